From an optimization exercise on the open Yosys and OpenROAD flow, aimed at small area, a short achievable clock period and few clock cycles; shortcuts taken in it are not production practice. The RTL was checked by simulation tests, not by an equivalence proof against the original design. Runs are listed by start time; runs that overlapped did not see each other's results, and the first one shown may already differ from the original design. The series may have gaps, and a smaller design here may also do less where the tests do not look.

==> flow/run.sh <==
#!/bin/bash
# synth_recipe.tcl (not shown) runs the flow's synth.tcl, then flattens the netlist and writes it again
# the make line also repeats each setting of config.mk as NAME=value (left out here)
make -C /OpenROAD-flow-scripts/flow DESIGN_CONFIG=/design/flow/config.mk WORK_HOME=/design/flow/orfs CLKGATE_MAP_FILE= SYNTH_SCRIPT=/design/flow/synth_recipe.tcl finish
==> flow/config.mk <==
export PLATFORM = sky130hd
export DESIGN_NAME = sphere_decoder
export DESIGN_NICKNAME = sphere_decoder
export VERILOG_FILES = /design/flow/design.v
export SDC_FILE = /design/flow/constraint.sdc
export NUM_CORES = 4
export LEC_CHECK = 0
export CAP_MARGIN = 20
export CORE_MARGIN = 2
export CORE_UTILIZATION = 40
export SLEW_MARGIN = 20
==> flow/constraint.sdc <==
create_clock -name core_clock -period 10.0 [get_ports {Clk}]
set_input_delay 2.0000 -clock core_clock [delete_from_list [all_inputs] [get_ports {Clk}]]
set_output_delay 2.0000 -clock core_clock [all_outputs]
set_load 0.01 [all_outputs]
==> flow/design.v <==
`timescale 1ns / 1ps
module sphere_decoder #(
    parameter WI = 10
)(
    input Clk,
    input Reset,
    input in_valid,
    input flagChannelorData,
    input [ (4*2*WI)-1 : 0] InData,
    output [11 : 0] OutData,
    output out_valid
);
    localparam S_IDLE = 3'd0;
    localparam S_GET = 3'd1;
    localparam S_LAYER4 = 3'd2;
    localparam S_LAYER3 = 3'd3;
    localparam S_LAYER2 = 3'd4;
    localparam S_LAYER1 = 3'd5;
    localparam S_OUT = 3'd6;
    localparam S_PREP = 3'd7;
    reg [2:0] state_r, state_w;
    reg [2:0] count_PSK_r, count_PSK_w;
    reg [3:0] count_best_r, count_best_w;
    reg [ (WI+11) : 0] k_best_r[0:7], k_best_w[0:7];
    reg [ (WI+11) : 0] k_prev_r[0:7], k_prev_w[0:7];
    reg [ (2*WI-1) : 0] channel_r[0:9], channel_w[0:9];
    reg [ (2*WI-1) : 0] z_r[0:3], z_w[0:3];
    reg [ (2*WI-1) : 0] pipelined_1_data1_r;
    reg [ (2*WI-1) : 0] pipelined_1_data2_r;
    reg [ (2*WI-1) : 0] pipelined_1_data3_r;
    reg [ (2*WI-1) : 0] pipelined_1_data4_r;
    reg [2:0] pipelined_1_PSK_r;
    reg [ (WI+11) : 0] pipelined_1_prev_r;
    reg [ (2*WI-1) : 0] pipelined_2_data1_r;
    reg [2:0] pipelined_2_PSK_r;
    reg [ (WI+11) : 0] pipelined_2_prev_r;
    wire [WI-1 : 0] real_1, imag_1;
    wire [WI-1 : 0] real_2, imag_2;
    wire [WI-1 : 0] real_3, imag_3;
    wire [WI-1 : 0] real_4, imag_4;
    wire [WI-1 : 0] temp1, temp2, temp3, temp4, temp5, temp6;
    wire [WI-1 : 0] final_dat_real, final_dat_imag;
    reg  [WI-1 : 0] current_z_real, current_z_imag;
    reg [ (WI-1) : 0] pipelined_3_data1_r;
    reg [11:0] pipelined_3_index_r;
    reg [2:0] pipelined_3_PSK_r;
    wire [WI-1 : 0] real_abs, imag_abs;
    wire [WI-1 : 0] temp9;
    wire [WI-1 : 0] final_dat_pipeleine3;
    reg [ (WI+11) : 0] choose_for_kbest[0:7];
    reg [WI+11 :0] next_best_data;
    reg comp1, comp2, comp3, comp4, comp5, comp6, comp7, comp8;
    wire big1, big2, big3, big4, big5, big6, big7, big8;
    wire can_start_compare;
    wire [3:0] pos;
    reg [2*WI-1 : 0] Rij_1, Rij_2, Rij_3, Rij_4;
    reg [2:0] PSK_1, PSK_2, PSK_3, PSK_4;
    wire [2*WI-1 : 0] result_1, result_2, result_3, result_4;
    reg flagChannelorData_r;
    reg in_valid_r;
    reg [ (4*2*WI)-1 : 0] InData_r;
    always@ (posedge Clk or posedge Reset) begin
        if(Reset) begin
            in_valid_r <= 1'd0;
            flagChannelorData_r <= 1'd0;
            InData_r <= {(8*WI){1'd0}};
        end
        else begin
            flagChannelorData_r <= flagChannelorData;
            in_valid_r <= in_valid;
            InData_r <= InData;
        end
    end
    reg out_valid_r;
    wire out_valid_w;
    assign out_valid = out_valid_r;
    assign out_valid_w = state_w==S_OUT; 
    assign OutData = k_prev_r[0][WI +: 12];
    integer i;
    always@ (*) begin
        for(i=0 ; i<=9; i=i+1) begin
            channel_w[i] = channel_r[i];
        end
        if(in_valid_r && flagChannelorData_r) begin
            if(count_best_r != 3'd2) begin
                channel_w[0] = channel_r[4];
                channel_w[1] = channel_r[5];
                channel_w[2] = channel_r[6];
                channel_w[3] = channel_r[7];
                channel_w[4] = channel_r[8];
                channel_w[5] = channel_r[9];
                channel_w[6] = InData_r[0 +: (2*WI)];
                channel_w[7] = InData_r[(2*WI) +: (2*WI)];
                channel_w[8] = InData_r[(4*WI) +: (2*WI)];
                channel_w[9] = InData_r[(6*WI) +: (2*WI)];
            end
            else begin
                channel_w[0] = channel_r[2];
                channel_w[1] = channel_r[3];
                channel_w[2] = channel_r[4];
                channel_w[3] = channel_r[5];
                channel_w[4] = channel_r[6];
                channel_w[5] = channel_r[7];
                channel_w[6] = channel_r[8];
                channel_w[7] = channel_r[9];
                channel_w[8] = InData_r[0 +: (2*WI)];
                channel_w[9] = InData_r[(2*WI) +: (2*WI)];
            end
        end
    end
    always@ (posedge Clk or posedge Reset) begin
        if(Reset) begin
            for(i=0 ; i<=9; i=i+1) begin
                channel_r[i] <= {(2*WI){1'd0}};
            end
        end
        else begin
            for(i=0 ; i<=9; i=i+1) begin
                channel_r[i] <= channel_w[i];
            end
        end
    end
    always@ (*) begin
        for(i=0 ; i<=3; i=i+1) begin
            z_w[i] = z_r[i];
        end
        if(in_valid_r && (!flagChannelorData_r)) begin
            z_w[0] = InData_r[0 +: (WI*2)];
            z_w[1] = InData_r[(2*WI) +: (WI*2)];
            z_w[2] = InData_r[(4*WI) +: (WI*2)];
            z_w[3] = InData_r[(6*WI) +: (WI*2)];
        end
    end
    always@ (posedge Clk or posedge Reset) begin
        if(Reset) begin
            for(i=0 ; i<=3; i=i+1) begin
                z_r[i] <= {(2*WI){1'd0}};
            end
        end
        else begin
            for(i=0 ; i<=3; i=i+1) begin
                z_r[i] <= z_w[i];
            end
        end
    end
    always@ (*) begin
        case(state_r)
            S_IDLE: state_w = (in_valid_r) ? S_GET : S_IDLE;
            S_GET:  state_w = (!in_valid_r) ? S_LAYER4 : S_GET;
            S_LAYER4: state_w = (count_best_r==4'b0100) ? S_LAYER3 : S_LAYER4;
            S_LAYER3: state_w = (count_best_r==4'b1011) ? S_LAYER2 : S_LAYER3;
            S_LAYER2: state_w = (count_best_r==4'b1011) ? S_LAYER1 : S_LAYER2;
            S_LAYER1: state_w = (count_best_r==4'b1011) ? S_OUT : S_LAYER1;
            S_OUT: state_w = (in_valid && (!flagChannelorData)) ? S_PREP : S_OUT; 
            S_PREP: state_w = S_LAYER4;
            default: state_w = state_r;
        endcase
    end
    always@ (posedge Clk or posedge Reset) begin
        if(Reset) begin
            state_r <= S_IDLE;
            out_valid_r <= 1'd0;
        end
        else begin
            state_r <= state_w;
            out_valid_r <= out_valid_w;
        end
    end
    always@ (*) begin
        count_PSK_w = 3'd0;
        if(state_r == S_LAYER4) begin
            if(state_w == S_LAYER3)
                count_PSK_w = 3'd0;
            else if(&count_PSK_r)
                count_PSK_w = count_PSK_r;
            else if (&(~count_best_r))  
                count_PSK_w = count_PSK_r + 3'd1;  
        end
        else if(state_r >= 3'd3 && state_r <= 3'd5) begin  
            if (!count_best_r[3])
                count_PSK_w = count_PSK_r + 3'd1;
        end
    end
    wire [3:0] temp10;
    assign temp10 = count_best_r + 4'd1;
    always@ (*) begin
        if((in_valid_r && flagChannelorData_r)) begin
            count_best_w = temp10;
        end
        else if(state_r != state_w) begin
            count_best_w = 4'd0;
        end
        else if( (&count_PSK_r) || (count_best_r[3] && count_best_r!=4'b1011) ) begin
            count_best_w = temp10;
        end
        else begin
            count_best_w = count_best_r;
        end
    end
    always@ (posedge Clk or posedge Reset) begin
        if(Reset) begin
            count_PSK_r <= 3'd0;
            count_best_r <= 4'd0;
        end
        else begin
            count_PSK_r <= count_PSK_w;
            count_best_r <= count_best_w;
        end
    end
    complex_mult_approx_unit #(.WI(WI)) u1 (.Rij(Rij_1), .PSK(PSK_1), .result(result_1));
    complex_mult_approx_unit #(.WI(WI)) u2 (.Rij(Rij_2), .PSK(PSK_2), .result(result_2));
    complex_mult_approx_unit #(.WI(WI)) u3 (.Rij(Rij_3), .PSK(PSK_3), .result(result_3));
    complex_mult_approx_unit #(.WI(WI)) u4 (.Rij(Rij_4), .PSK(PSK_4), .result(result_4));
    always@ (*) begin
        if(state_r == S_LAYER4) begin
            Rij_1 = channel_r[9];  
            Rij_2 = {(2*WI){1'd0}}; 
            Rij_3 = {(2*WI){1'd0}}; 
            Rij_4 = {(2*WI){1'd0}}; 
        end
        else if(state_r == S_LAYER3) begin
            Rij_1 = channel_r[7];
            Rij_2 = channel_r[8];
            Rij_3 = {(2*WI){1'd0}}; 
            Rij_4 = {(2*WI){1'd0}}; 
        end
        else if(state_r == S_LAYER2) begin
            Rij_1 = channel_r[4];
            Rij_2 = channel_r[5];
            Rij_3 = channel_r[6];
            Rij_4 = {(2*WI){1'd0}}; 
        end
        else if(state_r == S_LAYER1) begin
            Rij_1 = channel_r[0];
            Rij_2 = channel_r[1];
            Rij_3 = channel_r[2];
            Rij_4 = channel_r[3];
        end
        else begin
            Rij_1 = {(2*WI){1'd0}}; 
            Rij_2 = {(2*WI){1'd0}}; 
            Rij_3 = {(2*WI){1'd0}}; 
            Rij_4 = {(2*WI){1'd0}}; 
        end
    end
    always@ (*) begin
        if(state_r == S_LAYER4) begin
            PSK_1 = count_PSK_r;
            PSK_2 = 3'd0;
            PSK_3 = 3'd0;
            PSK_4 = 3'd0;
        end
        else if(state_r == S_LAYER3) begin
            PSK_1 = count_PSK_r;
            PSK_2 = k_prev_r[count_best_r[2:0]][WI +: 3];
            PSK_3 = 3'd0;
            PSK_4 = 3'd0;
        end
        else if(state_r == S_LAYER2) begin
            PSK_1 = count_PSK_r;
            PSK_2 = k_prev_r[count_best_r[2:0]][(WI+3) +: 3];
            PSK_3 = k_prev_r[count_best_r[2:0]][WI +: 3];
            PSK_4 = 3'd0;
        end
        else if(state_r == S_LAYER1) begin
            PSK_1 = count_PSK_r;
            PSK_2 = k_prev_r[count_best_r[2:0]][(WI+6) +: 3];
            PSK_3 = k_prev_r[count_best_r[2:0]][(WI+3) +: 3];
            PSK_4 = k_prev_r[count_best_r[2:0]][WI +: 3];
        end
        else begin
            PSK_1 = 3'd0;
            PSK_2 = 3'd0;
            PSK_3 = 3'd0;
            PSK_4 = 3'd0;
        end
    end
    always@ (*) begin
        case(state_r)
            S_LAYER4: begin
                current_z_real = z_r[3][WI +: WI];
                current_z_imag = z_r[3][0 +: WI];
            end
            S_LAYER3: begin
                current_z_real = z_r[2][WI +: WI];
                current_z_imag = z_r[2][0  +: WI];
            end
            S_LAYER2: begin
                current_z_real = z_r[1][WI +: WI];
                current_z_imag = z_r[1][0  +: WI];
            end
            S_LAYER1: begin
                current_z_real = z_r[0][WI +: WI];
                current_z_imag = z_r[0][0  +: WI];
            end
            default: begin
                current_z_real = {WI{1'd0}};
                current_z_imag = {WI{1'd0}};
            end
        endcase
    end
    assign real_1 = pipelined_1_data1_r[WI +: (WI)];
    assign imag_1 = pipelined_1_data1_r[0  +: (WI)];
    assign real_2 = pipelined_1_data2_r[WI +: (WI)];
    assign imag_2 = pipelined_1_data2_r[0  +: (WI)];
    assign real_3 = pipelined_1_data3_r[WI +: (WI)];
    assign imag_3 = pipelined_1_data3_r[0  +: (WI)];
    assign real_4 = pipelined_1_data4_r[WI +: (WI)];
    assign imag_4 = pipelined_1_data4_r[0  +: (WI)];
    assign temp1 = real_1 + real_2;
    assign temp2 = imag_1 + imag_2;
    assign temp3 = real_3 + real_4;
    assign temp4 = imag_3 + imag_4;
    assign temp5 = temp1 + temp3;
    assign temp6 = temp2 + temp4;
    assign final_dat_real = current_z_real - temp5;
    assign final_dat_imag = current_z_imag - temp6;
    assign real_abs = (pipelined_2_data1_r[2*WI-1]) ? (~pipelined_2_data1_r[WI +: WI] + { {(WI-1){1'd0}}, 1'd1}) : pipelined_2_data1_r[WI +: WI];
    assign imag_abs = (pipelined_2_data1_r[WI-1])   ? (~pipelined_2_data1_r[0 +:  WI] + { {(WI-1){1'd0}}, 1'd1}) : pipelined_2_data1_r[0 +: WI];
    assign temp9 = real_abs + imag_abs;
    assign final_dat_pipeleine3 = temp9 + pipelined_2_prev_r[0 +: WI];
    always@ (posedge Clk or posedge Reset) begin
        if(Reset) begin
            pipelined_1_data1_r <= {(2*WI){1'd0}}; 
            pipelined_1_data2_r <= {(2*WI){1'd0}};
            pipelined_1_data3_r <= {(2*WI){1'd0}};
            pipelined_1_data4_r <= {(2*WI){1'd0}};
            pipelined_1_prev_r  <= {(WI+12){1'd0}};
            pipelined_1_PSK_r   <= 3'd0;
            pipelined_2_data1_r <= {(2*WI){1'd0}};
            pipelined_2_prev_r  <= {(WI+12){1'd0}};
            pipelined_2_PSK_r   <= 3'd0;
            pipelined_3_data1_r <= {(2*WI){1'd0}};
            pipelined_3_index_r <= 12'd0;
            pipelined_3_PSK_r   <= 3'd0;
        end
        else begin
            pipelined_1_data1_r <= result_1;
            pipelined_1_data2_r <= result_2;
            pipelined_1_data3_r <= result_3;
            pipelined_1_data4_r <= result_4;
            pipelined_1_prev_r  <= k_prev_r[count_best_r[2:0]];
            pipelined_1_PSK_r   <= count_PSK_r;
            pipelined_2_data1_r <= {final_dat_real, final_dat_imag};
            pipelined_2_prev_r  <= pipelined_1_prev_r;
            pipelined_2_PSK_r   <= pipelined_1_PSK_r;
            pipelined_3_data1_r <= final_dat_pipeleine3;
            pipelined_3_index_r <= pipelined_2_prev_r[WI +: 12];
            pipelined_3_PSK_r   <= pipelined_2_PSK_r;
        end
    end
    assign pos = comp1 + comp2 + comp3 + comp4 + comp5 + comp6 + comp7 + comp8;
    assign big1 = pipelined_3_data1_r >= k_best_r[0][0 +: WI];
    assign big2 = pipelined_3_data1_r >= k_best_r[1][0 +: WI];
    assign big3 = pipelined_3_data1_r >= k_best_r[2][0 +: WI];
    assign big4 = pipelined_3_data1_r >= k_best_r[3][0 +: WI];
    assign big5 = pipelined_3_data1_r >= k_best_r[4][0 +: WI];
    assign big6 = pipelined_3_data1_r >= k_best_r[5][0 +: WI];
    assign big7 = pipelined_3_data1_r >= k_best_r[6][0 +: WI];
    assign big8 = pipelined_3_data1_r >= k_best_r[7][0 +: WI];
    assign can_start_compare = ( {count_best_r, count_PSK_r} > 7'b0001010 ) && (state_r >= 3'd3 && state_r <= 3'd5);
    always@ (*) begin
        if(can_start_compare) begin
            comp1 = big1;
            comp2 = big2;
            comp3 = big3;
            comp4 = big4;
            comp5 = big5;
            comp6 = big6;
            comp7 = big7;
            comp8 = big8;
        end
        else begin
            case(pipelined_3_PSK_r)
                3'd0: begin
                    comp1 = 1'd0;
                    comp2 = 1'd0;
                    comp3 = 1'd0;
                    comp4 = 1'd0;
                    comp5 = 1'd0;
                    comp6 = 1'd0;
                    comp7 = 1'd0;
                    comp8 = 1'd0;
                end
                3'd1: begin
                    comp1 = big1;
                    comp2 = 1'd0;
                    comp3 = 1'd0;
                    comp4 = 1'd0;
                    comp5 = 1'd0;
                    comp6 = 1'd0;
                    comp7 = 1'd0;
                    comp8 = 1'd0;
                end
                3'd2: begin
                    comp1 = big1;
                    comp2 = big2;
                    comp3 = 1'd0;
                    comp4 = 1'd0;
                    comp5 = 1'd0;
                    comp6 = 1'd0;
                    comp7 = 1'd0;
                    comp8 = 1'd0;
                end
                3'd3: begin
                    comp1 = big1;
                    comp2 = big2;
                    comp3 = big3;
                    comp4 = 1'd0;
                    comp5 = 1'd0;
                    comp6 = 1'd0;
                    comp7 = 1'd0;
                    comp8 = 1'd0;
                end
                3'd4: begin
                    comp1 = big1;
                    comp2 = big2;
                    comp3 = big3;
                    comp4 = big4;
                    comp5 = 1'd0;
                    comp6 = 1'd0;
                    comp7 = 1'd0;
                    comp8 = 1'd0;
                end
                3'd5: begin
                    comp1 = big1;
                    comp2 = big2;
                    comp3 = big3;
                    comp4 = big4;
                    comp5 = big5;
                    comp6 = 1'd0;
                    comp7 = 1'd0;
                    comp8 = 1'd0;
                end
                3'd6: begin
                    comp1 = big1;
                    comp2 = big2;
                    comp3 = big3;
                    comp4 = big4;
                    comp5 = big5;
                    comp6 = big6;
                    comp7 = 1'd0;
                    comp8 = 1'd0;
                end
                3'd7: begin
                    comp1 = big1;
                    comp2 = big2;
                    comp3 = big3;
                    comp4 = big4;
                    comp5 = big5;
                    comp6 = big6;
                    comp7 = big7;
                    comp8 = 1'd0;
                end
                default: begin
                    comp1 = 1'd0;
                    comp2 = 1'd0;
                    comp3 = 1'd0;
                    comp4 = 1'd0;
                    comp5 = 1'd0;
                    comp6 = 1'd0;
                    comp7 = 1'd0;
                    comp8 = 1'd0;
                end
            endcase
        end
    end
    always@ (*) begin
        case(state_r)
            S_LAYER4: next_best_data = {9'd0, pipelined_3_PSK_r, pipelined_3_data1_r};
            S_LAYER3: next_best_data = {6'd0, pipelined_3_PSK_r, pipelined_3_index_r[0 +: 3], pipelined_3_data1_r};
            S_LAYER2: next_best_data = {3'd0, pipelined_3_PSK_r, pipelined_3_index_r[0 +: 6], pipelined_3_data1_r};
            S_LAYER1: next_best_data = {pipelined_3_PSK_r, pipelined_3_index_r[0 +: 9], pipelined_3_data1_r};
            default: next_best_data = {(WI+12){1'd0}};
        endcase
    end
    always@ (*) begin
        case(pos)
            4'd0: begin
                choose_for_kbest[0] = next_best_data;
                choose_for_kbest[1] = k_best_r[0];
                choose_for_kbest[2] = k_best_r[1];
                choose_for_kbest[3] = k_best_r[2];
                choose_for_kbest[4] = k_best_r[3];
                choose_for_kbest[5] = k_best_r[4];
                choose_for_kbest[6] = k_best_r[5];
                choose_for_kbest[7] = k_best_r[6];          
            end
            4'd1: begin
                choose_for_kbest[0] = k_best_r[0];
                choose_for_kbest[1] = next_best_data;
                choose_for_kbest[2] = k_best_r[1];
                choose_for_kbest[3] = k_best_r[2];
                choose_for_kbest[4] = k_best_r[3];
                choose_for_kbest[5] = k_best_r[4];
                choose_for_kbest[6] = k_best_r[5];
                choose_for_kbest[7] = k_best_r[6];      
            end
            4'd2: begin
                choose_for_kbest[0] = k_best_r[0];
                choose_for_kbest[1] = k_best_r[1];
                choose_for_kbest[2] = next_best_data;
                choose_for_kbest[3] = k_best_r[2];
                choose_for_kbest[4] = k_best_r[3];
                choose_for_kbest[5] = k_best_r[4];
                choose_for_kbest[6] = k_best_r[5];
                choose_for_kbest[7] = k_best_r[6];       
            end
            4'd3: begin
                choose_for_kbest[0] = k_best_r[0];
                choose_for_kbest[1] = k_best_r[1];
                choose_for_kbest[2] = k_best_r[2];
                choose_for_kbest[3] = next_best_data;
                choose_for_kbest[4] = k_best_r[3];
                choose_for_kbest[5] = k_best_r[4];
                choose_for_kbest[6] = k_best_r[5];
                choose_for_kbest[7] = k_best_r[6];       
            end
            4'd4: begin
                choose_for_kbest[0] = k_best_r[0];
                choose_for_kbest[1] = k_best_r[1];
                choose_for_kbest[2] = k_best_r[2];
                choose_for_kbest[3] = k_best_r[3];
                choose_for_kbest[4] = next_best_data;
                choose_for_kbest[5] = k_best_r[4];
                choose_for_kbest[6] = k_best_r[5];
                choose_for_kbest[7] = k_best_r[6];      
            end
            4'd5: begin
                choose_for_kbest[0] = k_best_r[0];
                choose_for_kbest[1] = k_best_r[1];
                choose_for_kbest[2] = k_best_r[2];
                choose_for_kbest[3] = k_best_r[3];
                choose_for_kbest[4] = k_best_r[4];
                choose_for_kbest[5] = next_best_data;
                choose_for_kbest[6] = k_best_r[5];
                choose_for_kbest[7] = k_best_r[6];       
            end
            4'd6: begin
                choose_for_kbest[0] = k_best_r[0];
                choose_for_kbest[1] = k_best_r[1];
                choose_for_kbest[2] = k_best_r[2];
                choose_for_kbest[3] = k_best_r[3];
                choose_for_kbest[4] = k_best_r[4];
                choose_for_kbest[5] = k_best_r[5];
                choose_for_kbest[6] = next_best_data;
                choose_for_kbest[7] = k_best_r[6];       
            end
            4'd7: begin
                choose_for_kbest[0] = k_best_r[0];
                choose_for_kbest[1] = k_best_r[1];
                choose_for_kbest[2] = k_best_r[2];
                choose_for_kbest[3] = k_best_r[3];
                choose_for_kbest[4] = k_best_r[4];
                choose_for_kbest[5] = k_best_r[5];
                choose_for_kbest[6] = k_best_r[6];
                choose_for_kbest[7] = next_best_data;      
            end
            4'd8: begin
                choose_for_kbest[0] = k_best_r[0];
                choose_for_kbest[1] = k_best_r[1];
                choose_for_kbest[2] = k_best_r[2];
                choose_for_kbest[3] = k_best_r[3];
                choose_for_kbest[4] = k_best_r[4];
                choose_for_kbest[5] = k_best_r[5];
                choose_for_kbest[6] = k_best_r[6];
                choose_for_kbest[7] = k_best_r[7];
            end
            default: begin
                for(i=0 ;i<=7; i=i+1) begin
                    choose_for_kbest[i] = {(WI+12){1'd0}};
                end
            end
        endcase
    end
    always@ (*) begin
        for(i=0 ;i<=7 ;i=i+1) begin
            k_best_w[i] = choose_for_kbest[i];
        end
    end
    always@ (*) begin
        for(i=0 ;i<=7 ;i=i+1) begin
            k_prev_w[i] = k_prev_r[i];
        end
        if ((state_r == S_LAYER4 && (count_best_r==4'b0100)) ||  (state_r == S_LAYER3 && (count_best_r==4'b1011)) ||
            (state_r == S_LAYER2 && (count_best_r==4'b1011)) ||  (state_r == S_LAYER1 && (count_best_r==4'b1011))) begin
            for(i=0 ;i<=7 ;i=i+1) begin
                k_prev_w[i] = k_best_r[i];
            end
        end
        else if(state_r == S_PREP) begin
            for(i=0 ;i<=7 ;i=i+1) begin
                k_prev_w[i] = {(WI+12){1'd0}};
            end
        end
    end
    always@ (posedge Clk or posedge Reset) begin
        if(Reset) begin
            for(i=0 ;i<=7 ;i=i+1) begin
                k_best_r[i] <= {(WI+12){1'd0}};
                k_prev_r[i] <= {(WI+12){1'd0}};
            end
        end
        else begin
            for(i=0 ;i<=7 ;i=i+1) begin
                k_best_r[i] <= k_best_w[i];
                k_prev_r[i] <= k_prev_w[i];
            end
        end
    end
endmodule
module sqrt2_reciprocal_approx_unit #(
    parameter WI = 10
)(
    input  [ (WI-1) : 0] x,
    output [ (WI-1) : 0] y
);
    wire [WI+5 : 0] temp1, temp2, temp3;
    wire [WI+5 : 0] shift1, shift2, shift3, shift4;
    assign shift1 = { {6{x[WI-1]}} , x[WI-1 : 6], x[5:0]};
    assign shift2 = { {4{x[WI-1]}} , x[WI-1 : 4], x[3:0], 2'd0};
    assign shift3 = { {3{x[WI-1]}} , x[WI-1 : 3], x[2:0], 3'd0};
    assign shift4 = { {1{x[WI-1]}} , x[WI-1 : 1], x[0], 5'd0};
    assign temp1 = shift1 + shift2;
    assign temp2 = shift3 + shift4;
    assign temp3 = temp1  + temp2;
    assign y = temp3[6 +: WI];
endmodule
module complex_mult_approx_unit #(
    parameter WI = 10
)(
    input [2*WI-1 : 0] Rij,  
    input [2:0] PSK,
    output [2*WI-1 : 0] result
);
    wire [WI-1:0] real_R, imag_R;
    wire [WI-1:0] res1, res2;
    wire [WI-1:0] temp1, temp2, temp3, temp4;
    reg [WI-1:0] data1, data2, data3, data4;
    wire [WI-1:0] real_res, imag_res;
    assign real_R = Rij[WI +: WI];  
    assign imag_R = Rij[0 +: WI];   
    sqrt2_reciprocal_approx_unit #(.WI(WI)) u0 (.x(real_R), .y(res1));  
    sqrt2_reciprocal_approx_unit #(.WI(WI)) u1 (.x(imag_R), .y(res2));  
    assign temp1 = ~real_R + { {(WI-1){1'd0}}, 1'd1};  
    assign temp2 = ~imag_R + { {(WI-1){1'd0}}, 1'd1};  
    assign temp3 = ~res1 + { {(WI-1){1'd0}}, 1'd1};    
    assign temp4 = ~res2 + { {(WI-1){1'd0}}, 1'd1};    
    assign real_res = data1 + data2;
    assign imag_res = data3 + data4;
    assign result = {real_res, imag_res};
    always@ (*) begin
        case(PSK)
            3'd0: begin
                data1 = temp3;
                data2 = res2;
                data3 = temp3;
                data4 = temp4;
            end
            3'd1: begin
                data1 = temp1;
                data2 = {WI{1'd0}};
                data3 = temp2;
                data4 = {WI{1'd0}};
            end
            3'd2: begin
                data1 = temp2;
                data2 = {WI{1'd0}};
                data3 = real_R;
                data4 = {WI{1'd0}};
            end
            3'd3: begin
                data1 = temp3;
                data2 = temp4;
                data3 = res1;
                data4 = temp4;
            end
            3'd4: begin
                data1 = imag_R;
                data2 = {WI{1'd0}};
                data3 = temp1;
                data4 = {WI{1'd0}};
            end
            3'd5: begin
                data1 = res1;
                data2 = res2;
                data3 = temp3;
                data4 = res2;
            end
            3'd6: begin
                data1 = res1;
                data2 = temp4;
                data3 = res1;
                data4 = res2;
            end
            3'd7: begin
                data1 = real_R;
                data2 = {WI{1'd0}};
                data3 = imag_R;
                data4 = {WI{1'd0}};
            end
            default: begin
                data1 = {WI{1'd0}};
                data2 = {WI{1'd0}};
                data3 = {WI{1'd0}};
                data4 = {WI{1'd0}};
            end
        endcase
    end
endmodule
==> results of run 1 <==
## layout by cell type, fill, tap and decap left out, types with 96 or more instances in the layout
cell type	instances
xnor2_1	241
a21o_1	135
nor2_1	353
clkdlybuf4s50_1	96
dfrtp_1	847
ha_1	347
buf_4	109
a22o_1	178
fa_1	136
nand2_1	513
o21ai_0	454
inv_1	368
a21oi_1	285
mux2i_1	322
xor2_1	131
## layer usage
| layer | vias up | global-route usage (%) | part of all wire [%] |
|---|---|---|---|
| li1 | 21040 | - | - |
| met4 | 2 | 9.193 | 3.9 |
| met2 | 1585 | 41.22 | 46 |
| met5 | - | 0 | 0.0069 |
| met1 | 23020 | 36.01 | 44 |
| met3 | 332 | 3.260 | 5.9 |
## sequential cells by signal, summed over array words and instances, names as in the netlist, 3 cells and up
register / cells
channel_r: 200
k_best_r: 155
k_prev_r: 155
InData_r: 80
z_r: 80
pipelined_1_data1_r: 20
pipelined_1_data2_r: 20
pipelined_1_data3_r: 20
pipelined_1_data4_r: 20
pipelined_2_data1_r: 20
pipelined_1_prev_r: 19
pipelined_2_prev_r: 19
pipelined_3_data1_r: 10
pipelined_3_index_r: 9
count_best_r: 4
count_PSK_r: 3
pipelined_1_PSK_r: 3
pipelined_2_PSK_r: 3
pipelined_3_PSK_r: 3
state_r: 3
## per-stage QoR
step | hold slack, ns | instances | util [%] | setup TNS (ns)
final | 0.3478 | 7791 | 45.05 | 0
after global routing | 0.3553 | 7791 | 45.05 | 0
after CTS | 0.3488 | 7790 | 45.02 | 0
after detailed placement | 0.3347 | 7622 | 42.60 | 0
after global placement | 0.3320 | 7622 | 42.60 | 0
after floorplan | 0.3312 | 5867 | - | -3112.54
## final cells by class
cell class                      count  area share [%]
Tap cell                         1876           3.725
Multi-Input combinational cell   4310           51.79
Inverter                          372           2.222
Timing Repair Buffer              216           3.157
Clock buffer                      125           4.184
Clock inverter                     43           1.199
Sequential cell                   849           33.73
## worst paths after layout
| kind | start | end | slack, ns | depth (start not counted) |
|---|---|---|---|---|
| max | state_r[0] | pipelined_1_data1_r[9] | 1.44 | 27 |
| min in group asynchronous | Reset | InData_r[31] | 1.62 | 2 |
| max in group asynchronous | Reset | channel_r[6][9] | 6.58 | 4 |
| min | pipelined_1_PSK_r[1] | pipelined_2_PSK_r[1] | 0.35 | 0 |
| max reg2reg | state_r[0] | pipelined_1_data1_r[9] | 1.44 | 27 |
| min reg2reg | pipelined_1_PSK_r[1] | pipelined_2_PSK_r[1] | 0.35 | 0 |
## kinds of logic after synthesis
| logic type | synth area share (%) |
|---|---|
| compound gates | 20.92 |
| simple gates | 10.61 |
| flops | 37.57 |
| buf+inv | 5.027 |
| fa+ha+maj | 12.51 |
| mux | 7.597 |
| xor+xnor | 5.761 |
==> results.txt, run 1 <==
run status: no timing/DRC/antenna violations
FILL cells: 13.41k
H-tree Lvls: 3
antenna-violating nets left: 0
f_max: 0.1168 GHz
async set-reset flop share out of synthesis: 100.0%
Inserted Diodes: 0
DIE WIDTH: 380.0 um
boundary pin count: 97
Seq/Total Area, Yosys: 37.57%
Net Count, Synth: 6434
Cell Area, Synth: 56550 um2
top_reg_cell synth: dfrtp_1
Max Cap Viol: 0
YS warnings: 11
Unique masters post-synth: 105
die area: 144400 um2
post-CTS resize count: 0
Synth area leaders: dfrtp_1 38%, ha_1 7.7%, mux2i_1 5.7%, fa_1 4.8%, o21ai_0 4.0%
FF+latch area: 21250 um2
gpl congestion: 0.9493
number of vias per cell: 5.902
hold_buf cts: 0
fin crit share: 85.60%
PortBufs: 96
cts bufs inserted: 91
Buf+Inv Stages, Crit Path: 2
number of cell rows: 137
CP most frequent cell: ha_1
vias in the first global route: 44.96k
gr usage total: 25.83%
Reg clk slew, reported paths: 0.07 ns
largest net degree at the start of global routing: 157
Syn Inst Count: 5867
gr ovfl total: 0
Synth area leader: dfrtp_1
core area: 139900 um2
fin area: 63010 um2
Setup Buffers After CTS: 0
slowest stage delay, CP: 0.87 ns
layout cells sized above 1: 7.811%
Clock Sinks: 849
Slew HR: 15.18%
Tmin final: 8.560 ns
EDFF count, synth: 0
CP Class: register to register
max-slew violation count: 0
Worst Clk Skew: 0.07096 ns
CP arrival: 9.16 ns
initial antenna violation count: 7
Root Buffer: clkbuf_16
worst-skew pair later-pin latency: 0.74 ns
delay-heaviest family, CP: compound AO/OA/AOI/OAI gates
worst hold path type: register to register
PnR worst setup slack: 1.440 ns
DRT Pass-1 Iters: 6
die height: 380.0 um
Tightest Pin Transition: 1.272 ns
Synth top area share: 37.57%
number of nets in the layout: 6407
Commonest cells post-synth: 849 x dfrtp_1, 514 x nand2_1, 454 x o21ai_0
syn avg cell area: 9.639 um2
RSZ-0062 raised after global routing: no
WL/cell: 24.29 um
drt initial violations: 4243
DPL Wire Length: 137600 um
top-count cell post-synth: dfrtp_1
# DRC: 0
first-pass GRT wire length: 288000 um
Final Hold Viols: 0
routed vias: 45.99k
Worst setup SP type: register
worst slack, placed: 1.612 ns
area delta synth->final: 11.42%
Clock Path Buffers: 3
initial core utilization: 40.43%
register bit total from synthesis: 849
WP data required: 10.60 ns
CP Capture Type: register
area of the multi-input gates: 32630 um2
wirelength, routed: 189300 um
CP max-delay cell: dfrtp_4
Max Fanout on Critical Path: 38
CTS tree: done
Final setup viols: 0
Area after DPL: 59580 um2
Testbench counts, summed over its fixed seeds: cycles 83,744.
Power of run 1 is left out: the tool's default activity adds up to more than one toggle a clock period on the data nets, which glitch-free logic cannot reach.
==> run 2: changes to the inputs <==
==> flow/design.v (replaced) <==
`timescale 1ns / 1ps
module sphere_decoder #(
    parameter WI = 10
)(
    input Clk,
    input Reset,
    input in_valid,
    input flagChannelorData,
    input [ (4*2*WI)-1 : 0] InData,
    output [11 : 0] OutData,
    output out_valid
);
    integer i, j, k;
    function [9:0] h10;
        input [9:0] x;
        reg [15:0] xe, s1, c1, s2, c2, t;
        begin
            xe = {{6{x[9]}}, x};
            s1 = xe ^ (xe << 2) ^ (xe << 3);
            c1 = ((xe & (xe << 2)) | (xe & (xe << 3)) | ((xe << 2) & (xe << 3))) << 1;
            s2 = s1 ^ c1 ^ (xe << 5);
            c2 = ((s1 & c1) | (s1 & (xe << 5)) | (c1 & (xe << 5))) << 1;
            t = s2 + c2;
            h10 = t[15:6];
        end
    endfunction
    function le10;
        input [9:0] a, b;
        reg gt;
        integer q;
        begin
            gt = 1'b0;
            for (q = 0; q < 10; q = q + 1)
                gt = (a[q] & ~b[q]) | ((a[q] | ~b[q]) & gt);
            le10 = ~gt;
        end
    endfunction
    reg [1:0]  bc;           
    reg        fresh;        
    reg        run;          
    reg [5:0]  cnt;          
    reg        ov_r;
    wire start = in_valid & ~flagChannelorData & ~run;
    reg [19:0] ch [0:9];
    reg [19:0] zr [0:3];
    always @(posedge Clk) begin
        if (bc == 2'd0) begin
            ch[0] <= InData[19:0];  ch[1] <= InData[39:20];
            ch[2] <= InData[59:40]; ch[3] <= InData[79:60];
        end
        if (bc == 2'd1) begin
            ch[4] <= InData[19:0];  ch[5] <= InData[39:20];
            ch[6] <= InData[59:40]; ch[7] <= InData[79:60];
        end
        if (bc == 2'd2) begin
            ch[8] <= InData[19:0];  ch[9] <= InData[39:20];
        end
        if (!run) begin
            zr[0] <= InData[19:0];  zr[1] <= InData[39:20];
            zr[2] <= InData[59:40]; zr[3] <= InData[79:60];
        end
    end
    reg [3:0] lay;           
    reg       hold_b;        
    reg       a_srt0, a_l0;  
    reg [7:0] pf_sel;        
    reg       d_first, d_hold, d_last;
    reg [9:0] h_sel;         
    reg [3:0] h_slot;        
    reg       h_dsel;        
    wire [5:0] nn = run ? cnt + 6'd1 : (fresh ? 6'd61 : 6'd0);
    wire       nrun = start | (run & (cnt != 6'd34));
    always @(posedge Clk or posedge Reset) begin
        if (Reset) begin
            bc <= 2'd0;
            fresh <= 1'b0;
            run <= 1'b0;
            cnt <= 6'd0;
            ov_r <= 1'b0;
            lay <= 4'b0001;
            hold_b <= 1'b0;
            a_srt0 <= 1'b0;
            a_l0 <= 1'b0;
            pf_sel <= 8'd0;
            d_first <= 1'b0;
            d_hold <= 1'b1;
            d_last <= 1'b0;
            h_sel <= 10'd0;
            h_slot <= 4'd0;
            h_dsel <= 1'b0;
        end else begin
            if (in_valid & flagChannelorData & (bc != 2'd3)) begin
                bc <= bc + 2'd1;
                if (bc == 2'd2)
                    fresh <= 1'b1;
            end
            if (start)
                fresh <= 1'b0;
            run <= nrun;
            if (nrun)
                cnt <= nn;
            else
                cnt <= 6'd0;
            if (start)
                ov_r <= 1'b0;
            else if (run & (cnt == 6'd34))
                ov_r <= 1'b1;
            if (nrun && nn >= 6'd1 && nn <= 6'd11)
                lay <= 4'b0010;
            else if (nrun && nn >= 6'd12 && nn <= 6'd22)
                lay <= 4'b0100;
            else if (nrun && nn >= 6'd23 && nn <= 6'd33)
                lay <= 4'b1000;
            else
                lay <= 4'b0001;
            hold_b <= nrun & (nn >= 6'd61);
            a_srt0 <= nrun & (nn == 6'd2);
            a_l0 <= nrun & ((nn == 6'd13) || (nn == 6'd24));
            pf_sel[0] <= nrun & (nn == 6'd2);
            pf_sel[1] <= nrun & ((nn == 6'd13) || (nn == 6'd24));
            pf_sel[2] <= nrun & ((nn == 6'd3) || (nn == 6'd14) || (nn == 6'd25));
            pf_sel[3] <= nrun & ((nn == 6'd4) || (nn == 6'd15) || (nn == 6'd26));
            pf_sel[4] <= nrun & ((nn == 6'd5) || (nn == 6'd16) || (nn == 6'd27));
            pf_sel[5] <= nrun & ((nn == 6'd6) || (nn == 6'd17) || (nn == 6'd28));
            pf_sel[6] <= nrun & ((nn == 6'd7) || (nn == 6'd18) || (nn == 6'd29));
            pf_sel[7] <= nrun & ((nn == 6'd8) || (nn == 6'd19) || (nn == 6'd30));
            d_first <= nrun & ((nn == 6'd2) || (nn == 6'd5) || (nn == 6'd16) || (nn == 6'd27));
            d_last  <= nrun & ((nn == 6'd2) || (nn == 6'd12) || (nn == 6'd23));
            d_hold  <= ~(nrun & ((nn == 6'd2) || (nn >= 6'd5 && nn <= 6'd12) ||
                                 (nn >= 6'd16 && nn <= 6'd23) || (nn >= 6'd27 && nn <= 6'd34)));
            h_sel[0] <= nrun & (nn == 6'd22);                   
            h_sel[1] <= nrun & (nn == 6'd20);                   
            h_sel[2] <= nrun & (nn == 6'd21);                   
            h_sel[3] <= nrun & (nn == 6'd19);                   
            h_sel[4] <= nrun & (nn == 6'd11);                   
            h_sel[5] <= nrun & (nn == 6'd9);                    
            h_sel[6] <= nrun & (nn == 6'd10);                   
            h_sel[7] <= nrun & (nn == 6'd0);                    
            h_sel[8] <= nrun & ((nn == 6'd61) || (nn == 6'd31));  
            h_sel[9] <= nrun & ((nn == 6'd62) || (nn == 6'd32));  
            h_dsel <= nrun & ((nn == 6'd22) || (nn == 6'd11) || (nn == 6'd0) ||
                              (nn == 6'd62) || (nn == 6'd32));
            h_slot[0] <= |{h_sel[0], h_sel[4], h_sel[7], h_sel[9]};
            h_slot[1] <= |{h_sel[1], h_sel[5], h_sel[8]};
            h_slot[2] <= |{h_sel[2], h_sel[6]};
            h_slot[3] <= h_sel[3];
        end
    end
    assign out_valid = ov_r;
    reg [19:0] hin;
    always @(*) begin
        hin = 20'd0;
        for (i = 0; i < 10; i = i + 1)
            hin = hin | ({20{h_sel[i]}} & ch[i]);
    end
    reg [9:0] ha_r, hb_r;
    always @(posedge Clk) begin
        ha_r <= h10(hin[19:10]);
        hb_r <= h10(hin[9:0]);
    end
    wire [9:0] hu = ha_r - hb_r;
    wire [9:0] hv = ha_r + hb_r;
    reg [9:0] ru [0:3];
    reg [9:0] rv [0:3];
    reg [19:0] rdg;          
    always @(posedge Clk) begin
        if (h_dsel)
            rdg <= hin;
        for (i = 0; i < 4; i = i + 1)
            if (h_slot[i]) begin
                ru[i] <= hu;
                rv[i] <= hv;
            end
    end
    reg [19:0] r1, r2, r3, zl;
    always @(*) begin
        r1 = ({20{lay[1]}} & ch[8]) | ({20{lay[2]}} & ch[5]) | ({20{lay[3]}} & ch[1]);
        r2 = ({20{lay[2]}} & ch[6]) | ({20{lay[3]}} & ch[2]);
        r3 = ({20{lay[3]}} & ch[3]);
        zl = ({20{lay[0]}} & zr[3]) | ({20{lay[1]}} & zr[2]) |
             ({20{lay[2]}} & zr[1]) | ({20{lay[3]}} & zr[0]);
    end
    reg [21:0] L [0:7];
    reg [18:0] S [0:3];
    reg [12:0] srt [0:7];
    reg [8:0]  path_d;
    reg [18:0] pf_in, parf;
    always @(*) begin
        pf_in = ({19{pf_sel[0]}} & {srt[1][12:3], 6'd0, srt[1][2:0]}) |
                ({19{pf_sel[1]}} & {L[1][21:12], L[1][8:0]}) |
                ({19{pf_sel[2]}} & {L[2][21:12], L[2][8:0]}) |
                ({19{pf_sel[3]}} & {L[3][21:12], L[3][8:0]});
        for (i = 0; i < 4; i = i + 1)
            pf_in = pf_in | ({19{pf_sel[4+i]}} & S[i]);
    end
    always @(posedge Clk)
        parf <= pf_in;
    reg [18:0] par;
    always @(*) begin
        if (a_srt0)
            par = {srt[0][12:3], 6'd0, srt[0][2:0]};
        else if (a_l0)
            par = {L[0][21:12], L[0][8:0]};
        else
            par = parf;
    end
    wire [2:0] act = {lay[3], lay[3] | lay[2], lay[3] | lay[2] | lay[1]};
    reg [9:0] tre [1:3];
    reg [9:0] tim [1:3];
    reg [3:1] nre, nim;
    reg [2:0] s;
    reg [19:0] rs;
    reg c0, c1, c2, c3;
    always @(*) begin
        for (k = 1; k <= 3; k = k + 1) begin
            s = par[3*k-1 -: 3];
            rs = (k == 1) ? r1 : (k == 2) ? r2 : r3;
            c0 = act[k-1] & ((s == 3'd0) | (s == 3'd6));
            c1 = act[k-1] & ((s == 3'd1) | (s == 3'd7));
            c2 = act[k-1] & ((s == 3'd2) | (s == 3'd4));
            c3 = act[k-1] & ((s == 3'd3) | (s == 3'd5));
            nre[k] = act[k-1] & s[2];
            nim[k] = act[k-1] & s[1];
            tre[k] = (({10{c0}} & ru[k]) | ({10{c1}} & rs[19:10]) |
                      ({10{c2}} & rs[9:0]) | ({10{c3}} & rv[k])) ^ {10{nre[k]}};
            tim[k] = (({10{c0}} & rv[k]) | ({10{c1}} & rs[9:0]) |
                      ({10{c2}} & rs[19:10]) | ({10{c3}} & ru[k])) ^ {10{nim[k]}};
        end
    end
    function [9:0] add4;
        input [9:0] z, t1, t2, t3;
        input n1, n2, n3;
        reg [9:0] s1, cy1, s2, cy2;
        begin
            s1 = z ^ t1 ^ t2;
            cy1 = {((z & t1) | (z & t2) | (t1 & t2)), 1'b0} | {9'd0, n1};
            s2 = s1 ^ cy1 ^ t3;
            cy2 = {((s1 & cy1) | (s1 & t3) | (cy1 & t3)), 1'b0} | {9'd0, n2};
            add4 = s2 + cy2 + n3;
        end
    endfunction
    wire [9:0] ba_re = add4(zl[19:10], tre[1], tre[2], tre[3], nre[1], nre[2], nre[3]);
    wire [9:0] ba_im = add4(zl[9:0], tim[1], tim[2], tim[3], nim[1], nim[2], nim[3]);
    reg [19:0] b_r;
    reg [9:0]  p_r;
    reg [8:0]  path_b;
    always @(posedge Clk) begin
        if (!run)
            b_r <= InData[79:60];
        else if (!hold_b)
            b_r <= {ba_re, ba_im};
        if (!run || hold_b)
            p_r <= 10'd0;
        else
            p_r <= par[18:9];
        path_b <= par[8:0];
    end
    wire [9:0] da = rdg[19:10], db = rdg[9:0], du = ru[0], dv = rv[0];
    wire [9:0] bre = b_r[19:10], bim = b_r[9:0];
    wire [9:0] er [0:7];
    wire [9:0] ei [0:7];
    assign er[0] = bre + du;  assign ei[0] = bim + dv;
    assign er[1] = bre + da;  assign ei[1] = bim + db;
    assign er[2] = bre + db;  assign ei[2] = bim - da;
    assign er[3] = bre + dv;  assign ei[3] = bim - du;
    assign er[4] = bre - db;  assign ei[4] = bim + da;
    assign er[5] = bre - dv;  assign ei[5] = bim + du;
    assign er[6] = bre - du;  assign ei[6] = bim - dv;
    assign er[7] = bre - da;  assign ei[7] = bim - db;
    function [9:0] ped3;
        input [9:0] p, x, y;
        reg [9:0] xa, ya, s1, cy;
        begin
            xa = x ^ {10{x[9]}};
            ya = y ^ {10{y[9]}};
            s1 = p ^ xa ^ ya;
            cy = {((p & xa) | (p & ya) | (xa & ya)), 1'b0} | {9'd0, x[9]};
            ped3 = s1 + cy + y[9];
        end
    endfunction
    reg [9:0] ped [0:7];
    reg [8:0] path_c;
    always @(posedge Clk) begin
        for (k = 0; k < 8; k = k + 1)
            ped[k] <= ped3(p_r, er[k], ei[k]);
        path_c <= path_b;
    end
    reg [27:0] cw;           
    reg [6:0] bits [0:7];
    reg [2:0] rank [0:7];
    reg [12:0] so [0:7];
    reg fs1, fc1, fs2, fc2, fs3, fc3;
    integer q;
    always @(*) begin
        q = 0;
        for (k = 0; k < 8; k = k + 1)
            bits[k] = 7'd0;
        for (j = 0; j < 8; j = j + 1)
            for (k = j + 1; k < 8; k = k + 1) begin
                cw[q] = le10(ped[j], ped[k]);
                bits[k][j] = cw[q];
                bits[j][k-1] = ~cw[q];
                q = q + 1;
            end
        for (k = 0; k < 8; k = k + 1) begin
            fs1 = bits[k][0] ^ bits[k][1] ^ bits[k][2];
            fc1 = (bits[k][0] & bits[k][1]) | (bits[k][0] & bits[k][2]) | (bits[k][1] & bits[k][2]);
            fs2 = bits[k][3] ^ bits[k][4] ^ bits[k][5];
            fc2 = (bits[k][3] & bits[k][4]) | (bits[k][3] & bits[k][5]) | (bits[k][4] & bits[k][5]);
            fs3 = fs1 ^ fs2 ^ bits[k][6];
            fc3 = (fs1 & fs2) | (fs1 & bits[k][6]) | (fs2 & bits[k][6]);
            rank[k] = {(fc1 & fc2) | (fc1 & fc3) | (fc2 & fc3), fc1 ^ fc2 ^ fc3, fs3};
        end
        for (i = 0; i < 8; i = i + 1) begin
            so[i] = 13'd0;
            for (k = 0; k < 8; k = k + 1)
                so[i] = so[i] | ({13{rank[k] == i}} & {ped[k], k[2:0]});
        end
    end
    always @(posedge Clk) begin
        for (i = 0; i < 8; i = i + 1)
            srt[i] <= so[i];
        path_d <= path_c;
    end
    reg [63:0] c;
    reg [21:0] mo [0:7];
    reg [21:0] nb;
    reg selA, selB;
    always @(*) begin
        c = 64'd0;
        for (j = 0; j < 8; j = j + 1)
            for (k = 0; k < 8; k = k + 1)
                if (j + k <= 7)
                    c[8*j+k] = d_hold | (~d_first & le10(L[j][21:12], srt[k][12:3]));
        for (i = 0; i < 8; i = i + 1) begin
            mo[i] = 22'd0;
            for (j = 0; j <= i; j = j + 1) begin
                if (i == j)
                    selA = c[8*j];
                else
                    selA = c[8*j+i-j] & ~c[8*j+i-j-1];
                mo[i] = mo[i] | ({22{selA}} & L[j]);
            end
            for (k = 0; k <= i; k = k + 1) begin
                if (i == k)
                    selB = ~c[k];
                else
                    selB = ~c[8*(i-k)+k] & c[8*(i-k-1)+k];
                nb = {srt[k][12:3], path_d, srt[k][2:0]};
                mo[i] = mo[i] | ({22{selB}} & nb);
            end
        end
    end
    always @(posedge Clk) begin
        for (i = 0; i < 8; i = i + 1)
            L[i] <= mo[i];
        if (d_last)
            for (i = 0; i < 4; i = i + 1)
                S[i] <= {mo[i+4][21:12], mo[i+4][8:0]};
    end
    assign OutData = {L[0][2:0], L[0][5:3], L[0][8:6], L[0][11:9]};
endmodule
==> run 2 against run 1 <==
Still clean. Sequential share of layout area down 1.2 points. First-iteration DRC count up 150%. Via count up 33%. Count of clock-buffer cells in the layout up 8. Sequential cell count up 80. Register-to-register slack better by 1.4 ns. Critical path depth down 9. Worst hold slack worse by 0.022 ns. Die area up 15%. Setup slack better by 1.4 ns. Largest cell class unchanged.
==> results.txt, run 2 <==
critical hold path startpoint: path_b[7]
post-synthesis simple-gate area fraction: 10.93%
commonest non-fill, non-tap cell in the layout: a22oi_1
Clock Path Buffers: 3
Final setup viols: 0
number of cell rows: 148
H-tree Lvls: 3
WL/cell: 35.02 um
slowest stage delay, CP: 1.00 ns
DPL Wire Length: 218900 um
die area: 166500 um2
run status: no timing/DRC/antenna violations
top-count cell post-synth: a22oi_1
CTS tree: done
# DRC: 0
cts bufs inserted: 105
Post-Synth XOR/XNOR Area: 6.263%
register bit total from synthesis: 929
CP Class: register to register
worst hold endpoint: path_c[7]
gpl congestion: 1.043
max-slew violation count: 0
Commonest cells post-synth: 524 x a22oi_1, 495 x clkbuf_1, 494 x edfxtp_1
largest register by flop count: ch
CP most frequent cell: maj3_1
largest family of logic cells by synthesized area: compound AO/OA/AOI/OAI gates
post-CTS resize count: 0
drt initial violations: 10.42k
f_max: 0.1402 GHz
initial core utilization: 40.21%
Cell Area, Synth: 65310 um2
Synth area leaders: edfxtp_1 23%, dfxtp_1 12%, fa_1 6.4%, a22oi_1 6.0%, ha_1 5.1%
Worst setup SP type: register
CP arrival: 7.78 ns
Max Fanout on Critical Path: 18
die height: 408.1 um
CP Capture Type: register
Synth area leader: edfxtp_1
Setup Buffers After CTS: 0
boundary pin count: 97
core area: 162400 um2
Tightest Pin Transition: 1.388 ns
CP max-delay cell: nor3b_2
largest net degree at the start of global routing: 70
Clock Sinks: 929
Synth top area share: 22.71%
Reg clk slew, reported paths: 0.06 ns
beginning of the critical path: ped[0][0]
syn avg cell area: 9.606 um2
Fin Hold WS: 0.3257 ns
WP data required: 10.65 ns
first-pass GRT wire length: 441000 um
Post-Synth Adder-Cell Area: 15.04%
area delta synth->final: 11.82%
R2R Path Start: ped[0][0]
Root Buffer: clkbuf_16
Syn Inst Count: 6799
Setup TNS Final: 0 ns
wirelength, routed: 314600 um
hold_buf cts: 0
EDFF count, synth: 494
initial antenna violation count: 12
most frequent cells in the layout: 524 x a22oi_1, 494 x edfxtp_1, 473 x nand2_1
worst-path cell chain: inv_1 -> o21ai_1 -> a31oi_1 -> maj3_1 -> maj3_1 -> maj3_1 -> maj3_1 -> maj3_1 -> maj3_2 -> maj3_1 -> fa_1 -> inv_1 -> fa_1 -> fa_1 -> nor3b_2 -> a22o_1 -> a221oi_1 -> nand3_1
layout cells sized above 1: 8.643%
DRT Pass-1 Iters: 12
worst hold path cell count: 0
antenna-violating nets left: 0
delay-heaviest family, CP: adder cells
Buf+Inv Stages, Crit Path: 2
Unique masters post-synth: 88
RSZ-0062 raised after global routing: no
Final Hold Viols: 0
number of vias per cell: 6.790
worst hold path type: register to register
YS warnings: 15
Reg2Reg Depth: 18
gr ovfl total: 0
PnR worst setup slack: 2.869 ns
worst-skew pair later-pin latency: 0.82 ns
largest registers: ch x200, L x133, srt x104
Finished Core Util: 44.97%
fin crit share: 71.31%
Tmin final: 7.131 ns
Net Count, Synth: 7358
reg2reg end: srt[2][8]
top_reg_cell synth: edfxtp_1
Seq/Total Area, Yosys: 36.37%
worst slack, placed: 3.014 ns
PortBufs: 96
DIE WIDTH: 408.1 um
FILL cells: 15.44k
routed vias: 61.00k
Slew HR: 6.913%
FF-to-FF setup slack: 2.87 ns
mux cell area share after synthesis: 0.7395%
post-synthesis compound-gate area fraction: 24.60%
Worst Clk Skew: 0.1399 ns
vias in the first global route: 58.89k
async set-reset flop share out of synthesis: 4.521%
max FFs per register: 200
Max Cap Viol: 0
gr usage total: 36.45%
number of nets in the layout: 7272
run 2: cells by family (layout without fill, tap and decap cells):
kind of cell,after synthesis,after routing
buffers and inverters,1031,1035
and+or+nand+nor,1460,1460
AOI/OAI and AO/OA,2165,2165
other,0,5
muxes,43,43
DFF,929,929
adders and majority gates,704,704
xor gates and xnor gates,467,467
run 2: how the worst max path moves through the flow:
stage	slack [ns]	to	cells past startpoint
after floorplan	4.05	srt[2][8]	20
after CTS	3.01	srt[0][7]	18
after detailed placement	3.01	srt[5][0]	15
final	2.87	srt[2][8]	18
after global placement	2.99	srt[2][8]	18
after global routing	2.65	srt[0][11]	18
run 2: area by class of cell:
cell class	instances	area, um2	area share [%]
timing repair buffer	368	3003	4.112
inverter	470	1767	2.419
sequential	929	23770	32.54
clock buffer	133	2845	3.896
antenna	5	12.51	0.01713
tap	2175	2721	3.726
clock inverter	64	892.1	1.222
multi-input combinational	4839	38020	52.06
run 2: layer usage:
metal	track usage, %	wire [um]	part of all wire, %	vias to the layer above
met5	0.2011	120	0.038	-
met4	23.42	25880	8.2	12
met3	10.88	37690	12	1273
met2	54.84	132700	42	4657
met1	45.44	118200	38	29690
li1	-	-	-	25370
run 2: stage by stage:
stage	cell area (um2)	cells
after detailed placement	69240	8779
final	73030	8983
after global routing	73020	8978
after floorplan	65310	6799
after global placement	69240	8778
after CTS	72980	8976
Testbench counts for the RTL of run 2, summed over its fixed seeds: cycles 13,872.
Power of run 2 is left out for the same reason.
==> run 3: changes to the inputs <==
--- a/flow/config.mk
+++ b/flow/config.mk
@@ -9,3 +9,4 @@
 export CORE_MARGIN = 2
 export CORE_UTILIZATION = 40
+export SETUP_SLACK_MARGIN = 5
 export SLEW_MARGIN = 20
==> run 3 against run 2 <==
Clock skew decreased by 0.049 ns. Critical path depth rose by 6. Sequential cell count unchanged. Worst hold slack worse by 0.0083 ns. Sequential share of layout area fell by 3.3 points. Critical endpoint is now srt[3][10]. Highest routed layer unchanged.
==> results.txt, run 3 <==
gr usage total: 37.45%
CP Capture Type: register
Post-Synth Adder-Cell Area: 15.04%
PortBufs: 96
YS warnings: 15
f_max: 0.1694 GHz
largest net degree at the start of global routing: 69
Final Hold Viols: 0
vias in the first global route: 61.82k
Root Buffer: clkbuf_16
Clock Sinks: 929
CTS tree: done
Reg clk slew, reported paths: 0.07 ns
EDFF count, synth: 494
# DRC: 0
number of vias per cell: 6.835
Slew HR: 14.28%
CP Class: register to register
H-tree Lvls: 3
Setup TNS Final: 0 ns
Synth area leader: edfxtp_1
Finished Core Util: 50.32%
Clock Path Buffers: 3
initial antenna violation count: 18
Tmin final: 5.904 ns
Unique masters post-synth: 88
Synth area leaders: edfxtp_1 23%, dfxtp_1 12%, fa_1 6.4%, a22oi_1 6.0%, ha_1 5.1%
first-pass GRT wire length: 454200 um
Max Cap Viol: 0
Syn Inst Count: 6799
drt initial violations: 12.07k
wirelength, routed: 330900 um
antenna-violating nets left: 0
number of nets in the layout: 7805
initial core utilization: 40.21%
gpl congestion: 1.029
die area: 166500 um2
Worst Clk Skew: 0.09100 ns
layout cells sized above 1: 23.68%
top_reg_cell synth: edfxtp_1
RSZ-0062 raised after global routing: yes
largest registers: ch x200, L x133, srt x104
max FFs per register: 200
worst hold path type: register to register
worst-skew pair later-pin latency: 0.80 ns
run status: no timing/DRC/antenna violations
Seq/Total Area, Yosys: 36.37%
worst slack, placed: 3.536 ns
Worst setup SP type: register
WP data required: 10.70 ns
number of cell rows: 148
Commonest cells post-synth: 524 x a22oi_1, 495 x clkbuf_1, 494 x edfxtp_1
commonest non-fill, non-tap cell in the layout: buf_4
worst hold path cell count: 0
PnR worst setup slack: 4.096 ns
Buf+Inv Stages, Crit Path: 8
DRT Pass-1 Iters: 16
boundary pin count: 97
Net Count, Synth: 7358
core area: 162400 um2
register bit total from synthesis: 929
post-synthesis simple-gate area fraction: 10.93%
DIE WIDTH: 408.1 um
syn avg cell area: 9.606 um2
Post-Synth XOR/XNOR Area: 6.263%
cts bufs inserted: 106
mux cell area share after synthesis: 0.7395%
DPL Wire Length: 213300 um
top-count cell post-synth: a22oi_1
max-slew violation count: 0
Cell Area, Synth: 65310 um2
area delta synth->final: 25.12%
die height: 408.1 um
CP max-delay cell: fa_2
delay-heaviest family, CP: adder cells
routed vias: 65.04k
most frequent cells in the layout: 622 x buf_4, 494 x edfxtp_1, 470 x nand2_1
Tightest Pin Transition: 1.284 ns
gr ovfl total: 0
number of cells on the critical path: 24
worst-path cell chain: buf_12 -> buf_4 -> buf_12 -> buf_6 -> a21boi_2 -> o31ai_2 -> maj3_2 -> maj3_2 -> maj3_2 -> maj3_2 -> maj3_2 -> maj3_2 -> maj3_2 -> buf_4 -> fa_1 -> fa_2 -> fa_2 -> buf_6 -> buf_6 -> buf_6 -> nand2_4 -> nor2_4 -> a22oi_1 -> nand4_1
Final setup viols: 0
CP arrival: 6.60 ns
Synth top area share: 22.71%
async set-reset flop share out of synthesis: 4.521%
largest family of logic cells by synthesized area: compound AO/OA/AOI/OAI gates
Reg2Reg Depth: 24
slowest stage delay, CP: 0.57 ns
CP most frequent cell: maj3_2
Max Fanout on Critical Path: 6
post-synthesis compound-gate area fraction: 24.60%
WL/cell: 34.77 um
fin crit share: 59.04%
largest register by flop count: ch
==> run 3: cell counts after synthesis <==
Identical to the previous run, type by type.
==> run 3: logic make-up after synthesis <==
logic type                 Yosys count
buffers and inverters             1031
DFF                                929
adders and majority gates          704
xor gates and xnor gates           467
muxes                               43
and+or+nand+nor                   1460
AOI/OAI and AO/OA                 2165
==> run 3: layout make-up <==
type	count	area, um2
timing repair inverter	3	32.53
inverter	470	1792
fill	14600	80680
timing repair buffer	880	7983
clock inverter	58	689.4
antenna	3	7.507
clock buffer	142	3013
tap	2175	2721
sequential	929	23860
multi-input combinational	4856	41620
==> run 3: what timing repair did <==
item                                    4_1_cts  5_1_grt
buffers inserted                            401      145
hold endpoints to repair                      0        0
pin swaps                                   308      279
hold buffers                                  0        0
resized for setup                           433      278
endpoints found under the setup margin      241      233
gates cloned                                 21        9
==> run 3: through the flow <==
step           hold slack [ns]  std cells  area [um2]
6_report                0.3174       9516       81720
5_1_grt                 0.3239       9514       81710
4_1_cts                 0.3224       9358       79080
3_5_place_dp            0.3121       8736       69940
3_3_place_gp            0.3107       8736       69940
2_1_floorplan           0.3096       6799       66700
==> run 3: worst paths after layout <==
| check | from | end | slack [ns] |
|---|---|---|---|
| max in group asynchronous | Reset | d_last | 7.74 |
| min in group asynchronous | Reset | cnt[1] | 1.68 |
| worst min register to register | path_c[6] | path_d[6] | 0.32 |
| worst min-delay path | path_c[6] | path_d[6] | 0.32 |
| worst max-delay path | ped[1][0] | srt[3][10] | 4.10 |
| worst max register to register | ped[1][0] | srt[3][10] | 4.10 |
==> run 3: layer usage <==
metal  up-vias  GRT usage, %  wire, um
met4        20         26.44     29440
met3      1563         13.15     44880
met1     31620         45.86    119500
li1      26490             -         -
met5         -             0       154
met2      5345         54.75    137000
Power of run 3 is left out for the same reason.
==> run 4: changes to the inputs <==
--- a/flow/design.v
+++ b/flow/design.v
@@ -27,11 +27,21 @@
     function le10;
         input [9:0] a, b;
-        reg gt;
+        reg [9:0] g, e;
+        reg [4:0] g1, e1;
+        reg [2:0] g2, e2;
+        reg gg, eg;
         integer q;
         begin
-            gt = 1'b0;
-            for (q = 0; q < 10; q = q + 1)
-                gt = (a[q] & ~b[q]) | ((a[q] | ~b[q]) & gt);
-            le10 = ~gt;
+            g = a & ~b;
+            e = ~(a ^ b);
+            for (q = 0; q < 5; q = q + 1) begin
+                g1[q] = g[2*q+1] | (e[2*q+1] & g[2*q]);
+                e1[q] = e[2*q+1] & e[2*q];
+            end
+            g2[0] = g1[1] | (e1[1] & g1[0]);  e2[0] = e1[1] & e1[0];
+            g2[1] = g1[3] | (e1[3] & g1[2]);  e2[1] = e1[3] & e1[2];
+            g2[2] = g1[4];                    e2[2] = e1[4];
+            gg = g2[1] | (e2[1] & g2[0]);     eg = e2[1] & e2[0];
+            le10 = ~(g2[2] | (e2[2] & gg));
         end
     endfunction
@@ -69,4 +79,5 @@
     reg [3:0] h_slot;        
     reg       h_dsel;        
+    reg       h_clr;         
     wire [5:0] nn = run ? cnt + 6'd1 : (fresh ? 6'd61 : 6'd0);
     wire       nrun = start | (run & (cnt != 6'd34));
@@ -89,4 +100,5 @@
             h_slot <= 4'd0;
             h_dsel <= 1'b0;
+            h_clr <= 1'b0;
         end else begin
             if (in_valid & flagChannelorData & (bc != 2'd3)) begin
@@ -121,5 +133,5 @@
             pf_sel[2] <= nrun & ((nn == 6'd3) || (nn == 6'd14) || (nn == 6'd25));
             pf_sel[3] <= nrun & ((nn == 6'd4) || (nn == 6'd15) || (nn == 6'd26));
-            pf_sel[4] <= nrun & ((nn == 6'd5) || (nn == 6'd16) || (nn == 6'd27));
+            pf_sel[4] <= nrun & ((nn == 6'd5) || (nn == 6'd16) || (nn == 6'd27));  
             pf_sel[5] <= nrun & ((nn == 6'd6) || (nn == 6'd17) || (nn == 6'd28));
             pf_sel[6] <= nrun & ((nn == 6'd7) || (nn == 6'd18) || (nn == 6'd29));
@@ -143,6 +155,7 @@
             h_slot[0] <= |{h_sel[0], h_sel[4], h_sel[7], h_sel[9]};
             h_slot[1] <= |{h_sel[1], h_sel[5], h_sel[8]};
-            h_slot[2] <= |{h_sel[2], h_sel[6]};
-            h_slot[3] <= h_sel[3];
+            h_slot[2] <= |{h_sel[2], h_sel[6], h_clr};
+            h_slot[3] <= h_sel[3] | h_clr;
+            h_clr <= nrun & ((nn == 6'd63) || (nn == 6'd33));
         end
     end
@@ -182,5 +195,5 @@
     end
     reg [21:0] L [0:7];
-    reg [18:0] S [0:3];
+    reg [18:0] S [0:2];
     reg [12:0] srt [0:7];
     reg [8:0]  path_d;
@@ -190,7 +203,8 @@
                 ({19{pf_sel[1]}} & {L[1][21:12], L[1][8:0]}) |
                 ({19{pf_sel[2]}} & {L[2][21:12], L[2][8:0]}) |
-                ({19{pf_sel[3]}} & {L[3][21:12], L[3][8:0]});
-        for (i = 0; i < 4; i = i + 1)
-            pf_in = pf_in | ({19{pf_sel[4+i]}} & S[i]);
+                ({19{pf_sel[3]}} & {L[3][21:12], L[3][8:0]}) |
+                ({19{pf_sel[4]}} & {L[4][21:12], L[4][8:0]});
+        for (i = 0; i < 3; i = i + 1)
+            pf_in = pf_in | ({19{pf_sel[5+i]}} & S[i]);
     end
     always @(posedge Clk)
@@ -205,5 +219,4 @@
             par = parf;
     end
-    wire [2:0] act = {lay[3], lay[3] | lay[2], lay[3] | lay[2] | lay[1]};
     reg [9:0] tre [1:3];
     reg [9:0] tim [1:3];
@@ -211,19 +224,21 @@
     reg [2:0] s;
     reg [19:0] rs;
-    reg c0, c1, c2, c3;
+    reg [1:0] cl;
+    reg [9:0] xr, xi;
     always @(*) begin
         for (k = 1; k <= 3; k = k + 1) begin
             s = par[3*k-1 -: 3];
             rs = (k == 1) ? r1 : (k == 2) ? r2 : r3;
-            c0 = act[k-1] & ((s == 3'd0) | (s == 3'd6));
-            c1 = act[k-1] & ((s == 3'd1) | (s == 3'd7));
-            c2 = act[k-1] & ((s == 3'd2) | (s == 3'd4));
-            c3 = act[k-1] & ((s == 3'd3) | (s == 3'd5));
-            nre[k] = act[k-1] & s[2];
-            nim[k] = act[k-1] & s[1];
-            tre[k] = (({10{c0}} & ru[k]) | ({10{c1}} & rs[19:10]) |
-                      ({10{c2}} & rs[9:0]) | ({10{c3}} & rv[k])) ^ {10{nre[k]}};
-            tim[k] = (({10{c0}} & rv[k]) | ({10{c1}} & rs[9:0]) |
-                      ({10{c2}} & rs[19:10]) | ({10{c3}} & ru[k])) ^ {10{nim[k]}};
+            cl = {s[2] ^ s[1], s[0]};
+            case (cl)
+                2'd0: begin xr = ru[k];      xi = rv[k];      end
+                2'd1: begin xr = rs[19:10];  xi = rs[9:0];    end
+                2'd2: begin xr = rs[9:0];    xi = rs[19:10];  end
+                default: begin xr = rv[k];   xi = ru[k];      end
+            endcase
+            nre[k] = s[2];
+            nim[k] = s[1];
+            tre[k] = xr ^ {10{nre[k]}};
+            tim[k] = xi ^ {10{nim[k]}};
         end
     end
@@ -232,4 +247,5 @@
         input n1, n2, n3;
         reg [9:0] s1, cy1, s2, cy2;
+        reg [10:0] t;
         begin
             s1 = z ^ t1 ^ t2;
@@ -237,5 +253,6 @@
             s2 = s1 ^ cy1 ^ t3;
             cy2 = {((s1 & cy1) | (s1 & t3) | (cy1 & t3)), 1'b0} | {9'd0, n2};
-            add4 = s2 + cy2 + n3;
+            t = {s2, 1'b1} + {cy2, n3};
+            add4 = t[10:1];
         end
     endfunction
@@ -246,8 +263,6 @@
     reg [8:0]  path_b;
     always @(posedge Clk) begin
-        if (!run)
-            b_r <= InData[79:60];
-        else if (!hold_b)
-            b_r <= {ba_re, ba_im};
+        b_r <= ({20{~run}} & InData[79:60]) | ({20{hold_b}} & zr[3]) |
+               ({20{run & ~hold_b}} & {ba_re, ba_im});
         if (!run || hold_b)
             p_r <= 10'd0;
@@ -271,4 +286,5 @@
         input [9:0] p, x, y;
         reg [9:0] xa, ya, s1, cy;
+        reg [10:0] t;
         begin
             xa = x ^ {10{x[9]}};
@@ -276,5 +292,6 @@
             s1 = p ^ xa ^ ya;
             cy = {((p & xa) | (p & ya) | (xa & ya)), 1'b0} | {9'd0, x[9]};
-            ped3 = s1 + cy + y[9];
+            t = {s1, 1'b1} + {cy, y[9]};
+            ped3 = t[10:1];
         end
     endfunction
@@ -288,7 +305,8 @@
     reg [27:0] cw;           
     reg [6:0] bits [0:7];
-    reg [2:0] rank [0:7];
+    reg [6:0] t;
+    reg [7:0] oh [0:7];
+    reg tx;
     reg [12:0] so [0:7];
-    reg fs1, fc1, fs2, fc2, fs3, fc3;
     integer q;
     always @(*) begin
@@ -304,16 +322,20 @@
             end
         for (k = 0; k < 8; k = k + 1) begin
-            fs1 = bits[k][0] ^ bits[k][1] ^ bits[k][2];
-            fc1 = (bits[k][0] & bits[k][1]) | (bits[k][0] & bits[k][2]) | (bits[k][1] & bits[k][2]);
-            fs2 = bits[k][3] ^ bits[k][4] ^ bits[k][5];
-            fc2 = (bits[k][3] & bits[k][4]) | (bits[k][3] & bits[k][5]) | (bits[k][4] & bits[k][5]);
-            fs3 = fs1 ^ fs2 ^ bits[k][6];
-            fc3 = (fs1 & fs2) | (fs1 & bits[k][6]) | (fs2 & bits[k][6]);
-            rank[k] = {(fc1 & fc2) | (fc1 & fc3) | (fc2 & fc3), fc1 ^ fc2 ^ fc3, fs3};
+            t = bits[k];
+            tx = t[0] & t[6]; t[6] = t[0] | t[6]; t[0] = tx; tx = t[2] & t[3]; t[3] = t[2] | t[3]; t[2] = tx; tx = t[4] & t[5]; t[5] = t[4] | t[5]; t[4] = tx;
+            tx = t[0] & t[2]; t[2] = t[0] | t[2]; t[0] = tx; tx = t[1] & t[4]; t[4] = t[1] | t[4]; t[1] = tx; tx = t[3] & t[6]; t[6] = t[3] | t[6]; t[3] = tx;
+            tx = t[0] & t[1]; t[1] = t[0] | t[1]; t[0] = tx; tx = t[2] & t[5]; t[5] = t[2] | t[5]; t[2] = tx; tx = t[3] & t[4]; t[4] = t[3] | t[4]; t[3] = tx;
+            tx = t[1] & t[2]; t[2] = t[1] | t[2]; t[1] = tx; tx = t[4] & t[6]; t[6] = t[4] | t[6]; t[4] = tx;
+            tx = t[2] & t[3]; t[3] = t[2] | t[3]; t[2] = tx; tx = t[4] & t[5]; t[5] = t[4] | t[5]; t[4] = tx;
+            tx = t[1] & t[2]; t[2] = t[1] | t[2]; t[1] = tx; tx = t[3] & t[4]; t[4] = t[3] | t[4]; t[3] = tx; tx = t[5] & t[6]; t[6] = t[5] | t[6]; t[5] = tx;
+            oh[k][0] = ~t[6];
+            for (i = 1; i < 7; i = i + 1)
+                oh[k][i] = t[7-i] & ~t[6-i];
+            oh[k][7] = t[0];
         end
         for (i = 0; i < 8; i = i + 1) begin
             so[i] = 13'd0;
             for (k = 0; k < 8; k = k + 1)
-                so[i] = so[i] | ({13{rank[k] == i}} & {ped[k], k[2:0]});
+                so[i] = so[i] | ({13{oh[k][i]}} & {ped[k], k[2:0]});
         end
     end
@@ -356,6 +378,6 @@
             L[i] <= mo[i];
         if (d_last)
-            for (i = 0; i < 4; i = i + 1)
-                S[i] <= {mo[i+4][21:12], mo[i+4][8:0]};
+            for (i = 0; i < 3; i = i + 1)
+                S[i] <= {mo[i+5][21:12], mo[i+5][8:0]};
     end
     assign OutData = {L[0][2:0], L[0][5:3], L[0][8:6], L[0][11:9]};
--- a/flow/config.mk
+++ b/flow/config.mk
@@ -8,5 +8,5 @@
 export CAP_MARGIN = 20
 export CORE_MARGIN = 2
-export CORE_UTILIZATION = 40
+export CORE_UTILIZATION = 25
 export SETUP_SLACK_MARGIN = 5
 export SLEW_MARGIN = 20
==> run 4 against run 3 <==
Routed wire length up 3.5%. First-iteration DRC count down 13%. Largest cell class unchanged. Sequential cell count down 18. Count of clock-buffer cells in the layout down 19. Global-route usage down 15 points.
==> results.txt, run 4 <==
run status: no timing/DRC/antenna violations
gpl congestion: 1.017
Net Count, Synth: 8600
vias in the first global route: 64.91k
WL/cell: 30.11 um
Cell Area, Synth: 71080 um2
antenna-violating nets left: 0
max-slew violation count: 0
YS warnings: 15
gr ovfl total: 0
Syn Inst Count: 7450
initial antenna violation count: 35
Synth area leaders: edfxtp_1 19%, ha_1 16%, dfxtp_1 12%, a22oi_1 5.9%, fa_1 4.7%
Final setup viols: 0
fin crit share: 51.14%
Slew HR: 9.568%
worst hold path type: register to register
largest register by flop count: ch
gr usage total: 22.66%
Tightest Pin Transition: 1.342 ns
largest net degree at the start of global routing: 83
CP arrival: 5.70 ns
H-tree Lvls: 3
initial core utilization: 25.16%
Final Hold Viols: 0
CTS tree: done
FILL cells: 29.21k
routed vias: 67.57k
Clock Path Buffers: 3
Setup TNS Final: 0 ns
area delta synth->final: 17.10%
PortBufs: 96
RSZ-0062 raised after global routing: yes
top-count cell post-synth: ha_1
syn avg cell area: 9.541 um2
WP data required: 10.59 ns
# DRC: 0
number of cell rows: 195
number of vias per cell: 5.938
Worst setup SP type: register
EDFF count, synth: 455
Worst Clk Skew: 0.05131 ns
boundary pin count: 97
drt initial violations: 10.55k
Reg clk slew, reported paths: 0.06 ns
Synth area leader: edfxtp_1
core area: 282500 um2
layout cells sized above 1: 11.40%
max FFs per register: 200
Root Buffer: clkbuf_16
async set-reset flop share out of synthesis: 4.720%
most frequent cells in the layout: 879 x ha_1, 552 x a22oi_1, 456 x inv_1
Max Cap Viol: 0
first-pass GRT wire length: 477700 um
CP Class: register to register
Seq/Total Area, Yosys: 32.37%
DPL Wire Length: 241000 um
largest registers: ch x200, L x133, srt x104
Max Fanout on Critical Path: 21
Clock Sinks: 911
wirelength, routed: 342600 um
DIE WIDTH: 537.2 um
Commonest cells post-synth: 900 x ha_1, 563 x a22oi_1, 464 x inv_1
cts bufs inserted: 101
f_max: 0.1956 GHz
die area: 288600 um2
Tmin final: 5.114 ns
hold_buf cts: 0
die height: 537.2 um
worst-skew pair later-pin latency: 0.78 ns
number of nets in the layout: 8679
top_reg_cell synth: edfxtp_1
Synth top area share: 19.22%
DRT Pass-1 Iters: 12
commonest non-fill, non-tap cell in the layout: ha_1
CP Capture Type: register
Unique masters post-synth: 92
register bit total from synthesis: 911
Fin Hold WS: 0.3276 ns
-- run 4: metrics by stage --
| stage | instances | worst slack [ns] | area [um2] | utilization (%) |
|---|---|---|---|---|
| after CTS | 11280 | 4.975 | 81700 | 28.92 |
| after detailed placement | 11020 | 3.696 | 76920 | 27.23 |
| after floorplan | 7450 | 4.835 | 71160 | - |
| final | 11380 | 4.886 | 83240 | 29.46 |
| after global placement | 11020 | 3.684 | 76910 | 27.22 |
| after global routing | 11360 | 4.867 | 83200 | 29.45 |
-- run 4: layer usage --
layer  share of wire [%]  vias to the layer above  track usage [%]  wire length (um)
li1                    -                    28440                -                 -
met1                  40                    33110            29.51            136800
met2                  42                     4796            34.04            144500
met3                  12                     1202            6.693             40850
met4                 5.9                       24            11.12             20340
met5               0.048                        -                0               166
-- run 4: final cells by class --
type                            count  area (um2)  area share [%]
Antenna cell                       21       52.55         0.06313
Clock buffer                      123        2725           3.274
Clock inverter                     67       932.1           1.120
Multi-Input combinational cell   5581       45840           55.07
Tap cell                         3743        4683           5.626
Timing Repair inverter              3       23.77         0.02856
Sequential cell                   911       23090           27.74
Timing Repair Buffer              458        4065           4.884
Inverter                          473        1827           2.195
-- run 4: what timing repair did --
action | 4_1_cts | 5_1_grt
endpoints found under the setup margin | 134 | 159
cloned | 10 | 9
gates resized for setup | 134 | 179
setup buffers | 58 | 71
pin swaps | 37 | 79
-- run 4: logic make-up (layout without fill, tap and decap cells) --
kind of cell	Yosys count	count (layout)	synth area share, %
AO/OA/AOI/OAI	2315	2317	23.56
XOR/XNOR	456	456	5.696
adder cells (fa/ha/maj)	1072	1072	20.60
buffers and inverters	963	1124	5.168
flip-flops	911	911	32.37
multiplexers	29	29	0.4506
other	0	21	0
AND/OR/NAND/NOR	1704	1707	12.15
-- run 4: worst paths after layout --
kind	start	to	slack, ns	cells after the start
worst min-delay path	path_b[2]	path_c[2]	0.33	0
min in group asynchronous	Reset	pf_sel[6]	1.74	2
worst max register to register	srt[0][8]	L[4][8]	4.89	13
worst min register to register	path_b[2]	path_c[2]	0.33	0
worst max-delay path	srt[0][8]	L[4][8]	4.89	13
max in group asynchronous	Reset	lay[2]	7.67	2
-- run 4: critical path, stage by stage, from the launching register on --
cell,delay (ns)
dfxtp_1,0.86
inv_1,0.60
ha_1,0.45
o21ai_0,0.17
a21oi_1,0.10
o221ai_1,0.18
a21oi_1,0.11
o21ai_1,0.14
buf_4,0.38
and3b_1,0.23
buf_4,0.22
or3_1,0.37
nor3_1,0.91
o211ai_1,0.21
Testbench counts for the RTL of run 4, summed over its fixed seeds: cycles 13,872.
Power of run 4 is left out for the same reason.
==> run 5: changes to the inputs <==
--- a/flow/design.v
+++ b/flow/design.v
@@ -27,21 +27,21 @@
     function le10;
         input [9:0] a, b;
-        reg [9:0] g, e;
-        reg [4:0] g1, e1;
-        reg [2:0] g2, e2;
-        reg gg, eg;
+        reg [9:0] g, l;
+        reg [4:0] g1, l1;
+        reg [2:0] g2, l2;
+        reg gg;
         integer q;
         begin
             g = a & ~b;
-            e = ~(a ^ b);
+            l = ~a & b;
             for (q = 0; q < 5; q = q + 1) begin
-                g1[q] = g[2*q+1] | (e[2*q+1] & g[2*q]);
-                e1[q] = e[2*q+1] & e[2*q];
+                g1[q] = g[2*q+1] | (~l[2*q+1] & g[2*q]);
+                l1[q] = l[2*q+1] | (~g[2*q+1] & l[2*q]);
             end
-            g2[0] = g1[1] | (e1[1] & g1[0]);  e2[0] = e1[1] & e1[0];
-            g2[1] = g1[3] | (e1[3] & g1[2]);  e2[1] = e1[3] & e1[2];
-            g2[2] = g1[4];                    e2[2] = e1[4];
-            gg = g2[1] | (e2[1] & g2[0]);     eg = e2[1] & e2[0];
-            le10 = ~(g2[2] | (e2[2] & gg));
+            g2[0] = g1[1] | (~l1[1] & g1[0]);  l2[0] = l1[1] | (~g1[1] & l1[0]);
+            g2[1] = g1[3] | (~l1[3] & g1[2]);  l2[1] = l1[3] | (~g1[3] & l1[2]);
+            g2[2] = g1[4];                     l2[2] = l1[4];
+            gg = g2[1] | (~l2[1] & g2[0]);
+            le10 = ~(g2[2] | (~l2[2] & gg));
         end
     endfunction
--- a/flow/config.mk
+++ b/flow/config.mk
@@ -8,5 +8,6 @@
 export CAP_MARGIN = 20
 export CORE_MARGIN = 2
-export CORE_UTILIZATION = 25
+export CORE_UTILIZATION = 30
+export PLACE_DENSITY = 0.45
 export SETUP_SLACK_MARGIN = 5
 export SLEW_MARGIN = 20
==> run 5 against run 4 <==
Largest cell class unchanged. First-iteration DRC count decreased by 0.83%. Final area decreased by 3.6%. Worst hold slack got worse by 0.0092 ns. Sequential share of layout area increased by 1.0 points. Now fails the layout checks on capacitance limit, slew limit. Highest routed layer unchanged.
==> results.txt, run 5 <==
layout cells sized above 1: 12.48%
EDFF count, synth: 455
cts bufs inserted: 107
Net Count, Synth: 8317
gr ovfl total: 0
Slew HR: -0.6751%
SO Viols: capacitance limit, slew limit
Final Hold Viols: 0
most frequent cells in the layout: 638 x nand2_1, 542 x a22oi_1, 479 x inv_1
boundary pin count: 97
die height: 484 um
Synth area leaders: edfxtp_1 20%, dfxtp_1 12%, a22oi_1 5.9%, ha_1 5.8%, xnor2_1 4.9%
worst hold path cell count: 0
Tmin final: 5.037 ns
Clock Path Buffers: 3
top_reg_cell synth: edfxtp_1
Worst Clk Skew: 0.07992 ns
H-tree Lvls: 3
Final setup viols: 0
Cell Area, Synth: 69120 um2
number of vias per cell: 6.298
Reg clk slew, reported paths: 0.06 ns
core area: 229500 um2
largest net degree at the start of global routing: 59
# DRC: 0
register bit total from synthesis: 911
DPL Wire Length: 248600 um
vias in the first global route: 64.10k
Finished Core Util: 34.99%
CTS tree: done
top-count cell post-synth: nand2_1
first-pass GRT wire length: 497800 um
Root Buffer: clkbuf_16
Seq/Total Area, Yosys: 33.29%
async set-reset flop share out of synthesis: 4.720%
CP Capture Type: register
Synth area leader: edfxtp_1
RSZ-0062 raised after global routing: yes
wirelength, routed: 362200 um
Commonest cells post-synth: 638 x nand2_1, 545 x a22oi_1, 502 x clkbuf_1
largest registers: ch x200, L x133, srt x104
Reg2Reg Depth: 8
CP Class: register to register
worst hold path type: register to register
max FFs per register: 200
FILL cells: 23.46k
f_max: 0.1985 GHz
YS warnings: 15
DIE WIDTH: 484 um
Syn Inst Count: 7744
initial antenna violation count: 18
area delta synth->final: 16.14%
worst-skew pair later-pin latency: 0.79 ns
die area: 234300 um2
fin crit share: 50.37%
number of nets in the layout: 8318
Tightest Pin Transition: 1.494 ns
Worst setup SP type: register
commonest non-fill, non-tap cell in the layout: nand2_1
Synth top area share: 19.77%
initial core utilization: 30.12%
max-slew violation count: 1
CP arrival: 5.54 ns
syn avg cell area: 8.926 um2
gpl congestion: 1.016
routed vias: 68.44k
WL/cell: 33.33 um
Clock Sinks: 911
Unique masters post-synth: 103
antenna-violating nets left: 0
Max Cap Viol: 1
drt initial violations: 10.47k
Max Fanout on Critical Path: 16
DRT Pass-1 Iters: 13
largest register by flop count: ch
run status: complete, but fails checks
number of cell rows: 176
Setup TNS Final: 0 ns
WP data required: 10.51 ns
gr usage total: 29.19%
PortBufs: 96
## run 5: cell types whose count changed after synthesis, sizes merged, moves of 59 or more
cell / previous run / this run
ha: 900 / 323
maj3: 6 / 147
nand4: 182 / 110
nand2: 455 / 638
nor2b: 56 / 139
buf: 66 / 145
o22ai: 16 / 91
nand2b: 40 / 136
a221o: 19 / 106
o21a: 105 / 46
clkbuf: 424 / 504
## run 5: critical path, stage by stage (launching register included)
cell and delay (ns):
dfrtp_1 0.37, buf_4 0.27, clkinv_1 0.71, nand2_1 1.15, a2111oi_2 0.04, buf_4 0.28, or4_1 0.69, or4_1 0.78
a221o_1 0.42
## run 5: through the flow
stage	instance area [um2]	worst slack, ns	hold slack [ns]	std cells
floorplan	69150	4.927	0.3096	7744
global placement	73630	3.672	0.3107	10480
detailed placement	73640	3.673	0.3121	10480
CTS	78540	4.882	0.3240	10760
global route	80270	4.916	0.3255	10860
finish	80280	4.963	0.3183	10870
## run 5: cells by family after synthesis
group | after synthesis | share of synthesized area, %
AO/OA/AOI/OAI | 2545 | 27.01
AND/OR/NAND/NOR | 2011 | 14.35
buffers and inverters | 1180 | 6.623
flip-flops | 911 | 33.29
adder cells (fa/ha/maj) | 636 | 12.81
XOR/XNOR | 443 | 5.613
multiplexers | 18 | 0.3005
## run 5: layout make-up
type	instances	area (um2)	area share (%)
tap	3026	3786	4.716
timing repair buffer	533	4576	5.700
clock buffer	140	2913	3.628
sequential	911	23080	28.74
antenna	4	10.01	0.01247
multi-input combinational	5658	43000	53.56
timing repair inverter	3	23.77	0.02961
clock inverter	61	814.5	1.015
inverter	531	2083	2.595
## run 5: routing by layer
metal  vias to the layer above  wire, um  GRT usage (%)
met5                         -        95              0
met4                        14     23670          15.51
met3                      1175     37770          7.145
met2                      4674    158100          45.32
met1                     33500    142500          37.31
li1                      29080         -              -
## run 5: worst paths after layout
path                            from        end  slack [ns]
min in group asynchronous      Reset  pf_sel[2]        1.67
min                        path_b[2]  path_c[2]        0.32
max in group asynchronous      Reset  pf_sel[1]        7.71
min reg2reg                path_b[2]  path_c[2]        0.32
max reg2reg                  d_first    S[2][4]        4.96
max                          d_first    S[2][4]        4.96
## run 5: what timing repair did
item                       CTS  global route
buffers inserted            67           102
setup endpoints to repair  134           146
hold endpoints to repair     0             0
pin swaps                   32            84
gates resized for setup    162           207
hold buffers                 0             0
gates cloned                 9             6
Testbench counts for the RTL of run 5, summed over its fixed seeds: cycles 13,872.
Power of run 5 is not shown: the default activity estimate is doubtful for this run.
==> run 6: changes to the inputs <==
--- a/flow/design.v
+++ b/flow/design.v
@@ -51,5 +51,5 @@
     reg [5:0]  cnt;          
     reg        ov_r;
-    wire start = in_valid & ~flagChannelorData & ~run;
+    wire start = in_valid & ~flagChannelorData & (~run | ov_r);
     reg [19:0] ch [0:9];
     reg [19:0] zr [0:3];
@@ -66,5 +66,5 @@
             ch[8] <= InData[19:0];  ch[9] <= InData[39:20];
         end
-        if (!run) begin
+        if (~run | ov_r) begin
             zr[0] <= InData[19:0];  zr[1] <= InData[39:20];
             zr[2] <= InData[59:40]; zr[3] <= InData[79:60];
@@ -80,5 +80,5 @@
     reg       h_dsel;        
     reg       h_clr;         
-    wire [5:0] nn = run ? cnt + 6'd1 : (fresh ? 6'd61 : 6'd0);
+    wire [5:0] nn = (run & ~ov_r) ? cnt + 6'd1 : (fresh ? 6'd61 : 6'd0);
     wire       nrun = start | (run & (cnt != 6'd34));
     always @(posedge Clk or posedge Reset) begin
@@ -116,5 +116,5 @@
             if (start)
                 ov_r <= 1'b0;
-            else if (run & (cnt == 6'd34))
+            else if (run & (cnt == 6'd33))
                 ov_r <= 1'b1;
             if (nrun && nn >= 6'd1 && nn <= 6'd11)
@@ -194,5 +194,12 @@
              ({20{lay[2]}} & zr[1]) | ({20{lay[3]}} & zr[0]);
     end
+    reg [21:0] L0;
+    reg [18:0] Lr [1:7];
     reg [21:0] L [0:7];
+    always @(*) begin
+        L[0] = L0;
+        for (i = 1; i < 8; i = i + 1)
+            L[i] = {Lr[i][18:9], 3'd0, Lr[i][8:0]};
+    end
     reg [18:0] S [0:2];
     reg [12:0] srt [0:7];
@@ -263,7 +270,7 @@
     reg [8:0]  path_b;
     always @(posedge Clk) begin
-        b_r <= ({20{~run}} & InData[79:60]) | ({20{hold_b}} & zr[3]) |
-               ({20{run & ~hold_b}} & {ba_re, ba_im});
-        if (!run || hold_b)
+        b_r <= ({20{~run | ov_r}} & InData[79:60]) | ({20{hold_b}} & zr[3]) |
+               ({20{run & ~hold_b & ~ov_r}} & {ba_re, ba_im});
+        if (!run || hold_b || ov_r)
             p_r <= 10'd0;
         else
@@ -375,10 +382,14 @@
     end
     always @(posedge Clk) begin
-        for (i = 0; i < 8; i = i + 1)
-            L[i] <= mo[i];
+        L0 <= mo[0];
+        for (i = 1; i < 8; i = i + 1)
+            Lr[i] <= {mo[i][21:12], mo[i][8:0]};
         if (d_last)
             for (i = 0; i < 3; i = i + 1)
                 S[i] <= {mo[i+5][21:12], mo[i+5][8:0]};
     end
-    assign OutData = {L[0][2:0], L[0][5:3], L[0][8:6], L[0][11:9]};
+    wire        of34 = run & ov_r;
+    wire [11:0] outp = (of34 & ~le10(L[0][21:12], srt[0][12:3])) ?
+                       {path_d, srt[0][2:0]} : L[0][11:0];
+    assign OutData = {outp[2:0], outp[5:3], outp[8:6], outp[11:9]};
 endmodule
==> run 6 against run 5 <==
The run now finishes clean. Sequential cell count is the same. Non-clock buffer count grew 30. Synthesized cell count shrank 3.7%. First-iteration DRC count grew 6.6%. Utilization grew 0.66 points. Die area shrank 2.3%. Sequential share of layout area grew 0.14 points. Highest routed layer unchanged.
==> results.txt, run 6 <==
antenna-violating nets left: 0
CP arrival: 3.91 ns
fin area: 79920 um2
number of vias per cell: 6.290
gpl congestion: 1.012
commonest non-fill, non-tap cell in the layout: a22oi_1
DRT Pass-1 Iters: 13
Unique masters post-synth: 92
hold_buf cts: 0
routed vias: 66.80k
WL met3: 36550 um
CTS tree: done
Cell Area, Synth: 67540 um2
die height: 478.5 um
critical hold path startpoint: path_b[6]
Worst setup SP type: register
drt initial violations: 11.16k
FILL cells: 22.83k
Metal-1 WL: 141900 um
Synth top area share: 20.23%
async set-reset flop share out of synthesis: 4.720%
Commonest cells post-synth: 565 x a22oi_1, 559 x clkbuf_1, 505 x nand2_1
Synth area leaders: edfxtp_1 20%, dfxtp_1 12%, a22oi_1 6.3%, ha_1 6.0%, fa_1 4.9%
Synth area leader: edfxtp_1
Tmin final: 5.907 ns
Max Fanout on Critical Path: 4
area delta synth->final: 18.34%
Final Hold Viols: 0
FF-to-FF setup slack: 4.75 ns
CP max-delay cell: a221o_2
wirelength, routed: 360400 um
initial antenna violation count: 19
Reg clk slew, reported paths: 0.06 ns
Clock Sinks: 911
core area: 224200 um2
max FFs per register: 200
worst-path cell chain: a21boi_2 -> o311ai_1 -> a32oi_1 -> maj3_2 -> maj3_2 -> a221o_2 -> and3_4 -> buf_6 -> mux2_4 -> buf_6
Worst Clk Skew: 0.1150 ns
top_reg_cell synth: edfxtp_1
DIE WIDTH: 478.5 um
Met2 Routed Length: 157400 um
number of nets in the layout: 8096
Seq/Total Area, Yosys: 34.07%
gr usage total: 30.16%
largest net degree at the start of global routing: 58
gr ovfl total: 0
top-count cell post-synth: a22oi_1
initial core utilization: 30.12%
register bit total from synthesis: 911
syn avg cell area: 9.054 um2
EDFF count, synth: 455
R2R Path Start: pf_sel[1]
WL/cell: 33.94 um
RSZ-0062 raised after global routing: yes
CP Class: register to output pin
largest register by flop count: ch
die area: 228900 um2
vias in the first global route: 63.60k
boundary pin count: 97
largest registers: ch x200, Lr x133, srt x104
Syn Inst Count: 7459
# DRC: 0
H-tree Lvls: 3
Setup TNS Final: 0 ns
slowest stage delay, CP: 0.48 ns
WP data required: 8.00 ns
Root Buffer: clkbuf_16
cts bufs inserted: 108
first-pass GRT wire length: 500300 um
layout cells sized above 1: 14.32%
worst hold path type: register to register
Max Cap Viol: 0
number of cell rows: 174
most frequent cells in the layout: 563 x a22oi_1, 503 x nand2_1, 462 x inv_1
CP Capture Type: output pin
worst-skew pair later-pin latency: 0.82 ns
Area after DPL: 72380 um2
Clock Path Buffers: 3
Fin Hold WS: 0.3226 ns
fin crit share: 59.07%
max-slew violation count: 0
Top Layer Used: met5
Slew HR: 15.04%
PortBufs: 96
run status: no timing/DRC/antenna violations
Tightest Pin Transition: 1.272 ns
DPL Wire Length: 246100 um
Final setup viols: 0
f_max: 0.1693 GHz
Net Count, Synth: 8032
YS warnings: 16
==> run 6: changes by cell type in the layout (fill, tap and decap cells not counted), sizes merged, moves of 33 or more <==
cell | before | now
inv | 521 | 488
a22o | 116 | 71
a222oi | 167 | 211
o21ai | 319 | 274
nand2 | 638 | 505
buf | 429 | 471
a221oi | 85 | 125
a21oi | 375 | 429
xor2 | 57 | 99
o21bai | 46 | 80
nor3 | 122 | 89
==> run 6: area by class of cell <==
cell class | instances | area (um2) | area share (%)
Sequential cell | 911 | 23090 | 28.88
Tap cell | 2992 | 3744 | 4.684
Clock buffer | 138 | 2967 | 3.712
Clock inverter | 68 | 818.3 | 1.024
Inverter | 513 | 1991 | 2.491
Timing Repair Buffer | 563 | 5056 | 6.326
Antenna cell | 9 | 22.52 | 0.02818
Multi-Input combinational cell | 5426 | 42240 | 52.85
==> run 6: what timing repair did <==
item                                    4_1_cts  5_1_grt
buffers inserted                            134       74
gates cloned                                 13        0
endpoints found under the setup margin      152      187
hold endpoints to repair                      0        0
resized for setup                           315      194
pin swaps                                    99      150
==> run 6: final timing paths <==
check                                  end  cells past startpoint
worst max-delay path            OutData[7]                     10
worst min-delay path             path_c[6]                      0
worst max register to register     b_r[19]                     26
worst min register to register   path_c[6]                      0
max in group asynchronous           lay[3]                      2
min in group asynchronous           cnt[3]                      2
==> run 6: stage by stage <==
step           setup WS (ns)  instances  utilization [%]
2_1_floorplan          4.925       7459                -
3_3_place_gp           3.537      10180            32.26
3_5_place_dp           3.484      10180            32.28
4_1_cts                4.121      10540            35.02
5_1_grt                4.052      10610            35.64
6_report               4.093      10620            35.64
==> run 6: logic make-up (layout without fill, tap and decap cells) <==
kind of cell    Yosys count  in the layout  share of synthesized area (%)
mux                      25             25                         0.3946
compound gates         2537           2537                          27.44
fa+ha+maj               630            630                          13.00
other cells               0              9                              0
simple gates           1773           1775                          12.89
flops                   911            911                          34.07
buf+inv                1126           1282                          6.280
xor+xnor                457            459                          5.926
==> run 6: worst max-delay path, delay by kind of cell, from the launching register on <==
family | cells | cell delay [ns]
simple gates | 1 | 0.29
buf+inv | 2 | 0.26
compound gates | 4 | 1.17
fa+ha+maj | 2 | 0.62
mux | 1 | 0.33
flops | 1 | 0.46
==> run 6: per-layer routing <==
metal / vias up / GRT usage (%)
li1: 28240 / -
met1: 32840 / 38.22
met2: 4488 / 46.73
met3: 1218 / 7.674
met4: 18 / 16.53
met5: - / 0.08403
Testbench counts for the RTL of run 6, summed over its fixed seeds: cycles 13,488.
Power of run 6 is left out: the tool's default activity adds up to more than one toggle a clock period on the data nets, which glitch-free logic cannot reach.
==> run 7: changes to the inputs <==
--- a/flow/design.v
+++ b/flow/design.v
@@ -51,5 +51,5 @@
     reg [5:0]  cnt;          
     reg        ov_r;
-    wire start = in_valid & ~flagChannelorData & (~run | ov_r);
+    wire start = in_valid & ~flagChannelorData & ~run;
     reg [19:0] ch [0:9];
     reg [19:0] zr [0:3];
@@ -66,5 +66,5 @@
             ch[8] <= InData[19:0];  ch[9] <= InData[39:20];
         end
-        if (~run | ov_r) begin
+        if (!run) begin
             zr[0] <= InData[19:0];  zr[1] <= InData[39:20];
             zr[2] <= InData[59:40]; zr[3] <= InData[79:60];
@@ -80,5 +80,5 @@
     reg       h_dsel;        
     reg       h_clr;         
-    wire [5:0] nn = (run & ~ov_r) ? cnt + 6'd1 : (fresh ? 6'd61 : 6'd0);
+    wire [5:0] nn = run ? cnt + 6'd1 : (fresh ? 6'd61 : 6'd0);
     wire       nrun = start | (run & (cnt != 6'd34));
     always @(posedge Clk or posedge Reset) begin
@@ -116,5 +116,5 @@
             if (start)
                 ov_r <= 1'b0;
-            else if (run & (cnt == 6'd33))
+            else if (run & (cnt == 6'd34))
                 ov_r <= 1'b1;
             if (nrun && nn >= 6'd1 && nn <= 6'd11)
@@ -270,7 +270,7 @@
     reg [8:0]  path_b;
     always @(posedge Clk) begin
-        b_r <= ({20{~run | ov_r}} & InData[79:60]) | ({20{hold_b}} & zr[3]) |
-               ({20{run & ~hold_b & ~ov_r}} & {ba_re, ba_im});
-        if (!run || hold_b || ov_r)
+        b_r <= ({20{~run}} & InData[79:60]) | ({20{hold_b}} & zr[3]) |
+               ({20{run & ~hold_b}} & {ba_re, ba_im});
+        if (!run || hold_b)
             p_r <= 10'd0;
         else
@@ -389,7 +389,4 @@
                 S[i] <= {mo[i+5][21:12], mo[i+5][8:0]};
     end
-    wire        of34 = run & ov_r;
-    wire [11:0] outp = (of34 & ~le10(L[0][21:12], srt[0][12:3])) ?
-                       {path_d, srt[0][2:0]} : L[0][11:0];
-    assign OutData = {outp[2:0], outp[5:3], outp[8:6], outp[11:9]};
+    assign OutData = {L[0][2:0], L[0][5:3], L[0][8:6], L[0][11:9]};
 endmodule
--- a/flow/config.mk
+++ b/flow/config.mk
@@ -8,6 +8,5 @@
 export CAP_MARGIN = 20
 export CORE_MARGIN = 2
-export CORE_UTILIZATION = 30
-export PLACE_DENSITY = 0.45
+export CORE_UTILIZATION = 25
 export SETUP_SLACK_MARGIN = 5
 export SLEW_MARGIN = 20
==> run 7 against run 6 <==
Synthesized area grew 2.4%. Sequential share of layout area shrank 0.16 points. Utilization shrank 6.5 points.
==> results.txt, run 7 <==
worst-skew pair later-pin latency: 0.79 ns
worst hold path cell count: 0
number of nets in the layout: 8269
routed vias: 70.43k
CTS tree: done
Root Buffer: clkbuf_16
RSZ-0062 raised after global routing: yes
Net Count, Synth: 8288
syn avg cell area: 8.960 um2
YS warnings: 16
antenna-violating nets left: 0
layout cells sized above 1: 12.45%
DIE WIDTH: 529.9 um
Reg clk slew, reported paths: 0.07 ns
commonest non-fill, non-tap cell in the layout: nand2_1
Final setup viols: 0
wirelength, routed: 351600 um
area of the multi-input gates: 42720 um2
top_reg_cell synth: edfxtp_1
DPL Wire Length: 242000 um
Cell Area, Synth: 69130 um2
gpl congestion: 1.067
FF+latch area: 23090 um2
DRT Pass-1 Iters: 13
fin area: 80390 um2
Clock Path Buffers: 3
Finished Core Util: 29.15%
initial antenna violation count: 25
Worst Clk Skew: 0.1117 ns
Syn Inst Count: 7716
FILL cells: 28.89k
CP Class: register to register
gr ovfl total: 0
Final Hold Viols: 0
Unique masters post-synth: 115
# DRC: 0
Synth area leader: edfxtp_1
worst hold path type: register to register
Area after DPL: 74200 um2
top-count cell post-synth: nand2_1
CP arrival: 5.57 ns
run status: no timing/DRC/antenna violations
f_max: 0.1962 GHz
EDFF count, synth: 455
cts bufs inserted: 98
register bit total from synthesis: 911
number of cell rows: 193
FF-to-FF setup slack: 4.90 ns
WL/cell: 30.56 um
Setup TNS Final: 0 ns
H-tree Lvls: 3
number of vias per cell: 6.123
critical hold path startpoint: path_c[0]
initial core utilization: 25.07%
die height: 529.9 um
Slew HR: 10.48%
async set-reset flop share out of synthesis: 4.720%
Tmin final: 5.097 ns
largest register by flop count: ch
vias in the first global route: 65.28k
Commonest cells post-synth: 581 x nand2_1, 567 x a22oi_1, 477 x inv_1
Max Fanout on Critical Path: 14
drt initial violations: 13.00k
worst hold endpoint: path_d[0]
fin crit share: 50.97%
gr usage total: 23.76%
largest registers: ch x200, Lr x133, srt x104
reg2reg end: S[2][17]
max-slew violation count: 0
WP data required: 10.47 ns
max FFs per register: 200
Seq/Total Area, Yosys: 33.28%
PortBufs: 96
die area: 280800 um2
Worst setup SP type: register
most frequent cells in the layout: 581 x nand2_1, 564 x a22oi_1, 462 x inv_1
CP Capture Type: register
boundary pin count: 97
Clock Sinks: 911
largest net degree at the start of global routing: 68
first-pass GRT wire length: 489400 um
Reg2Reg Depth: 10
Synth area leaders: edfxtp_1 20%, dfxtp_1 12%, a22oi_1 6.2%, ha_1 5.8%, xnor2_1 4.8%
core area: 275800 um2
area delta synth->final: 16.28%
Tightest Pin Transition: 1.341 ns
Max Cap Viol: 0
Synth top area share: 19.76%
[run 7: cell types whose count changed in the layout (fill, tap and decap cells not counted), sizes merged, moves of 39 or more]
cell | previous run | this run
a22o | 71 | 114
a32oi | 5 | 44
a222oi | 211 | 133
inv | 488 | 527
nand2 | 505 | 582
o21ai | 274 | 323
buf | 471 | 408
a21oi | 429 | 373
nor2 | 384 | 440
[run 7: metal layers]
layer  GRT usage (%)  wire [um]  vias up
met5               0         86        -
met4           11.25      23390       14
met3           8.066      47160     1571
met2           35.03     143700     5920
met1           30.93     137200    33980
li1                -          -    28950
[run 7: worst max path at each step]
stage,startpoint,to,slack [ns],cells after the start
final,register,S[2][17],4.90,10
after global routing,b_r[11],ped[4][9],4.73,25
after CTS,rdg[1],ped[4][9],4.81,25
after detailed placement,pf_sel[1],b_r[9],3.75,21
after global placement,pf_sel[1],b_r[19],3.80,21
after floorplan,pf_sel[0],b_r[9],5.01,23
[run 7: area by class of cell]
cell class / instances / share of cell area, %
clock inverters: 69 / 0.9852
well taps: 3705 / 5.767
inverters: 532 / 2.599
diodes: 16 / 0.04981
multi-input cells: 5640 / 53.15
flip-flops and latches: 911 / 28.72
repair inverters: 2 / 0.01868
clock buffers: 116 / 3.200
repair buffers: 512 / 5.511
[run 7: critical path, cell delays in order (launching register included)]
cell and delay (ns):
edfxtp_1 0.84, inv_1 0.50, nor4_1 0.57, a211oi_1 0.08
nand2_1 0.16, a21oi_1 0.18, and4_1 0.66, a22oi_1 0.81
o211ai_1 0.22, a2111oi_1 0.59, nand3_1 0.25
[run 7: kinds of logic (layout without fill, tap and decap cells)]
family,Yosys count,in the layout,share of synthesized area (%)
XOR/XNOR,443,444,5.623
other,0,16,0
multiplexers,28,28,0.4434
AND/OR/NAND/NOR,1971,1971,13.99
AO/OA/AOI/OAI,2570,2570,27.37
adder cells (fa/ha/maj),627,627,12.66
flip-flops,911,911,33.28
buffers and inverters,1166,1231,6.624
[run 7: metrics by stage]
stage          worst slack, ns  hold slack (ns)  cells
6_report                 4.903           0.3224  11500
5_1_grt                  4.725           0.3292  11490
4_1_cts                  4.814           0.3258  11390
3_5_place_dp             3.746           0.3121  11120
3_3_place_gp             3.801           0.3117  11120
2_1_floorplan            5.007           0.3096   7716
[run 7: timing repair]
item                       CTS  global route
pin swaps                   39           114
setup endpoints to repair  160           149
hold buffers                 0             0
gates cloned                 7             3
resized for setup          144           220
buffers inserted            78            91
Testbench counts for the RTL of run 7, summed over its fixed seeds: cycles 13,872.
Power of run 7 is left out for the same reason.
==> run 8: changes to the inputs <==
--- a/flow/config.mk
+++ b/flow/config.mk
@@ -6,7 +6,8 @@
 export NUM_CORES = 4
 export LEC_CHECK = 0
-export CAP_MARGIN = 20
+export CAP_MARGIN = 30
 export CORE_MARGIN = 2
-export CORE_UTILIZATION = 25
+export CORE_UTILIZATION = 30
+export PLACE_DENSITY = 0.45
 export SETUP_SLACK_MARGIN = 5
-export SLEW_MARGIN = 20
+export SLEW_MARGIN = 30
==> run 8 against run 7 <==
Still clean. First-iteration DRC count decreased by 19%. Clock skew is 0.0069 ns lower. Worst hold slack better by 0.0048 ns. Global-route usage is 5.9 points higher. Sequential share of layout area grew 0.14 points. Utilization grew 5.7 points. Final cell count is 5.9% lower. Final area decreased by 0.46%. Non-clock buffer count fell by 4. Synthesized area unchanged. Count of clock-buffer cells in the layout grew 21. Die area decreased by 17%. Critical endpoint is now S[1][14]. Highest routed layer unchanged.
==> results.txt, run 8 <==
run status: no timing/DRC/antenna violations
Setup TNS Final: 0 ns
Tightest Pin Transition: 1.211 ns
CP Capture Type: register
die height: 484.0 um
WL/cell: 33.75 um
first-pass GRT wire length: 504800 um
CP Class: register to register
drt initial violations: 10.58k
Synth area leader: edfxtp_1
antenna-violating nets left: 0
boundary pin count: 97
layout cells sized above 1: 12.76%
Syn Inst Count: 7716
initial antenna violation count: 12
# DRC: 0
hold_buf cts: 0
max FFs per register: 200
Commonest cells post-synth: 581 x nand2_1, 567 x a22oi_1, 477 x inv_1
initial core utilization: 30.13%
fin crit share: 51.14%
vias in the first global route: 64.37k
DIE WIDTH: 484.0 um
commonest non-fill, non-tap cell in the layout: nand2_1
CTS tree: done
syn avg cell area: 8.960 um2
gr ovfl total: 0
f_max: 0.1955 GHz
Slew HR: 18.24%
top-count cell post-synth: nand2_1
PortBufs: 96
DPL Wire Length: 256700 um
CP arrival: 5.62 ns
Synth area leaders: edfxtp_1 20%, dfxtp_1 12%, a22oi_1 6.2%, ha_1 5.8%, xnor2_1 4.8%
area delta synth->final: 15.75%
worst-skew pair later-pin latency: 0.80 ns
largest register by flop count: ch
Clock Sinks: 911
number of cell rows: 176
gpl congestion: 1.010
max-slew violation count: 0
Max Cap Viol: 0
Worst Clk Skew: 0.1048 ns
Area after DPL: 73510 um2
Tmin final: 5.114 ns
Unique masters post-synth: 115
number of vias per cell: 6.307
YS warnings: 16
Seq/Total Area, Yosys: 33.28%
Synth top area share: 19.76%
async set-reset flop share out of synthesis: 4.720%
top_reg_cell synth: edfxtp_1
gr usage total: 29.66%
most frequent cells in the layout: 578 x nand2_1, 562 x a22oi_1, 462 x inv_1
Root Buffer: clkbuf_16
wirelength, routed: 365400 um
Worst setup SP type: register
RSZ-0062 raised after global routing: yes
DRT Pass-1 Iters: 12
Fin Hold WS: 0.3272 ns
WP data required: 10.50 ns
Max Fanout on Critical Path: 14
register bit total from synthesis: 911
largest registers: ch x200, Lr x133, srt x104
EDFF count, synth: 455
Final setup viols: 0
worst hold path type: register to register
routed vias: 68.29k
H-tree Lvls: 3
die area: 234300 um2
largest net degree at the start of global routing: 63
Cell Area, Synth: 69130 um2
fin area: 80020 um2
Reg clk slew, reported paths: 0.07 ns
Clock Path Buffers: 3
number of nets in the layout: 8273
Final Hold Viols: 0
cts bufs inserted: 107
core area: 229500 um2
Net Count, Synth: 8288
==> run 8: cell counts after synthesis <==
Identical to the previous run, type by type.
==> run 8: area by class of cell <==
type,instances,area (um2)
well taps,3026,3786
multi-input cells,5639,42790
diodes,6,15.01
clock inverters,66,894.6
repair inverters,2,15.01
inverters,532,2083
clock buffers,137,2902
repair buffers,508,4443
fillers,23340,149400
flip-flops and latches,911,23090
==> run 8: critical path, stage by stage, from the launching register on <==
cell,delay [ns]
dfxtp_1,0.82
inv_1,0.46
o21ai_0,0.26
o311ai_0,0.42
a211oi_2,0.55
nor2_1,0.20
nor4b_2,0.20
buf_4,0.28
a221o_1,0.38
a2111oi_0,0.88
o2111a_1,0.31
nand2_1,0.12
==> run 8: final timing paths <==
| path | startpoint | endpoint | slack [ns] | cells after the start |
|---|---|---|---|---|
| min reg2reg | path_b[1] | path_c[1] | 0.33 | 0 |
| max in group asynchronous | Reset | h_dsel | 7.83 | 2 |
| max reg2reg | srt[2][5] | S[1][14] | 4.89 | 11 |
| min | path_b[1] | path_c[1] | 0.33 | 0 |
| min in group asynchronous | Reset | lay[2] | 1.65 | 2 |
| max | srt[2][5] | S[1][14] | 4.89 | 11 |
==> run 8: what timing repair did <==
item,in CTS,in global routing
resized for setup,162,210
buffers inserted,81,76
setup endpoints to repair,145,126
cloned,6,2
pin swaps,43,83
==> run 8: metrics by stage <==
| step | instances | utilization, % | setup slack (ns) |
|---|---|---|---|
| finish | 10830 | 34.87 | 4.886 |
| global route | 10820 | 34.87 | 4.843 |
| CTS | 10740 | 34.27 | 4.963 |
| detailed placement | 10450 | 32.04 | 4.053 |
| global placement | 10450 | 31.99 | 3.982 |
| floorplan | 7716 | - | 5.007 |
==> run 8: cells by family (layout without fill, tap and decap cells) <==
group	Yosys count	in the layout	synth area share (%)
xor gates and xnor gates	443	443	5.623
AOI/OAI and AO/OA	2570	2570	27.37
and+or+nand+nor	1971	1971	13.99
adders and majority gates	627	627	12.66
DFF	911	911	33.28
muxes	28	28	0.4434
other	0	6	0
buffers and inverters	1166	1245	6.624
==> run 8: metal layers <==
| layer | vias to the layer above | track usage, % | share of wire (%) |
|---|---|---|---|
| li1 | 28970 | - | - |
| met1 | 33530 | 38.10 | 40 |
| met2 | 4647 | 46.06 | 44 |
| met3 | 1134 | 7.082 | 10 |
| met4 | 8 | 15.58 | 6.5 |
| met5 | - | 0 | 0.013 |
Power of run 8 is left out for the same reason.

what the ideal ports hide:
Ports are ideal in the flow. The routed layouts listed here were re-timed in OpenROAD. Step 1 sets driving cells, clkbuf_16 on the clock port and buf_2 on the other inputs (assumed; they add their load-dependent delay and slew). Step 2 adds t to the input delays and takes it off the output delays; t is the mean of the earliest and latest rising clock arrival at the registers after step 1. Input paths then give back, and output paths get back, about the clock's delay inside the block. a / b / c = ideal ports / drivers / drivers and shift; a / b = the first two.
run | t, ns | slack for setup (ns) | pins driven straight from the clock port
run 1 | 0.776 | 1.440 / 1.440 / 1.440 | 1
run 2 | 0.828 | 2.869 / 2.869 / 2.869 | 1
run 3 | 0.842 | 4.096 / 4.096 / 4.096 | 1
run 4 | 0.834 | 4.886 / 4.886 / 4.886 | 1
run 5 | 0.855 | 4.963 / 4.963 / 4.963 | 1
run 6 | 0.859 | 4.093 / 3.998 / 4.755 | 1
run 7 | 0.819 | 4.903 / 4.903 / 4.903 | 1
run 8 | 0.847 | 4.886 / 4.886 / 4.886 | 1
